Background: an optimization exercise with open tools, aiming at small area. Do not read the settings as production practice.
Function was checked by simulation only, so behaviour that the tests miss may differ from the original.
Order is by start time. A run may have started before the one above it ended, and the first run may already hold edits.
Not every run is shown, and edits may drop behaviour that the tests do not exercise.

[run.sh]
#!/bin/bash
# synth_recipe.tcl (not shown) runs the flow's synth.tcl, then flattens the netlist and writes it again
# the make line also repeats each setting of config.mk as NAME=value (left out here)
make -C /OpenROAD-flow-scripts/flow DESIGN_CONFIG=/design/flow/config.mk WORK_HOME=/design/flow/orfs CLKGATE_MAP_FILE= SYNTH_SCRIPT=/design/flow/synth_recipe.tcl finish
[design.v]
`timescale 1ns/1ps
module axi_servo_pwm #
   (
    parameter integer C_CLK_FREQ_HZ     = 100000000,
    parameter integer C_PERIOD_US       = 20000,
    parameter integer C_DUTY_MIN_US     = 500,
    parameter integer C_DUTY_MAX_US     = 1800
)  (
    input wire         resetn,
    input wire         clk,
    input signed [7:0] position,
    input signed [7:0] trim,
    input wire         enable,
    output reg         servo_ctl
);
    localparam integer COUNT_BITS       = $clog2((C_CLK_FREQ_HZ / 1000000) * C_PERIOD_US - 1);
    localparam integer DUTY_MIN_COUNT   = (C_CLK_FREQ_HZ / 1000000) * C_DUTY_MIN_US - 1;
    localparam integer DUTY_MAX_COUNT   = (C_CLK_FREQ_HZ / 1000000) * C_DUTY_MAX_US - 1;
    localparam integer PERIOD_COUNT     = (C_CLK_FREQ_HZ / 1000000) * C_PERIOD_US - 1;
    localparam integer STEP_SIZE        = ((C_CLK_FREQ_HZ / 1000000) * (C_DUTY_MAX_US - C_DUTY_MIN_US) / 256);
    localparam integer CENTER_COUNT     = DUTY_MIN_COUNT + ((C_CLK_FREQ_HZ / 1000000) * (C_DUTY_MAX_US - C_DUTY_MIN_US)) / 2;
    reg signed [COUNT_BITS-1:0] position_reg;
    reg signed [COUNT_BITS-1:0] trim_reg;
    reg signed [COUNT_BITS-1:0] target_position;
    reg signed [COUNT_BITS:0] pwm_counter;
    always @(posedge clk) begin
        if (resetn == 1'b0)
            pwm_counter <= 0;
        else begin
            if ((enable == 1'b0) || (pwm_counter == PERIOD_COUNT))
                pwm_counter <= 0;
            else
                pwm_counter <= pwm_counter + 1;
        end
    end
    always @(posedge clk) begin
        if (pwm_counter == PERIOD_COUNT) begin
            position_reg    <= position * STEP_SIZE;
            trim_reg        <= trim * STEP_SIZE;
            target_position <= CENTER_COUNT + position_reg + trim_reg;
        end
    end
    always @(posedge clk) begin
        if (resetn == 1'b0)
            servo_ctl <= 1'b0;
        else
            if (((pwm_counter <= DUTY_MIN_COUNT) || (pwm_counter <= target_position)) &&
                (pwm_counter <= DUTY_MAX_COUNT) && (enable == 1'b1))
                servo_ctl  <= 1'b1;
            else
                servo_ctl <= 1'b0;
    end
endmodule
`timescale 1ns / 1ps
module axi_servo_ctl #
   (
    parameter integer C_AXI_DATA_WIDTH  = 32,
    parameter integer C_CLK_FREQ_HZ     = 100000000,
    parameter integer C_AXI_ADDR_WIDTH  = 32,
    parameter integer C_NUM_SERVOS      = 8,
    parameter integer C_PERIOD_US       = 20000,
    parameter integer C_DUTY_MIN_US     = 500,
    parameter integer C_DUTY_MAX_US     = 1800
)  (
    output wire [C_NUM_SERVOS-1:0]        servo_ctl,
    input wire                            s_axi_aclk,
    input wire                            s_axi_aresetn,
    input wire [C_AXI_ADDR_WIDTH-1:0]     s_axi_awaddr,
    input wire [2:0]                      s_axi_awprot,
    input wire                            s_axi_awvalid,
    output reg                            s_axi_awready,
    input wire [C_AXI_DATA_WIDTH-1:0]     s_axi_wdata,
    input wire                            s_axi_wvalid,
    output reg                            s_axi_wready,
    output reg [1:0]                      s_axi_bresp,
    output reg                            s_axi_bvalid,
    input wire                            s_axi_bready,
    input wire [C_AXI_ADDR_WIDTH-1:0]     s_axi_araddr,
    input wire [2:0]                      s_axi_arprot,
    input wire                            s_axi_arvalid,
    output reg                            s_axi_arready,
    output reg [C_AXI_DATA_WIDTH-1:0]     s_axi_rdata,
    output reg [1:0]                      s_axi_rresp,
    output reg                            s_axi_rvalid,
    input wire                            s_axi_rready
    );
    localparam integer       ADDR_LSB           = (C_AXI_DATA_WIDTH / 32) + 1;
    localparam integer       OPT_MEM_ADDR_BITS  = $clog2(1 + 2 * C_NUM_SERVOS);
    reg [C_AXI_DATA_WIDTH-1:0]  enable_reg;
    reg [C_AXI_DATA_WIDTH-1:0]  trim_reg [C_NUM_SERVOS-1:0];
    reg [C_AXI_DATA_WIDTH-1:0]  position_reg [C_NUM_SERVOS-1:0];
    reg [OPT_MEM_ADDR_BITS-1:0] reg_waddr;
    reg [OPT_MEM_ADDR_BITS-1:0] reg_raddr;
    wire                        slv_reg_rden;
    wire                        slv_reg_wren;
    reg [C_AXI_DATA_WIDTH-1:0]  reg_data_out;
    always @(posedge s_axi_aclk) begin
        if (s_axi_aresetn == 1'b0)
            s_axi_awready <= 1'b0;
        else begin
            if (~s_axi_awready && s_axi_awvalid && s_axi_wvalid)
                s_axi_awready <= 1'b1;
            else
                s_axi_awready <= 1'b0;
        end
    end
    always @(posedge s_axi_aclk) begin
        if (s_axi_aresetn == 1'b0)
            reg_waddr <= 0;
        else
            if (~s_axi_awready && s_axi_awvalid && s_axi_wvalid)
                reg_waddr <= s_axi_awaddr[ADDR_LSB+OPT_MEM_ADDR_BITS:ADDR_LSB];
    end
    always @(posedge s_axi_aclk) begin
        if (s_axi_aresetn == 1'b0)
            s_axi_wready <= 1'b0;
        else
            if (~s_axi_wready && s_axi_wvalid && s_axi_awvalid)
                s_axi_wready <= 1'b1;
            else
                s_axi_wready <= 1'b0;
    end
    assign slv_reg_wren  = s_axi_wready && s_axi_wvalid && s_axi_awready && s_axi_awvalid;
    always @(posedge s_axi_aclk) begin
        if (s_axi_aresetn == 1'b0) begin
            enable_reg <= 0;
            for(int i = 0; i < C_NUM_SERVOS; i = i + 1) begin
                    trim_reg[i]     <= 0;
                    position_reg[i] <= 0;
            end
        end
        else begin
            if (slv_reg_wren) begin
                if (reg_waddr == 0)
                    enable_reg <= s_axi_wdata;
                else begin
                    for (int i = 1; i <= C_NUM_SERVOS; i = i + 1) begin
                        if (reg_waddr == 2 * i - 1)
                            trim_reg[i-1]  <= s_axi_wdata;
                        else if (reg_waddr == 2 * i)
                            position_reg[i-1] <= s_axi_wdata;
                    end
                end
            end
        end
    end
    always @(posedge s_axi_aclk) begin
        if (s_axi_aresetn == 1'b0) begin
            s_axi_bvalid <= 0;
            s_axi_bresp  <= 2'b0;
        end
        else
            if (s_axi_awready && s_axi_awvalid && ~s_axi_bvalid && s_axi_wready && s_axi_wvalid) begin
                s_axi_bvalid <= 1'b1;
                s_axi_bresp  <= 2'b0;
            end
            else if (s_axi_bready && s_axi_bvalid)
                s_axi_bvalid <= 1'b0;
    end
    always @(posedge s_axi_aclk) begin
        if (s_axi_aresetn == 1'b0) begin
            s_axi_arready <= 1'b0;
            reg_raddr     <= 0;
        end
        else
            if (~s_axi_arready && s_axi_arvalid) begin
                s_axi_arready <= 1'b1;
                reg_raddr     <= s_axi_araddr[ADDR_LSB+OPT_MEM_ADDR_BITS:ADDR_LSB];
            end
            else
                s_axi_arready <= 1'b0;
    end
    always @(posedge s_axi_aclk) begin
        if (s_axi_aresetn == 1'b0) begin
            s_axi_rvalid <= 1'b0;
            s_axi_rresp  <= 2'b0;
        end
        else
            if (s_axi_arready && s_axi_arvalid && ~s_axi_rvalid) begin
                s_axi_rvalid <= 1'b1;
                s_axi_rresp  <= 2'b0;
            end
            else if (s_axi_rvalid && s_axi_rready)
                s_axi_rvalid <= 1'b0;
    end
    assign slv_reg_rden  = s_axi_arready & s_axi_arvalid & ~s_axi_rvalid;
    always_comb begin
        reg_data_out  <= 0;
        if (reg_raddr == 0)
            reg_data_out <= enable_reg;
        for(int i = 1; i <= C_NUM_SERVOS; i = i + 1) begin
            if (reg_raddr == 2 * i - 1)
                reg_data_out <= trim_reg[i-1];
            else if (reg_raddr == 2 * i)
                reg_data_out <= position_reg[i-1];
        end
    end
    always @(posedge s_axi_aclk) begin
        if (s_axi_aresetn == 1'b0)
            s_axi_rdata <= 0;
        else
            if (slv_reg_rden)
                s_axi_rdata <= reg_data_out;
    end
    genvar i;
    generate
        for (i = 0; i < C_NUM_SERVOS; i = i + 1) begin
            axi_servo_pwm #
               (
                .C_CLK_FREQ_HZ  ( C_CLK_FREQ_HZ         ),
                .C_PERIOD_US    ( C_PERIOD_US           ),
                .C_DUTY_MAX_US  ( C_DUTY_MAX_US         ),
                .C_DUTY_MIN_US  ( C_DUTY_MIN_US         )
               ) pwm
               (
                .resetn         ( s_axi_aresetn         ),
                .clk            ( s_axi_aclk            ),
                .position       ( position_reg[i][7:0]  ),
                .trim           ( trim_reg[i][7:0]      ),
                .enable         ( enable_reg[i]         ),
                .servo_ctl      ( servo_ctl[i]          )
               );
        end
    endgenerate
endmodule
[constraint.sdc]
create_clock -name core_clock -period 10.0 [get_ports {s_axi_aclk}]
set_input_delay 2.0000 -clock core_clock [delete_from_list [all_inputs] [get_ports {s_axi_aclk}]]
set_output_delay 2.0000 -clock core_clock [all_outputs]
set_load 0.01 [all_outputs]
[config.mk]
export PLATFORM = sky130hd
export DESIGN_NAME = axi_servo_ctl
export DESIGN_NICKNAME = axi_servo_ctl
export VERILOG_FILES = /design/flow/design.v
export SDC_FILE = /design/flow/constraint.sdc
export NUM_CORES = 4
export LEC_CHECK = 0
export CAP_MARGIN = 20
export CORE_MARGIN = 2
export CORE_UTILIZATION = 40
export SLEW_MARGIN = 20
==> results.cfg, run 1 <==
[clock_tree]
clockBufferDepth = 3
cts_num_sinks = 1231
cts_root_buf = clkbuf_16
cts_tree = done
post_cts_buffers = 0
cts.clk_slew.worst_paths_ns = 0.06
numCtsBuffers = 147
cts_htree_levels = 4
ctsHoldBuffers = 0
cts_resized = 0
worstSkewPairLatency_ns = 0.83

[floorplanning]
dieArea_um2 = 216000
rows = 169
initial_core_util = 0.402
die_h_um = 465
fp.coreArea_um2 = 212000
die_w_um = 465
ios = 158

[yosys]
synth_ff_type = dfxtp_1
netlist_area_um2 = 85000
syn_avg_cell_area_um2 = 9.04
ys_async_sr_fraction = 0
ys_ff_latch = 1231
yosysUniqueCellTypes = 89
synth_edf_count = 456
yosysSeqAreaShare = 0.344
synth_cells = 9403
ys_warn_count = 6

[placement]
place_hpwl_um = 162000
gp_congestion = 0.896
io_buffers = 93
placed_area_um2 = 88500

[layout]
nets = 11000
utilization = 0.442
design_area_um2 = 93700
multi_input_area_um2 = 49700
area.growth.synth_to_final_pct = 10.2
regArea_um2 = 29200
drive_gt1_frac = 0.0442
filler_cell_count = 20200

[sta]
period_share = 0.501
timing.final.crit_period_ns = 5.01
worst_slew_pin_slew_ns = 1.31
setup-violations-final = 0
worst_clock_skew_ns = 0.0514
holdWs_ns = 0.453
slew_headroom = 0.128
maxSlewViolCount = 0
fmax_mhz = 199
setup_tns_ns = 0
finalHoldViolations = 0
rsz0062_at_grt = no

[grt]
grt_pass1_wl_um = 356000
antenna_found_initial = 15
grt_pass1_vias = 64700
grt_overflow = 0
grt_max_degree = 240
grt_usage = 0.205

[route]
wirelength_um = 224000
drt_iter0_markers = 4983
wire_per_inst_um = 18.3
route.detailed.drc = 0
antenna_left = 0
drtPass1Iterations = 7
vias = 65300
viasPerCell = 5.31

[critical_path]
path_depth = 16
start_kind = flop
path_delay_family = adder cells
critPathKind = reg2reg
reg2regPathDepth = 16
crit_top_cell = inv_1
cp-end-kind = flop
cp.arrival_ns = 5.56
cp_num_buf_inv = 4
crit_chain = inv_1 > ha_1 > fa_1 > inv_1 > ha_1 > inv_1 > fa_1 > inv_1 > fa_1 > a21oi_1 > o21ai_0 > o41ai_1 > o21ai_0 > nor3_1 > o21bai_1 > xor2_1
slowest_stage = dfxtp_1
crit_required_ns = 10.54
slowest_delay_ns = 0.72
crit_path_max_fanout = 8

[run]
max_cap_viol_count = 0

[hold_path]
holdPathStages = 2
hold_path.class = reg2reg

[run_status]
outcome = finished clean
-- layout by cell type (no fill, tap or decap), types with 178 or more instances in the layout --
| master | count |
|---|---|
| nor2_1 | 491 |
| nand2_1 | 1352 |
| dfxtp_1 | 773 |
| xnor2_1 | 291 |
| a21oi_1 | 930 |
| inv_1 | 1248 |
| ha_1 | 1120 |
| o21ai_0 | 239 |
| a21o_1 | 178 |
| fa_1 | 392 |
| edfxtp_1 | 456 |
-- cell families after synthesis --
family,after synthesis,share of synthesized area
mux,47,0.00559
compound gates,1966,0.141
simple gates,2566,0.132
fa+ha+maj,1512,0.257
xor+xnor,452,0.0466
other cells,1,0.0000441
buf+inv,1628,0.0739
flops,1231,0.344
-- path summary, 6_finish.rpt --
| path | startpoint | endpoint | slack (ns) |
|---|---|---|---|
| setup / recovery | position_reg[3][0] | genblk1[3].pwm.position_reg[16] | 4.99 |
| hold reg to reg | enable_reg[26] | enable_reg[26] | 0.45 |
| hold / removal | enable_reg[26] | enable_reg[26] | 0.45 |
| setup reg to reg | position_reg[3][0] | genblk1[3].pwm.position_reg[16] | 4.99 |
-- synthesized netlist by cell type (all sizes together), types with 60 or more instances --
cell type | count | area, um2
a21o | 178 | 1340
a21oi | 931 | 4660
and3 | 64 | 400
buf | 62 | 403
clkbuf | 317 | 1190
dfxtp | 775 | 15500
edfxtp | 456 | 13700
fa | 392 | 7850
ha | 1120 | 14000
inv | 1249 | 4690
nand2 | 1353 | 5080
nand3 | 113 | 566
nand4 | 91 | 569
nor2 | 515 | 1950
nor2b | 67 | 419
nor3 | 158 | 823
o21a | 112 | 841
o21ai | 255 | 1280
o22ai | 60 | 375
xnor2 | 291 | 2550
xor2 | 161 | 1410
-- metal layers --
metal | vias up | global-route usage | routed length [um]
met5 | - | 0 | 66
li1 | 31600 | - | -
met4 | 10 | 0.0852 | 9560
met3 | 458 | 0.0329 | 15000
met1 | 31300 | 0.272 | 98200
met2 | 1899 | 0.332 | 101000
-- metrics by stage --
step | std cells | setup WS [ns]
CTS | 12300 | 4.95
global placement | 12000 | 4.63
global route | 12300 | 4.68
detailed placement | 12000 | 4.57
finish | 12300 | 4.99
floorplan | 9406 | 2.37
-- cell type report --
class / instances / share of cell area
multi-input combinational: 6547 / 0.530
sequential: 1231 / 0.312
inverter: 1249 / 0.0501
clock buffer: 198 / 0.0442
tap: 2821 / 0.0377
timing repair buffer: 161 / 0.0157
clock inverter: 72 / 0.00971
antenna: 4 / 0.000107
-- tightest hold or removal path, cell delays in order (launching register included) --
cell,delay [ns]
dfxtp_1,0.30
nand2_1,0.05
a21oi_1,0.05
Power of run 1 is not shown: the default activity estimate is doubtful for this run.
==> run 2, diff against run 1 <==
==> design.v (replaced) <==
`timescale 1ns/1ps
module axi_servo_pwm (
    input  wire       resetn,
    input  wire       clk,
    input  wire [7:0] position,
    input  wire [7:0] trim,
    input  wire       enable,
    output reg        servo_ctl
);
    reg [8:0]  lo;
    reg [11:0] hi;
    reg [8:0]  pend;    
    reg [8:0]  tgt;     
    wire lo_end = &{lo[8:3], lo[1]};
    wire wrap   = &{hi[11:7], hi[2:1], lo[8:5]};
    always @(posedge clk) begin
        if (!resetn || !enable || wrap) begin
            hi <= 12'd30;
            lo <= 9'd89;
        end else if (lo_end) begin
            hi <= hi + 12'd1;
            lo <= 9'd0;
        end else
            lo <= lo + 9'd1;
    end
    wire [8:0] sum = {1'b0, ~position[7], position[6:0]} + {1'b0, ~trim[7], trim[6:0]};
    always @(posedge clk) begin
        if (wrap) begin
            pend <= sum;
            tgt  <= pend;
        end
    end
    wire le_min = (hi < 12'd128) || (hi == 12'd128 && lo <= 9'd402);
    wire le_max = (hi < 12'd385) || (hi == 12'd385 && lo <= 9'd103);
    wire le_tgt = hi[8:0] <= tgt;
    always @(posedge clk)
        servo_ctl <= resetn && enable && le_max && (le_min || le_tgt);
endmodule
`timescale 1ns / 1ps
module axi_servo_ctl #
   (
    parameter integer C_AXI_DATA_WIDTH  = 32,
    parameter integer C_CLK_FREQ_HZ     = 100000000,
    parameter integer C_AXI_ADDR_WIDTH  = 32,
    parameter integer C_NUM_SERVOS      = 8,
    parameter integer C_PERIOD_US       = 20000,
    parameter integer C_DUTY_MIN_US     = 500,
    parameter integer C_DUTY_MAX_US     = 1800
)  (
    output wire [7:0]                     servo_ctl,
    input wire                            s_axi_aclk,
    input wire                            s_axi_aresetn,
    input wire [C_AXI_ADDR_WIDTH-1:0]     s_axi_awaddr,
    input wire [2:0]                      s_axi_awprot,
    input wire                            s_axi_awvalid,
    output wire                           s_axi_awready,
    input wire [C_AXI_DATA_WIDTH-1:0]     s_axi_wdata,
    input wire                            s_axi_wvalid,
    output wire                           s_axi_wready,
    output wire [1:0]                     s_axi_bresp,
    output reg                            s_axi_bvalid,
    input wire                            s_axi_bready,
    input wire [C_AXI_ADDR_WIDTH-1:0]     s_axi_araddr,
    input wire [2:0]                      s_axi_arprot,
    input wire                            s_axi_arvalid,
    output reg                            s_axi_arready,
    output reg [C_AXI_DATA_WIDTH-1:0]     s_axi_rdata,
    output wire [1:0]                     s_axi_rresp,
    output reg                            s_axi_rvalid,
    input wire                            s_axi_rready
    );
    reg [17*32-1:0] regs;
    reg aw_rdy;
    assign s_axi_awready = aw_rdy;
    assign s_axi_wready  = aw_rdy;
    assign s_axi_bresp   = 2'b00;
    assign s_axi_rresp   = 2'b00;
    always @(posedge s_axi_aclk)
        aw_rdy <= s_axi_aresetn && !aw_rdy && s_axi_awvalid && s_axi_wvalid;
    wire wren = aw_rdy && s_axi_awvalid && s_axi_wvalid;
    always @(posedge s_axi_aclk) begin
        if (!s_axi_aresetn)
            s_axi_bvalid <= 1'b0;
        else if (wren && !s_axi_bvalid)
            s_axi_bvalid <= 1'b1;
        else if (s_axi_bready && s_axi_bvalid)
            s_axi_bvalid <= 1'b0;
    end
    wire [4:0]  widx = s_axi_awaddr[6:2];
    wire [31:0] wd   = s_axi_wdata & {32{s_axi_aresetn}};
    genvar k;
    generate
        for (k = 0; k < 17; k = k + 1) begin : g_reg
            always @(posedge s_axi_aclk)
                if (!s_axi_aresetn || (wren && widx == k))
                    regs[32 * k +: 32] <= wd;
        end
    endgenerate
    always @(posedge s_axi_aclk) begin
        if (!s_axi_aresetn)
            s_axi_arready <= 1'b0;
        else
            s_axi_arready <= !s_axi_arready && s_axi_arvalid;
    end
    wire rden = s_axi_arready && s_axi_arvalid && !s_axi_rvalid;
    always @(posedge s_axi_aclk) begin
        if (!s_axi_aresetn)
            s_axi_rvalid <= 1'b0;
        else if (rden)
            s_axi_rvalid <= 1'b1;
        else if (s_axi_rvalid && s_axi_rready)
            s_axi_rvalid <= 1'b0;
    end
    wire [4:0] ridx = s_axi_araddr[6:2];
    reg [31:0] rmux;
    always @(*) begin
        rmux = 32'd0;
        if (ridx <= 5'd16)
            rmux = regs[32 * ridx +: 32];
    end
    always @(posedge s_axi_aclk)
        if (rden)
            s_axi_rdata <= rmux;
    genvar i;
    generate
        for (i = 0; i < 8; i = i + 1) begin : g_servo
            axi_servo_pwm pwm (
                .resetn    ( s_axi_aresetn           ),
                .clk       ( s_axi_aclk              ),
                .position  ( regs[32 * (2 * i + 2) +: 8] ),
                .trim      ( regs[32 * (2 * i + 1) +: 8] ),
                .enable    ( regs[i]                 ),
                .servo_ctl ( servo_ctl[i]            )
            );
        end
    endgenerate
endmodule
==> run 2 against run 1 <==
Compared with the run above: worst setup slack better by 0.38 ns; non-clock buffer count down 33; global-route usage down 3.4 points; cell area down 52%; critical path depth down 8; clock-buffer cell count down 65; sequential share of layout area up 25 points; hold slack worse by 0.039 ns; fmax up 8.2%; die area down 54%; core utilization up 2.0 points; flip-flop and latch count down 331; critical path type is now in2reg; highest routed layer is now met4.
==> results.cfg, run 2 <==
[layout]
filler_cell_count = 8278
nets = 3151
multi_input_area_um2 = 13100
largest_reg_flops = 544
utilization = 0.463
final_cells = 4215
regArea_um2 = 25200
drive_gt1_frac = 0.122
final_cell_mix = 720 x edfxtp_1, 243 x nor2_1, 180 x dfxtp_1
final_common_cell = edfxtp_1
area.growth.synth_to_final_pct = 14.7
top_register = regs

[yosys]
netlist_area_um2 = 39000
synth_edf_count = 720
synth_top_area_share = 0.555
ys_async_sr_fraction = 0
ys_ff_latch = 900
synth_ff_type = edfxtp_1
synth_top_family_by_area = multiplexers
synth_compound_area_frac = 0.0551
yosysTopAreaCell = edfxtp_1
syn_avg_cell_area_um2 = 14.3
yosysUniqueCellTypes = 62
synth_common_cells = 720 x edfxtp_1, 244 x nor2_1, 180 x dfxtp_1, 176 x ha_1, 142 x o21ai_0
yosys.area_share.simple = 0.0872
synth.most_common_cell = edfxtp_1
synth_area_leaders = edfxtp_1 55%, dfxtp_1 9.2%, mux4_2 7.4%
ys_warn_count = 2
synth_cells = 2717
synthXorXnorAreaFrac = 0.0362
synth_fa_ha_area_frac = 0.0606
yosysSeqAreaShare = 0.647
synth_mux_area_frac = 0.0907

[floorplanning]
die_w_um = 316
rows = 114
dieArea_um2 = 99900
initial_core_util = 0.403
die_h_um = 316
ios = 158
fp.coreArea_um2 = 96600

[route]
wire_per_inst_um = 20.3
antenna_left = 0
wirelength_um = 85600
route.detailed.drc = 0
viasPerCell = 5.33
drtPass1Iterations = 5
drt_iter0_markers = 1650
vias = 22500

[placement]
place_inst = 4035
place_hpwl_um = 52000
io_buffers = 93
gp_congestion = 0.840

[grt]
grt_overflow = 0
antenna_found_initial = 2
grt_pass1_wl_um = 131000
grt_usage = 0.171
grt_max_degree = 66
grt_pass1_vias = 22800

[clock_tree]
ctsHoldBuffers = 0
post_cts_buffers = 0
cts_resized = 0
cts_root_buf = clkbuf_16
numCtsBuffers = 97
cts_htree_levels = 3
cts_tree = done
worstSkewPairLatency_ns = 0.66
cts_num_sinks = 900
cts.clk_slew.worst_paths_ns = 0.06
clockBufferDepth = 3

[sta]
worst_clock_skew_ns = 0.0277
finalHoldViolations = 0
rsz0062_at_grt = no
maxSlewViolCount = 0
worst_slew_pin_slew_ns = 1.03
fmax_mhz = 216
setup-violations-final = 0
slew_headroom = 0.311
period_share = 0.464
holdWs_ns = 0.414
setup_tns_ns = 0
timing.final.crit_period_ns = 4.64

[critical_path]
cp-end-kind = flop
timing.rr.start = aw_rdy
critPathKind = in2reg
start_kind = input pin
startpoint = s_axi_araddr[3]
cp.arrival_ns = 4.99
r2r-end = regs[106]
crit_path_max_fanout = 45
regToRegSetupSlack_ns = 7.41
crit_required_ns = 10.36
reg2regPathDepth = 4

[hold_path]
holdPathStages = 0
hold_end = g_servo[1].pwm.tgt[7]
hold_path.class = reg2reg
hold_start = g_servo[1].pwm.pend[7]

[run_status]
outcome = finished clean

[run]
max_cap_viol_count = 0
## run 2: changes by cell type after synthesis, moves of 206 or more
cell      change
clkbuf_1    -274
edfxtp_1    +264
fa_1        -384
nor2_1      -266
xnor2_1     -206
dfxtp_1     -595
nand2_1    -1232
ha_1        -944
inv_1      -1126
a21oi_1     -806
## run 2: worst max-delay path, stage by stage
cell and delay, ns:
buf_4 0.51, buf_4 0.66, buf_4 0.69, mux4_2 0.45, mux2i_1 0.15, nor2_1 0.08
a21oi_1 0.25, o21ai_0 0.13
## run 2: area by class of cell
class | instances | share of cell area
Antenna cell | 1 | 0.0000560
Clock buffer | 133 | 0.0611
Clock inverter | 46 | 0.00843
Inverter | 123 | 0.0103
Multi-Input combinational cell | 1608 | 0.293
Sequential cell | 900 | 0.564
Tap cell | 1276 | 0.0357
Timing Repair Buffer | 128 | 0.0266
## run 2: per-layer routing
metal | routed length (um) | GRT usage | vias to the layer above
met1 | 36900 | 0.226 | 11300
li1 | - | - | 10500
met4 | 2240 | 0.0515 | 0
met2 | 42000 | 0.291 | 538
met3 | 4360 | 0.0279 | 128
met5 | 0 | 0 | -
## run 2: cells by family after synthesis
logic type / after synthesis
DFF: 900
and+or+nand+nor: 695
AOI/OAI and AO/OA: 371
buffers and inverters: 212
muxes: 193
adders and majority gates: 184
xor gates and xnor gates: 161
other: 1
## run 2: how the worst max path moves through the flow
stage                     cells after the start  slack, ns        endpoint
final                                         8       5.36  s_axi_rdata[1]
after detailed placement                      8       4.68  s_axi_rdata[1]
after global placement                        8       4.70  s_axi_rdata[0]
after CTS                                     8       5.38  s_axi_rdata[1]
after global routing                          8       5.25  s_axi_rdata[2]
after floorplan                               3       4.71        regs[32]
## run 2: per-stage QoR
step           area [um2]  worst slack [ns]
4_1_cts             44700              5.38
5_1_grt             44700              5.25
3_5_place_dp        41600              4.68
3_3_place_gp        41600              4.70
6_report            44700              5.36
2_1_floorplan       39000              4.71
Power of run 2 is not shown: the default activity estimate is doubtful for this run.
==> run 3, diff against run 2 <==
--- a/design.v
+++ b/design.v
@@ -11,18 +11,26 @@
     reg [11:0] hi;
-    reg [8:0]  pend;    
-    reg [8:0]  tgt;     
-    wire lo_end = &{lo[8:3], lo[1]};
-    wire wrap   = &{hi[11:7], hi[2:1], lo[8:5]};
+    reg [8:0]  pend;
+    reg [8:0]  tgt;
+    wire [9:0] lo_inc = {1'b0, lo} + 10'd1;
+    wire lo_end = lo_inc[9];
+    wire wrap   = &{hi[11:7], hi[2:1], lo[8:5], lo[2], lo[0]};    
+    wire clr    = !resetn || !enable || wrap;
     always @(posedge clk) begin
-        if (!resetn || !enable || wrap) begin
-            hi <= 12'd30;
-            lo <= 9'd89;
-        end else if (lo_end) begin
-            hi <= hi + 12'd1;
-            lo <= 9'd0;
-        end else
-            lo <= lo + 9'd1;
+        lo <= clr ? 9'd94  : (lo_inc[8:0] | {6'd0, lo_end, 1'b0, lo_end});
+        hi <= clr ? 12'd30 : hi + {11'd0, lo_end};
     end
-    wire [8:0] sum = {1'b0, ~position[7], position[6:0]} + {1'b0, ~trim[7], trim[6:0]};
-    always @(posedge clk) begin
+    wire [7:0] a = {~position[7], position[6:0]};
+    wire [7:0] b = {~trim[7], trim[6:0]};
+    wire [8:0] c;
+    wire [8:0] sum;
+    assign c[0] = 1'b0;
+    genvar n;
+    generate
+        for (n = 0; n < 8; n = n + 1) begin : g_add
+            assign sum[n]   = a[n] ^ b[n] ^ c[n];
+            assign c[n + 1] = (a[n] & b[n]) | (a[n] & c[n]) | (b[n] & c[n]);
+        end
+    endgenerate
+    assign sum[8] = c[8];
+    always @(posedge clk)
         if (wrap) begin
@@ -31,6 +39,12 @@
         end
-    end
-    wire le_min = (hi < 12'd128) || (hi == 12'd128 && lo <= 9'd402);
-    wire le_max = (hi < 12'd385) || (hi == 12'd385 && lo <= 9'd103);
-    wire le_tgt = hi[8:0] <= tgt;
+    wire [9:0] k;
+    assign k[0] = 1'b1;
+    generate
+        for (n = 0; n < 9; n = n + 1) begin : g_cmp
+            assign k[n + 1] = (tgt[n] & ~hi[n]) | (tgt[n] & k[n]) | (~hi[n] & k[n]);
+        end
+    endgenerate
+    wire le_tgt = k[9];
+    wire le_min = (hi < 12'd128) || (hi == 12'd128 && lo <= 9'd407);
+    wire le_max = (hi < 12'd385) || (hi == 12'd385 && lo <= 9'd108);
     always @(posedge clk)
@@ -115,6 +129,7 @@
     reg [31:0] rmux;
+    integer j;
     always @(*) begin
         rmux = 32'd0;
-        if (ridx <= 5'd16)
-            rmux = regs[32 * ridx +: 32];
+        for (j = 0; j < 17; j = j + 1)
+            rmux = rmux | (regs[32 * j +: 32] & {32{ridx == j}});
     end
--- a/config.mk
+++ b/config.mk
@@ -7,5 +7,6 @@
 export LEC_CHECK = 0
-export CAP_MARGIN = 20
+export CAP_MARGIN = 0
 export CORE_MARGIN = 2
-export CORE_UTILIZATION = 40
-export SLEW_MARGIN = 20
+export CORE_UTILIZATION = 60
+export CTS_BUF_LIST = sky130_fd_sc_hd__clkbuf_4
+export SLEW_MARGIN = 0
==> run 3 against run 2 <==
Compared with the run above: clock skew up 0.0074 ns; register-to-register slack got worse by 1.3 ns; routed wire length up 1.2%; global-route usage increased by 12 points; sequential share of layout area increased by 5.7 points; flip-flop and latch count stayed put; die area is 39% lower; critical path depth up 1; first-iteration DRC count up 18%; hold slack worse by 0.0052 ns; cell area fell by 9.1%; worst setup slack better by 0.30 ns; critical path type unchanged; critical endpoint is now s_axi_rdata[2].
==> results.cfg, run 3 <==
[clock_tree]
worstSkewPairLatency_ns = 1.06
cts_tree = done
clockBufferDepth = 3
post_cts_buffers = 0
cts_htree_levels = 4
cts_root_buf = clkbuf_4
numCtsBuffers = 219
cts.clk_slew.worst_paths_ns = 0.07
ctsHoldBuffers = 0
cts_num_sinks = 900
cts_resized = 0

[floorplanning]
die_h_um = 248
rows = 89
fp.coreArea_um2 = 58900
dieArea_um2 = 61300
die_w_um = 248
ios = 158
initial_core_util = 0.605

[grt]
antenna_found_initial = 3
grt_max_degree = 43
grt_overflow = 0
grt_pass1_vias = 21800
grt_usage = 0.288
grt_pass1_wl_um = 129000

[yosys]
synth.most_common_cell = edfxtp_1
synth_area_leaders = edfxtp_1 61%, dfxtp_1 10%, a22oi_1 3.2%
yosysTopAreaCell = edfxtp_1
ys_warn_count = 2
yosysSeqAreaShare = 0.708
syn_avg_cell_area_um2 = 14.5
synth_common_cells = 720 x edfxtp_1, 180 x dfxtp_1, 168 x nor2_1, 151 x a22oi_1, 142 x nand2_1
netlist_area_um2 = 35600
yosysUniqueCellTypes = 73
synth_top_area_share = 0.607
synth_edf_count = 720
synth_cells = 2461
synth_ff_type = edfxtp_1
ys_ff_latch = 900
ys_async_sr_fraction = 0

[layout]
design_area_um2 = 40600
multi_input_area_um2 = 9860
utilization = 0.690
final_common_cell = edfxtp_1
area.growth.synth_to_final_pct = 14.0
final_cell_mix = 720 x edfxtp_1, 309 x clkbuf_4, 180 x dfxtp_1
regArea_um2 = 25200
largest_reg_flops = 544
filler_cell_count = 4157
top_register = regs
nets = 2940
drive_gt1_frac = 0.153

[sta]
fmax_mhz = 231
setup-violations-final = 0
timing.final.crit_period_ns = 4.34
worst_slew_pin_slew_ns = 1.03
rsz0062_at_grt = no
worst_clock_skew_ns = 0.0351
setup_tns_ns = 0
period_share = 0.434
finalHoldViolations = 0
maxSlewViolCount = 0
slew_headroom = 0.311

[critical_path]
start_kind = input pin
cp.arrival_ns = 5.21
slowest_stage = nor3_2
crit_chain = clkdlybuf4s50_1 > and2b_1 > nand2b_1 > nor3_2 > buf_4 > a22o_1 > a221oi_1 > and3_1 > nand4_1
slowest_delay_ns = 0.80
reg2regPathDepth = 10
crit_required_ns = 10.87
cp-end-kind = flop
critPathKind = in2reg
crit_path_max_fanout = 25

[route]
wire_per_inst_um = 23.5
wirelength_um = 86600
drt_iter0_markers = 1940
viasPerCell = 6.00
drtPass1Iterations = 6
antenna_left = 0
vias = 22100
route.detailed.drc = 0

[placement]
placed_area_um2 = 37800
io_buffers = 93
place_hpwl_um = 50400
gp_congestion = 0.901

[run]
max_cap_viol_count = 0

[hold_path]
hold_path.class = reg2reg
holdPathStages = 0

[run_status]
outcome = finished clean
==> run 3: cell types whose count changed after synthesis, moves of 24 or more <==
cell,previous run,this run
a21oi_1,124,41
a221oi_1,1,45
a22o_1,0,37
a22oi_1,1,151
fa_1,8,56
ha_1,176,40
mux2i_1,65,1
mux4_2,128,0
nor2_1,244,168
o21a_1,26,2
o21ai_0,142,50
==> run 3: stage by stage <==
step                std cells  hold slack, ns  setup WS [ns]
floorplan                2464           0.400           4.73
global placement         3287           0.401           4.76
detailed placement       3287           0.405           4.71
CTS                      3677           0.397           5.86
global route             3679           0.425           5.69
finish                   3684           0.408           5.66
==> run 3: final timing paths <==
kind	from	to	slack, ns
max	s_axi_araddr[5]	s_axi_rdata[2]	5.66
min	g_servo[1].pwm.pend[8]	g_servo[1].pwm.tgt[8]	0.41
max reg2reg	regs[96]	g_servo[1].pwm.pend[7]	6.07
min reg2reg	g_servo[1].pwm.pend[8]	g_servo[1].pwm.tgt[8]	0.41
==> run 3: layer usage <==
metal / GRT usage / vias to the layer above / routed length (um)
met1: 0.378 / 10900 / 34500
met4: 0.120 / 2 / 2690
met5: 0 / - / 14
li1: - / 10000 / -
met3: 0.0615 / 170 / 7300
met2: 0.469 / 993 / 42100
==> run 3: cell families after synthesis <==
kind of cell	synth area share
other	0.000105
buffers and inverters	0.0247
adders and majority gates	0.0508
and+or+nand+nor	0.0966
xor gates and xnor gates	0.0310
muxes	0.000913
DFF	0.708
AOI/OAI and AO/OA	0.0880
==> run 3: final cells by class <==
cell class                      instances  share of cell area
Inverter                              118              0.0109
Multi-Input combinational cell       1353               0.243
Clock buffer                          309              0.0571
Clock inverter                         81              0.0121
Antenna cell                            7            0.000431
Tap cell                              773              0.0238
Sequential cell                       900               0.621
Timing Repair Buffer                  143              0.0321
==> run 3: critical path: cells and delay by family <==
| family | cells | cell delay [ns] |
|---|---|---|
| AND/OR/NAND/NOR | 5 | 1.60 |
| buffers and inverters | 2 | 1.31 |
| AO/OA/AOI/OAI | 2 | 0.28 |
Power of run 3 is not shown: the default activity estimate is doubtful for this run.
==> run 4, diff against run 3 <==
--- a/config.mk
+++ b/config.mk
@@ -10,3 +10,3 @@
 export CORE_UTILIZATION = 60
-export CTS_BUF_LIST = sky130_fd_sc_hd__clkbuf_4
+export CTS_BUF_LIST = sky130_fd_sc_hd__clkbuf_8
 export SLEW_MARGIN = 0
==> run 4 against run 3 <==
Compared with the run above: still clean; hold slack better by 0.0028 ns; critical path type unchanged; flip-flop and latch count unchanged; largest cell class unchanged; die area unchanged.
==> results.cfg, run 4 <==
[run_status]
outcome = finished clean

[critical_path]
start_kind = input pin
crit_required_ns = 10.61
slowest_stage = nor3_2
startpoint = s_axi_araddr[5]
timing.rr.start = regs[96]
crit_path_max_fanout = 25
critPathKind = in2reg
cp-end-kind = flop
crit_chain = clkdlybuf4s50_1 > and2b_1 > nand2b_1 > nor3_2 > buf_4 > a22o_1 > a221oi_1 > and3_1 > nand4_1
cp.arrival_ns = 5.18
slowest_delay_ns = 0.79

[grt]
grt_pass1_vias = 21200
grt_overflow = 0
antenna_found_initial = 2
grt_pass1_wl_um = 128000
grt_max_degree = 43
grt_usage = 0.286

[yosys]
ys_async_sr_fraction = 0
synth_top_area_share = 0.607
synth_ff_type = edfxtp_1
synth.most_common_cell = edfxtp_1
synth_common_cells = 720 x edfxtp_1, 180 x dfxtp_1, 168 x nor2_1, 151 x a22oi_1, 142 x nand2_1
synth_area_leaders = edfxtp_1 61%, dfxtp_1 10%, a22oi_1 3.2%
ys_warn_count = 2
synth_edf_count = 720
yosysSeqAreaShare = 0.708
ys_ff_latch = 900
synth_cells = 2461
yosysUniqueCellTypes = 73
yosysTopAreaCell = edfxtp_1
netlist_area_um2 = 35600
syn_avg_cell_area_um2 = 14.5

[hold_path]
hold_path.class = reg2reg
hold_start = g_servo[2].pwm.pend[2]

[sta]
period_share = 0.456
setup_tns_ns = 0
finalHoldViolations = 0
maxSlewViolCount = 0
fmax_mhz = 219
rsz0062_at_grt = no
layout_setup_ws_ns = 5.44
setup-violations-final = 0
worst_slew_pin_slew_ns = 1.01
worst_clock_skew_ns = 0.0377
timing.final.crit_period_ns = 4.56
slew_headroom = 0.321

[clock_tree]
cts_resized = 0
worstSkewPairLatency_ns = 0.81
clockBufferDepth = 3
post_cts_buffers = 0
cts_num_sinks = 900
numCtsBuffers = 147
cts_tree = done
ctsHoldBuffers = 0
cts_root_buf = clkbuf_8
cts.clk_slew.worst_paths_ns = 0.06
cts_htree_levels = 4

[layout]
multi_input_area_um2 = 9860
drive_gt1_frac = 0.106
area.growth.synth_to_final_pct = 13.8
regArea_um2 = 25200
final_cell_mix = 720 x edfxtp_1, 180 x dfxtp_1, 171 x inv_1
filler_cell_count = 4081
nets = 2868
largest_reg_flops = 544
top_register = regs
final_common_cell = edfxtp_1

[run]
max_cap_viol_count = 0

[route]
drt_iter0_markers = 1906
antenna_left = 0
route.detailed.drc = 0
wire_per_inst_um = 24.2
wirelength_um = 86100
viasPerCell = 6.08
vias = 21600
drtPass1Iterations = 10

[floorplanning]
rows = 89
dieArea_um2 = 61300
initial_core_util = 0.605
die_w_um = 248
ios = 158
die_h_um = 248
fp.coreArea_um2 = 58900

[placement]
gp_congestion = 0.901
io_buffers = 93
dpl_worst_slack_ns = 4.71
place_hpwl_um = 50400
-- run 4: final timing paths --
| path | cells past startpoint | slack, ns | to |
|---|---|---|---|
| worst min register to register | 0 | 0.41 | g_servo[2].pwm.tgt[2] |
| worst min-delay path | 0 | 0.41 | g_servo[2].pwm.tgt[2] |
| worst max register to register | 10 | 6.08 | g_servo[1].pwm.pend[7] |
| worst max-delay path | 9 | 5.44 | s_axi_rdata[2] |
-- run 4: through the flow --
| step | instance area [um2] | std cells | utilization | hold WS [ns] |
|---|---|---|---|---|
| 3_5_place_dp | 37800 | 3287 | 0.642 | 0.405 |
| 4_1_cts | 40600 | 3556 | 0.688 | 0.412 |
| 2_1_floorplan | 35600 | 2464 | - | 0.400 |
| 6_report | 40600 | 3557 | 0.688 | 0.411 |
| 5_1_grt | 40600 | 3557 | 0.688 | 0.422 |
| 3_3_place_gp | 37800 | 3287 | 0.642 | 0.401 |
-- run 4: critical path, delay by kind of cell --
family                 cells  cell delay, ns
AOI/OAI and AO/OA          2            0.28
buffers and inverters      2            1.31
and+or+nand+nor            5            1.57
-- run 4: cells by family after synthesis --
kind of cell,synth area share
adders and majority gates,0.0508
AOI/OAI and AO/OA,0.0880
muxes,0.000913
buffers and inverters,0.0247
DFF,0.708
and+or+nand+nor,0.0966
other,0.000105
xor gates and xnor gates,0.0310
-- run 4: metal layers --
layer | GRT usage | share of wire | wire length, um
met2 | 0.468 | 0.49 | 41900
met4 | 0.117 | 0.032 | 2780
met1 | 0.379 | 0.40 | 34700
met3 | 0.0554 | 0.077 | 6610
met5 | 0 | 0.00016 | 14
-- run 4: layout make-up --
class / count / area share
sequential: 900 / 0.622
tap: 773 / 0.0238
antenna: 1 / 0.0000617
timing repair buffer: 143 / 0.0321
inverter: 118 / 0.0109
clock buffer: 156 / 0.0529
clock inverter: 113 / 0.0151
multi-input combinational: 1353 / 0.243
Power of run 4 is not shown: the default activity estimate is doubtful for this run.
==> run 5, diff against run 4 <==
--- a/config.mk
+++ b/config.mk
@@ -10,3 +10,5 @@
 export CORE_UTILIZATION = 60
-export CTS_BUF_LIST = sky130_fd_sc_hd__clkbuf_8
+export CTS_BUF_LIST = sky130_fd_sc_hd__clkbuf_16
+export CTS_CLUSTER_DIAMETER = 80
+export CTS_CLUSTER_SIZE = 26
 export SLEW_MARGIN = 0
==> run 5 against run 4 <==
Compared with the run above: first-iteration DRC count decreased by 1.9%; via count decreased by 3.6%; cell count decreased by 5.4%; die area is the same; fmax fell by 4.3%; global-route usage fell by 1.0 points; cell area shrank 3.5%; hold slack improved by 0.013 ns; routed wire length decreased by 2.5%; worst setup slack got worse by 0.20 ns.
==> results.cfg, run 5 <==
[grt]
met3_usage = 0.0410
grt_pass1_vias = 20200
gr-usage-met2 = 0.458
antenna_found_initial = 1
grt_usage = 0.275
met1_usage = 0.376
grt_max_degree = 43
grt_pass1_wl_um = 124000
top_usage_layer = met2
grt_overflow = 0

[yosys]
yosysSeqAreaShare = 0.708
ys_async_sr_fraction = 0
synth_area_leaders = edfxtp_1 61%, dfxtp_1 10%, a22oi_1 3.2%
synth_cells = 2461
yosysUniqueCellTypes = 73
synth_edf_count = 720
synth_fa_ha_area_frac = 0.0508
synth_common_cells = 720 x edfxtp_1, 180 x dfxtp_1, 168 x nor2_1, 151 x a22oi_1, 142 x nand2_1
synth_compound_area_frac = 0.0880
synth_top_area_share = 0.607
synth_top_family_by_area = simple AND/OR/NAND/NOR gates
ys_ff_latch = 900
yosysTopAreaCell = edfxtp_1
syn_avg_cell_area_um2 = 14.5
yosys.area_share.simple = 0.0966
synth.most_common_cell = edfxtp_1
ys_warn_count = 2
synthXorXnorAreaFrac = 0.0310
netlist_area_um2 = 35600
synth_mux_area_frac = 0.000913
synth_ff_type = edfxtp_1

[sta]
period_share = 0.477
fmax_mhz = 210
slew_headroom = 0.302
rsz0062_at_grt = no
setup_tns_ns = 0
finalHoldViolations = 0
setup-violations-final = 0
timing.final.crit_period_ns = 4.77
maxSlewViolCount = 0
worst_slew_pin_slew_ns = 1.04
worst_clock_skew_ns = 0.0209

[clock_tree]
cts.clk_slew.worst_paths_ns = 0.09
ctsHoldBuffers = 0
cts_htree_levels = 2
worstSkewPairLatency_ns = 0.61
clockBufferDepth = 3
cts_root_buf = clkbuf_16
post_cts_buffers = 0
numCtsBuffers = 43
cts_resized = 0
cts_tree = done
cts_num_sinks = 900

[critical_path]
crit_path_max_fanout = 25
cp-end-kind = flop
r2r-end = g_servo[1].pwm.pend[7]
slowest_delay_ns = 0.81
reg2regPathDepth = 10
cp.arrival_ns = 5.20
critPathKind = in2reg
cp_num_buf_inv = 2
regToRegSetupSlack_ns = 6.08
path_delay_family = simple AND/OR/NAND/NOR gates
crit_required_ns = 10.43
start_kind = input pin
slowest_stage = nor3_2
timing.rr.start = regs[96]
crit_chain = clkdlybuf4s50_1 > and2b_1 > nand2b_1 > nor3_2 > buf_4 > a22o_1 > a221oi_1 > and3_1 > nand4_1
startpoint = s_axi_araddr[5]

[hold_path]
hold_path.class = reg2reg
hold_end = g_servo[5].pwm.tgt[0]
holdPathStages = 0
hold_start = g_servo[5].pwm.pend[0]

[layout]
final_cell_mix = 720 x edfxtp_1, 180 x dfxtp_1, 161 x nor2_1
filler_cell_count = 4157
drive_gt1_frac = 0.0659
final_common_cell = edfxtp_1
largest_reg_flops = 544
diodes = 0
top_register = regs
area.growth.synth_to_final_pct = 9.90
nets = 2764

[placement]
gp_congestion = 0.901
io_buffers = 93
place_hpwl_um = 50400

[floorplanning]
die_w_um = 248
dieArea_um2 = 61300
die_h_um = 248
initial_core_util = 0.605
rows = 89
ios = 158
fp.coreArea_um2 = 58900

[route]
wire_per_inst_um = 24.9
drt_iter0_markers = 1869
wirelength_um = 83900
vias = 20800
drtPass1Iterations = 6
route.detailed.drc = 0
viasPerCell = 6.19
antenna_left = 0

[run]
max_cap_viol_count = 0

[run_status]
outcome = finished clean
run 5: layout make-up:
type	instances	area, um2	share of cell area
sequential	900	25200	0.644
clock inverter	32	184	0.00470
inverter	118	443	0.0113
clock buffer	47	1180	0.0300
timing repair buffer	143	1300	0.0333
multi-input combinational	1353	9860	0.252
tap	773	967	0.0247
run 5: logic make-up (layout without fill, tap and decap cells):
group,count (synthesis),count (layout)
DFF,900,900
and+or+nand+nor,684,684
AOI/OAI and AO/OA,422,422
buffers and inverters,211,340
xor gates and xnor gates,126,126
adders and majority gates,114,114
muxes,3,3
other,1,4
run 5: worst register-to-register path, cell delays in order (launching register included):
cell and delay [ns]:
edfxtp_1 0.43, ha_1 0.23, fa_1 0.38, fa_1 0.47, fa_1 0.45, fa_1 0.42
fa_1 0.39, fa_1 0.38, inv_1 0.08, fa_1 0.47, inv_1 0.08
run 5: per-layer routing:
layer	routed length, um	vias up
met1	33800	10400
met2	40600	817
met5	19	-
li1	-	9460
met3	6670	151
met4	2760	2
run 5: worst max path at each step:
stage | to | slack [ns] | depth (start not counted)
6_report | s_axi_rdata[2] | 5.23 | 9
5_1_grt | s_axi_rdata[2] | 5.19 | 9
4_1_cts | s_axi_rdata[2] | 5.35 | 9
3_5_place_dp | s_axi_rdata[2] | 4.71 | 9
3_3_place_gp | s_axi_rdata[2] | 4.76 | 9
2_1_floorplan | regs[288] | 4.73 | 2
run 5: metrics by stage:
step | hold slack (ns) | utilization | worst slack (ns) | instance area [um2] | cells
final | 0.424 | 0.665 | 5.23 | 39200 | 3366
after global routing | 0.432 | 0.665 | 5.19 | 39200 | 3366
after CTS | 0.425 | 0.665 | 5.35 | 39200 | 3366
after detailed placement | 0.405 | 0.642 | 4.71 | 37800 | 3287
after global placement | 0.401 | 0.642 | 4.76 | 37800 | 3287
after floorplan | 0.400 | - | 4.73 | 35600 | 2464
Power of run 5 is not shown: the default activity estimate is doubtful for this run.
==> run 6, diff against run 5 <==
--- a/config.mk
+++ b/config.mk
@@ -11,4 +11,4 @@
 export CTS_BUF_LIST = sky130_fd_sc_hd__clkbuf_16
-export CTS_CLUSTER_DIAMETER = 80
-export CTS_CLUSTER_SIZE = 26
+export CTS_CLUSTER_DIAMETER = 90
+export CTS_CLUSTER_SIZE = 30
 export SLEW_MARGIN = 0
==> run 6 against run 5 <==
Compared with the run above: still clean on timing, DRC and antenna; worst setup slack worse by 0.034 ns; routed wire length is 0.22% higher; first-iteration DRC count grew 15%; critical path depth did not move; cell area decreased by 0.40%; global-route usage about the same; non-clock buffer count did not move; register-to-register slack lost 0.02 ns; hold slack gained 0.0025 ns; flip-flop and latch count did not move; critical endpoint unchanged; largest cell class unchanged.
==> results.cfg, run 6 <==
[run_status]
outcome = finished clean

[floorplanning]
ios = 158
die_h_um = 248
initial_core_util = 0.605
die_w_um = 248
fp.coreArea_um2 = 58900
dieArea_um2 = 61300
rows = 89

[critical_path]
reg2regPathDepth = 10
crit_required_ns = 10.43
cp-end-kind = flop
regToRegSetupSlack_ns = 6.06
crit_path_max_fanout = 25
timing.rr.start = regs[96]
cp.arrival_ns = 5.23
critPathKind = in2reg
start_kind = input pin
r2r-end = g_servo[1].pwm.pend[7]

[yosys]
synth_compound_area_frac = 0.0880
synth_common_cells = 720 x edfxtp_1, 180 x dfxtp_1, 168 x nor2_1, 151 x a22oi_1, 142 x nand2_1
synth_top_area_share = 0.607
synth.most_common_cell = edfxtp_1
synth_area_leaders = edfxtp_1 61%, dfxtp_1 10%, a22oi_1 3.2%
syn_avg_cell_area_um2 = 14.5
yosysUniqueCellTypes = 73
yosysTopAreaCell = edfxtp_1
ys_ff_latch = 900
synth_mux_area_frac = 0.000913
synth_top_family_by_area = simple AND/OR/NAND/NOR gates
netlist_area_um2 = 35600
synth_fa_ha_area_frac = 0.0508
yosysSeqAreaShare = 0.708
synth_ff_type = edfxtp_1
ys_async_sr_fraction = 0
synth_edf_count = 720
ys_warn_count = 2
synthXorXnorAreaFrac = 0.0310
yosys.area_share.simple = 0.0966
synth_cells = 2461

[route]
antenna_left = 0
drtPass1Iterations = 7
vias = 20900
route.detailed.drc = 0
wirelength_um = 84100
wire_per_inst_um = 25.1
viasPerCell = 6.24
drt_iter0_markers = 2149

[grt]
grt_overflow = 0
grt_pass1_wl_um = 124000
antenna_found_initial = 1
grt_pass1_vias = 20100
grt_max_degree = 43
grt_usage = 0.276

[clock_tree]
worstSkewPairLatency_ns = 0.60
numCtsBuffers = 38
cts.clk_slew.worst_paths_ns = 0.10
cts_tree = done
cts_resized = 0
ctsHoldBuffers = 0
cts_htree_levels = 2
post_cts_buffers = 0
cts_num_sinks = 900
clockBufferDepth = 3
cts_root_buf = clkbuf_16

[layout]
drive_gt1_frac = 0.0652
filler_cell_count = 4186
top_register = regs
final_common_cell = edfxtp_1
largest_reg_flops = 544
area.growth.synth_to_final_pct = 9.46
final_cell_mix = 720 x edfxtp_1, 180 x dfxtp_1, 161 x nor2_1
nets = 2759

[sta]
slew_headroom = 0.297
setup_tns_ns = 0
rsz0062_at_grt = no
setup-violations-final = 0
worst_clock_skew_ns = 0.0178
finalHoldViolations = 0
period_share = 0.480
fmax_mhz = 208
worst_slew_pin_slew_ns = 1.05
maxSlewViolCount = 0
timing.final.crit_period_ns = 4.80

[hold_path]
hold_end = g_servo[5].pwm.tgt[0]
hold_start = g_servo[5].pwm.pend[0]
hold_path.class = reg2reg
holdPathStages = 0

[placement]
gp_congestion = 0.901
place_hpwl_um = 50400
io_buffers = 93

[run]
max_cap_viol_count = 0
==> run 6: cell counts after synthesis <==
Identical to the previous run, type by type.
==> run 6: worst max-delay path, cell delays in order <==
cell             delay, ns
clkdlybuf4s50_1       0.73
and2b_1               0.29
nand2b_1              0.15
nor3_2                0.81
buf_4                 0.58
a22o_1                0.24
a221oi_1              0.05
and3_1                0.18
nand4_1               0.18
==> run 6: worst max-delay path by stage <==
stage                    start        endpoint  slack [ns]
6_report       s_axi_araddr[5]  s_axi_rdata[2]        5.20
3_3_place_gp   s_axi_araddr[5]  s_axi_rdata[2]        4.76
3_5_place_dp   s_axi_araddr[5]  s_axi_rdata[2]        4.71
2_1_floorplan  s_axi_awaddr[3]       regs[288]        4.73
5_1_grt        s_axi_araddr[5]  s_axi_rdata[2]        5.22
4_1_cts        s_axi_araddr[5]  s_axi_rdata[2]        5.35
==> run 6: final cells by class <==
type / instances / area, um2 / area share
clock buffers: 41 / 1030 / 0.0263
repair buffers: 143 / 1300 / 0.0334
diodes: 1 / 2.50 / 0.0000642
inverters: 118 / 443 / 0.0114
multi-input cells: 1353 / 9860 / 0.253
clock inverters: 22 / 175 / 0.00449
well taps: 773 / 967 / 0.0248
flip-flops and latches: 900 / 25200 / 0.647
==> run 6: cell families (layout without fill, tap and decap cells) <==
family,count (synthesis),count (layout)
AND/OR/NAND/NOR,684,684
AO/OA/AOI/OAI,422,422
XOR/XNOR,126,126
flip-flops,900,900
other,1,5
adder cells (fa/ha/maj),114,114
buffers and inverters,211,324
multiplexers,3,3
==> run 6: metrics by stage <==
stage	setup WS (ns)	hold slack (ns)	utilization	area (um2)	instances
6_report	5.20	0.427	0.662	39000	3351
5_1_grt	5.22	0.435	0.662	39000	3350
4_1_cts	5.35	0.429	0.662	39000	3350
3_5_place_dp	4.71	0.405	0.642	37800	3287
3_3_place_gp	4.76	0.401	0.642	37800	3287
2_1_floorplan	4.73	0.400	-	35600	2464
==> run 6: routing by layer <==
metal  global-route usage  vias up  wire, um
met4               0.0925        0      2940
met2                0.459      856     40700
li1                     -     9452         -
met1                0.377    10400     34100
met5                    0        -         0
met3               0.0394      152      6360
Power of run 6 is not shown: the default activity estimate is doubtful for this run.
==> run 7, diff against run 6 <==
==> flow/run.sh (new file) <==
#!/bin/bash
# Layout flow: the standard ORFS flow (standard.sh), with
#  - port buffers of the smallest buffer cell (buf_1) instead of the default choice,
#  - a clock tree of clkbuf_8 leaf clusters without balancing dummy loads.
# Everything else, synthesis included, is the standard flow. Full tool output goes to
# logs under this folder (orfs/logs/...) and the make output to flow_make.log.
set -euo pipefail
bash standard.sh \
  "BUFFER_PORTS_ARGS=-buffer_cell sky130_fd_sc_hd__buf_1" \
  "CTS_ARGS=-sink_clustering_enable -repair_clock_nets -dont_use_dummy_load -buf_list sky130_fd_sc_hd__clkbuf_8 -sink_clustering_size 16 -sink_clustering_max_diameter 50" \
  finish > flow_make.log 2>&1
==> standard.sh (new file) <==
#!/bin/bash
# synth_recipe.tcl (not shown) runs the flow's synth.tcl, then flattens the netlist and writes it again
# the make line also repeats each setting of config.mk as NAME=value (left out here)
make -C /OpenROAD-flow-scripts/flow DESIGN_CONFIG=/design/flow/config.mk WORK_HOME=/design/flow/orfs CLKGATE_MAP_FILE= SYNTH_SCRIPT=/design/flow/synth_recipe.tcl "${@:-finish}"
--- a/config.mk
+++ b/config.mk
@@ -10,5 +10,2 @@
 export CORE_UTILIZATION = 60
-export CTS_BUF_LIST = sky130_fd_sc_hd__clkbuf_16
-export CTS_CLUSTER_DIAMETER = 90
-export CTS_CLUSTER_SIZE = 30
 export SLEW_MARGIN = 0
removed: run.sh
==> run 7 against run 6 <==
Compared with the run above: still clean on timing, DRC and antenna; worst setup slack improved by 0.37 ns; non-clock buffer count shrank 4; clock-buffer cell count up 44; cell area fell by 1.6%; clock skew up 0.043 ns; core utilization down 1.0 points; cell count increased by 0.57%; first-iteration DRC count shrank 4.7%; critical endpoint unchanged; largest cell class unchanged.
==> results.cfg, run 7 <==
[grt]
grt_pass1_vias = 20700
grt_max_degree = 47
grt_usage = 0.282
grt_pass1_wl_um = 127000
grt_overflow = 0
antenna_found_initial = 2

[critical_path]
critPathKind = in2reg
cp-end-kind = flop
cp.arrival_ns = 4.92
crit_path_max_fanout = 24
reg2regPathDepth = 10
start_kind = input pin
crit_required_ns = 10.48

[yosys]
synth_area_leaders = edfxtp_1 61%, dfxtp_1 10%, a22oi_1 3.2%
synth.most_common_cell = edfxtp_1
ys_warn_count = 2
netlist_area_um2 = 35600
synth_cells = 2461
ys_ff_latch = 900
yosysSeqAreaShare = 0.708
synth_common_cells = 720 x edfxtp_1, 180 x dfxtp_1, 168 x nor2_1, 151 x a22oi_1, 142 x nand2_1
yosysUniqueCellTypes = 73
ys_async_sr_fraction = 0
yosysTopAreaCell = edfxtp_1
syn_avg_cell_area_um2 = 14.5
synth_top_area_share = 0.607
synth_edf_count = 720
synth_ff_type = edfxtp_1

[layout]
final_cell_mix = 720 x edfxtp_1, 180 x dfxtp_1, 161 x nor2_1
area.growth.synth_to_final_pct = 7.74
final_common_cell = edfxtp_1
nets = 2802
drive_gt1_frac = 0.0755
largest_reg_flops = 544
multi_input_area_um2 = 9880
design_area_um2 = 38400
final_cells = 3370
regArea_um2 = 25200
filler_cell_count = 4318
utilization = 0.652
top_register = regs

[placement]
place_inst = 3283
io_buffers = 93
place_hpwl_um = 49700
placed_area_um2 = 37200
gp_congestion = 0.880

[floorplanning]
initial_core_util = 0.605
rows = 89
die_w_um = 248
dieArea_um2 = 61300
fp.coreArea_um2 = 58900
ios = 158
die_h_um = 248

[sta]
setup-violations-final = 0
period_share = 0.443
finalHoldViolations = 0
setup_tns_ns = 0
timing.final.crit_period_ns = 4.43
worst_clock_skew_ns = 0.0605
rsz0062_at_grt = no
fmax_mhz = 226
maxSlewViolCount = 0
slew_headroom = 0.397
worst_slew_pin_slew_ns = 0.898

[clock_tree]
ctsHoldBuffers = 0
cts_htree_levels = 3
cts_num_sinks = 900
post_cts_buffers = 0
cts_tree = done
numCtsBuffers = 85
clockBufferDepth = 3
cts_root_buf = clkbuf_8
worstSkewPairLatency_ns = 0.69
cts_resized = 0
cts.clk_slew.worst_paths_ns = 0.09

[route]
vias = 21000
viasPerCell = 6.23
antenna_left = 0
wirelength_um = 85400
route.detailed.drc = 0
wire_per_inst_um = 25.3
drt_iter0_markers = 2049
drtPass1Iterations = 6

[run_status]
outcome = finished clean

[hold_path]
holdPathStages = 0
hold_path.class = reg2reg

[run]
max_cap_viol_count = 0
[run 7: cell types whose count changed in the layout (fill, tap and decap cells not counted), sizes merged]
cell / before / now
buf: 51 / 138
diode: 1 / 2
clkinvlp: 2 / 0
clkdlybuf4s50: 92 / 0
clkinv: 6 / 0
bufinv: 1 / 0
inv: 131 / 118
clkbuf: 41 / 86
[run 7: cell type report]
class	count	share of cell area
sequential	900	0.657
multi-input combinational	1353	0.257
clock buffer	85	0.0305
tap	773	0.0252
timing repair buffer	139	0.0182
inverter	118	0.0115
antenna	2	0.000130
[run 7: path summary, 6_finish.rpt]
kind / to / slack [ns] / start
setup / recovery: s_axi_rdata[2] / 5.57 / s_axi_araddr[3]
hold reg to reg: g_servo[1].pwm.tgt[3] / 0.39 / g_servo[1].pwm.pend[3]
hold / removal: g_servo[1].pwm.tgt[3] / 0.39 / g_servo[1].pwm.pend[3]
setup reg to reg: g_servo[6].pwm.pend[7] / 6.09 / regs[416]
[run 7: metal layers]
metal | vias up | routed length (um) | track usage
met3 | 167 | 6850 | 0.0434
met1 | 10400 | 34300 | 0.385
li1 | 9482 | - | -
met5 | - | 10 | 0
met4 | 2 | 3000 | 0.107
met2 | 887 | 41300 | 0.463
[run 7: metrics by stage]
stage | worst slack (ns) | hold WS [ns]
3_5_place_dp | 4.96 | 0.405
3_3_place_gp | 5.02 | 0.402
2_1_floorplan | 4.73 | 0.400
6_report | 5.57 | 0.394
5_1_grt | 5.58 | 0.401
4_1_cts | 5.69 | 0.396
[run 7: cells by family after synthesis]
| logic type | after synthesis | share of synthesized area |
|---|---|---|
| xor+xnor | 126 | 0.0310 |
| flops | 900 | 0.708 |
| other cells | 1 | 0.000105 |
| mux | 3 | 0.000913 |
| compound gates | 422 | 0.0880 |
| fa+ha+maj | 114 | 0.0508 |
| buf+inv | 211 | 0.0247 |
| simple gates | 684 | 0.0966 |
[run 7: critical path: stages]
cell,delay [ns]
buf_1,0.55
nand2_1,0.37
nor4_4,0.76
buf_4,0.58
a22oi_1,0.22
and3_1,0.22
nand4_1,0.18
Power of run 7 is not shown: the default activity estimate is doubtful for this run.
==> run 8, diff against run 7 <==
==> flow/run.sh (replaced) <==
#!/bin/bash
# Layout flow: the standard ORFS flow (standard.sh) with three changes:
#  1. after the standard synthesis, the combinational gates are mapped again by ABC with an
#     area-oriented script (flow/reopt.tcl, flow/area.abc); the flip-flops are untouched. The
#     new netlist is used only if a SAT proof (flow/equiv.ys) shows it equal to the standard
#     one with the flip-flops cut into ports; otherwise the standard netlist is kept;
#  2. port buffers of the smallest buffer cell (buf_1);
#  3. a clock tree of clkbuf_8 leaf clusters without balancing dummy loads.
# Each tool writes its full output to a log in this folder (orfs/logs/... for ORFS steps).
set -euo pipefail
HERE=$PWD
FL=$HERE/flow
R=$HERE/orfs/results/$FLOW_PLATFORM/axi_servo_ctl/base
LIB=$FLOW_HOME/platforms/$FLOW_PLATFORM/lib/sky130_fd_sc_hd__tt_025C_1v80.lib
YOSYS=$(command -v yosys || echo "$FLOW_HOME/../tools/install/yosys/bin/yosys")

bash standard.sh synth > synth_make.log 2>&1

cp "$R/1_2_yosys.v" std_1_2_yosys.v
python3 "$FL/genmodels.py" "$LIB" cells.v > genmodels.log 2>&1
DONT_USE=$(make -s -C "$FLOW_HOME" DESIGN_CONFIG="$HERE/config.mk" print-DONT_USE_CELLS 2>/dev/null | sed 's/^DONT_USE_CELLS: //')
if LIBFILE="$LIB" CELLS_V=cells.v IN_V=std_1_2_yosys.v TOP="$FLOW_TOP" DONT_USE="$DONT_USE" \
     ABC_SCRIPT="$FL/area.abc" OUT_V=reopt.v "$YOSYS" -c "$FL/reopt.tcl" > reopt.log 2>&1 &&
   python3 "$FL/cutff.py" std_1_2_yosys.v std_cut.v > cutff.log 2>&1 &&
   python3 "$FL/cutff.py" reopt.v reopt_cut.v >> cutff.log 2>&1 &&
   "$YOSYS" "$FL/equiv.ys" > equiv.log 2>&1 &&
   grep -q "SAT proof finished - no model found: SUCCESS" equiv.log; then
  echo "using the re-mapped netlist" > reopt_used.txt
  cp reopt.v "$R/1_2_yosys.v"
  touch "$R/1_2_yosys.v"
else
  echo "re-mapping failed or was not proven; keeping the standard netlist" > reopt_used.txt
fi

bash standard.sh \
  "BUFFER_PORTS_ARGS=-buffer_cell sky130_fd_sc_hd__buf_1" \
  "CTS_ARGS=-sink_clustering_enable -repair_clock_nets -dont_use_dummy_load -buf_list sky130_fd_sc_hd__clkbuf_8 -sink_clustering_size 16 -sink_clustering_max_diameter 50" \
  finish > flow_make.log 2>&1
==> flow/area.abc (new file) <==
&get -n
&st
&dch -f
&nf -R 1000
&put
strash
&get -n
&st
&dch -f
&nf -R 1000
&put
strash
&get -n
&st
&dch -f
&nf -R 1000
&put
==> flow/cutff.py (new file) <==
#!/usr/bin/env python3
"""Cut the flip-flops of a flat cell netlist: each flop's Q becomes a new input port and its
D/DE new output ports, named after the flop instance. usage: cutff.py IN.v OUT.v"""
import re, sys
t = open(sys.argv[1]).read()
inst = re.compile(r'^\s*(sky130_fd_sc_hd__(?:e?dfxtp)_\d)\s+(\\\S+|\S+)\s*\((.*?)\);\s*$', re.S | re.M)
newports, decls, assigns = [], [], []
def sub(m):
    cell, name, body = m.groups()
    pins = dict(re.findall(r'\.(\w+)\s*\(\s*(.*?)\s*\)\s*(?:,|$)', body.strip(), re.S))
    n = re.sub(r'\W', '_', name.lstrip('\\'))
    newports.append('ff_q_' + n); decls.append('  input ff_q_%s;' % n)
    assigns.append('  assign %s = ff_q_%s ;' % (pins['Q'], n))
    newports.append('ff_d_' + n); decls.append('  output ff_d_%s;' % n)
    assigns.append('  assign ff_d_%s = %s ;' % (n, pins['D']))
    if 'DE' in pins:
        newports.append('ff_de_' + n); decls.append('  output ff_de_%s;' % n)
        assigns.append('  assign ff_de_%s = %s ;' % (n, pins['DE']))
    return ''
t2 = inst.sub(sub, t)
# add ports to the module header
m = re.search(r'module\s+\w+\s*\(', t2)
t2 = t2[:m.end()] + ', '.join(newports) + ', ' + t2[m.end():]
t2 = t2.replace('endmodule', '\n'.join(decls + assigns) + '\nendmodule', 1)
open(sys.argv[2], 'w').write(t2)
print(len(newports), 'ports')
==> flow/equiv.ys (new file) <==
# Combinational equivalence of two netlists whose flip-flops are cut into ports (cutff.py).
read_verilog cells.v
read_verilog std_cut.v
rename axi_servo_ctl gold
read_verilog reopt_cut.v
rename axi_servo_ctl gate
hierarchy -check
flatten gold gate
proc
opt_clean
miter -equiv -flatten -make_outputs gold gate miter
hierarchy -top miter
sat -verify -prove trigger 0 miter
==> flow/genmodels.py (new file) <==
#!/usr/bin/env python3
"""Write Verilog models of the liberty's cells: combinational cells as assigns from their
liberty functions, sequential ones as blackboxes. usage: genmodels.py LIB OUT.v"""
import re, sys

def blocks(text, start, kind):
    """yield (name, body) for each 'kind (name) { body }' group directly inside text[start:]."""
    pat = re.compile(r'\b' + kind + r'\s*\(\s*"?([^")]*)"?\s*\)\s*\{')
    for m in pat.finditer(text, start):
        i = m.end(); depth = 1
        while depth:
            c = text[i]
            if c == '{': depth += 1
            elif c == '}': depth -= 1
            i += 1
        yield m.group(1), text[m.end():i - 1]

lib = open(sys.argv[1]).read()
out = []
for cname, body in blocks(lib, 0, 'cell'):
    seq = re.search(r'\b(ff|latch|statetable|ff_bank|latch_bank)\s*\(', body) is not None
    pins = []
    for pname, pbody in blocks(body, 0, 'pin'):
        d = re.search(r'direction\s*:\s*"?(\w+)', pbody)
        f = re.search(r'\bfunction\s*:\s*"([^"]*)"', pbody)
        tri = re.search(r'three_state', pbody)
        pins.append((pname, d.group(1) if d else None, f.group(1) if f else None, tri))
    if not pins:
        continue
    seen = set(); ports = []
    for p in pins:
        if p[1] in ('input', 'output', 'inout') and p[0] not in seen:
            seen.add(p[0]); ports.append(p)
    decl = ', '.join(p[0] for p in ports)
    lines = []
    comb_ok = not seq
    for pname, d, f, tri in ports:
        if d == 'output' and (f is None or tri):
            comb_ok = False
    if comb_ok:
        lines.append('module %s(%s);' % (cname, decl))
        for pname, d, f, tri in ports:
            lines.append('  %s %s;' % (d, pname))
        for pname, d, f, tri in ports:
            if d == 'output':
                e = f.replace('!', '~')
                e = re.sub(r'\b1\b', "1'b1", e); e = re.sub(r'\b0\b', "1'b0", e)
                lines.append('  assign %s = %s;' % (pname, e))
    else:
        lines.append('(* blackbox *)')
        lines.append('module %s(%s);' % (cname, decl))
        for pname, d, f, tri in ports:
            lines.append('  %s %s;' % (d, pname))
    lines.append('endmodule')
    out.append('\n'.join(lines))
open(sys.argv[2], 'w').write('\n'.join(out) + '\n')
==> flow/reopt.tcl (new file) <==
# Re-map the combinational logic of the standard synthesis netlist for area. The flip-flops
# stay as they are (same instances, names and cell types); only the gates between them are
# mapped again with ABC.
yosys -import
set lib $::env(LIBFILE)
read_verilog $::env(CELLS_V)
read_verilog $::env(IN_V)
hierarchy -top $::env(TOP)
flatten
techmap
opt -fast
set dont_use {}
foreach c $::env(DONT_USE) { lappend dont_use -dont_use $c }
abc -script $::env(ABC_SCRIPT) -liberty $lib {*}$dont_use
opt_clean -purge
setundef -zero
splitnets
opt_clean -purge
hilomap -singleton -hicell sky130_fd_sc_hd__conb_1 HI -locell sky130_fd_sc_hd__conb_1 LO
insbuf -buf sky130_fd_sc_hd__buf_4 A X
opt_clean -purge
read_liberty -lib -overwrite $lib
check -assert -mapped
tee -o $::env(OUT_V).stat stat -liberty $lib
write_verilog -noattr -nohex -nodec $::env(OUT_V)
==> run 8 against run 7 <==
Compared with the run above: largest cell class unchanged; critical path depth unchanged; worst setup slack improved by 0.38 ns; hold slack got worse by 0.0076 ns; still clean; synthesized cell count decreased by 4.2%.
==> results.cfg, run 8 <==
[run_status]
outcome = finished clean

[clock_tree]
cts_num_sinks = 900
post_cts_buffers = 0
numCtsBuffers = 82
clockBufferDepth = 3
cts_htree_levels = 3
ctsHoldBuffers = 0
worstSkewPairLatency_ns = 0.69
cts_resized = 0
cts_tree = done
cts.clk_slew.worst_paths_ns = 0.09
cts_root_buf = clkbuf_8

[layout]
final_cell_mix = 720 x edfxtp_1, 180 x dfxtp_1, 154 x a222oi_1
nets = 2677
largest_reg_flops = 544
final_common_cell = edfxtp_1
area.growth.synth_to_final_pct = 8.79
top_register = regs
drive_gt1_frac = 0.0663
filler_cell_count = 4170

[route]
wire_per_inst_um = 25.6
antenna_left = 0
route.detailed.drc = 0
drt_iter0_markers = 2706
viasPerCell = 6.51
drtPass1Iterations = 13
wirelength_um = 84900
vias = 21600

[floorplanning]
fp.coreArea_um2 = 56400
die_w_um = 243
dieArea_um2 = 59000
initial_core_util = 0.607
die_h_um = 243
rows = 87
ios = 158

[sta]
worst_slew_pin_slew_ns = 1.22
maxSlewViolCount = 0
period_share = 0.406
layout_setup_ws_ns = 5.94
rsz0062_at_grt = no
setup_tns_ns = 0
holdWs_ns = 0.386
finalHoldViolations = 0
setup-violations-final = 0
worst_clock_skew_ns = 0.0655
fmax_mhz = 247
slew_headroom = 0.183
timing.final.crit_period_ns = 4.06

[critical_path]
start_kind = input pin
crit_path_max_fanout = 20
timing.rr.start = regs[513]
r2r-end = g_servo[7].pwm.pend[6]
cp-end-kind = flop
crit_required_ns = 10.52
critPathKind = in2reg
regToRegSetupSlack_ns = 6.58
reg2regPathDepth = 9
cp.arrival_ns = 4.57

[placement]
place_hpwl_um = 49400
gp_congestion = 0.852
dpl_worst_slack_ns = 5.29
io_buffers = 93

[yosys]
netlist_area_um2 = 34200
synth_cells = 2357
syn_avg_cell_area_um2 = 14.5
ys_warn_count = 2

[grt]
grt_usage = 0.289
grt_max_degree = 38
antenna_found_initial = 1
grt_overflow = 0
grt_pass1_vias = 20500
grt_pass1_wl_um = 127000

[hold_path]
hold_start = g_servo[6].pwm.pend[7]
hold_end = g_servo[6].pwm.tgt[7]
hold_path.class = reg2reg
holdPathStages = 0

[run]
max_cap_viol_count = 0
## run 8: changes by cell type in the layout (fill, tap and decap cells not counted), sizes merged, moves of 44 or more
cell and change:
fa -56, xor2 -44, clkinv +54, o21ai +94
inv -118, a22oi -112, a222oi +137, nor3 +45
a21oi +79
## run 8: layer usage
metal	routed length (um)	part of all wire	global-route usage	vias to the layer above
met4	2820	0.033	0.0938	0
li1	-	-	-	9740
met2	40500	0.48	0.468	1075
met1	33800	0.40	0.405	10600
met3	7820	0.092	0.0454	170
met5	0	0	0	-
## run 8: cell type report
| class | instances | area [um2] | share of cell area |
|---|---|---|---|
| tap | 756 | 946 | 0.0254 |
| sequential | 900 | 25200 | 0.677 |
| inverter | 54 | 203 | 0.00544 |
| clock buffer | 82 | 1130 | 0.0303 |
| timing repair buffer | 137 | 683 | 0.0183 |
| multi-input combinational | 1393 | 9060 | 0.243 |
| antenna | 1 | 2.50 | 0.0000672 |
## run 8: how the worst max path moves through the flow
stage	from	endpoint	slack (ns)	depth (start not counted)
floorplan	s_axi_awaddr[6]	regs[128]	4.82	2
global placement	s_axi_araddr[5]	s_axi_rdata[5]	5.27	7
detailed placement	s_axi_araddr[5]	s_axi_rdata[5]	5.29	7
CTS	s_axi_araddr[5]	s_axi_rdata[5]	6.03	7
global route	s_axi_araddr[2]	s_axi_rdata[9]	5.96	8
finish	s_axi_araddr[2]	s_axi_rdata[7]	5.94	7
## run 8: stage by stage
step                std cells  utilization  instance area (um2)
CTS                      3322        0.661                37200
detailed placement       3240        0.641                36100
global route             3323        0.661                37200
global placement         3240        0.641                36100
floorplan                2360            -                34300
finish                   3323        0.661                37200
## run 8: critical path: stages
cell and delay (ns):
buf_1 0.38, nand2b_1 0.30, nor2_2 0.77, buf_4 0.52, a222oi_1 0.20, and4_1 0.27, nand3_1 0.11
Power of run 8 is not shown: the default activity estimate is doubtful for this run.
==> run 9, diff against run 8 <==
--- a/design.v
+++ b/design.v
@@ -85,3 +85,8 @@
     );
-    reg [17*32-1:0] regs;
+    wire resetn = s_axi_aresetn;
+    reg [31:0]     en_r;      
+    reg [16*8-1:0] lowb;      
+    reg [8*24-1:0] ra, rb;    
+    reg            ph;        
+    reg            clr2;      
     reg aw_rdy;
@@ -91,7 +96,8 @@
     assign s_axi_rresp   = 2'b00;
+    wire aw_req = resetn && !aw_rdy && s_axi_awvalid && s_axi_wvalid;
+    wire wren   = aw_rdy && s_axi_awvalid && s_axi_wvalid;
     always @(posedge s_axi_aclk)
-        aw_rdy <= s_axi_aresetn && !aw_rdy && s_axi_awvalid && s_axi_wvalid;
-    wire wren = aw_rdy && s_axi_awvalid && s_axi_wvalid;
+        aw_rdy <= aw_req;
     always @(posedge s_axi_aclk) begin
-        if (!s_axi_aresetn)
+        if (!resetn)
             s_axi_bvalid <= 1'b0;
@@ -103,9 +109,28 @@
     wire [4:0]  widx = s_axi_awaddr[6:2];
-    wire [31:0] wd   = s_axi_wdata & {32{s_axi_aresetn}};
+    wire [31:0] wd   = s_axi_wdata & {32{resetn}};
+    always @(posedge s_axi_aclk)
+        if (!resetn || (wren && widx == 5'd0))
+            en_r <= wd;
     genvar k;
     generate
-        for (k = 0; k < 17; k = k + 1) begin : g_reg
+        for (k = 1; k <= 16; k = k + 1) begin : g_low
             always @(posedge s_axi_aclk)
-                if (!s_axi_aresetn || (wren && widx == k))
-                    regs[32 * k +: 32] <= wd;
+                if (!resetn || (wren && widx == k))
+                    lowb[8 * (k - 1) +: 8] <= wd[7:0];
+        end
+    endgenerate
+    wire       wring = (widx != 5'd0) && (widx <= 5'd16);
+    wire [3:0] wm1   = widx[3:0] - 4'd1;
+    wire       win_b = !(ph ^ widx[0]);
+    wire       ins   = (aw_req || wren) && resetn && wring && win_b;
+    wire       hold  = resetn && !clr2;
+    genvar i;
+    generate
+        for (i = 0; i < 8; i = i + 1) begin : g_ring
+            wire s1 = ins && (wm1[3:1] == i);
+            wire s2 = !s1 && hold;
+            always @(posedge s_axi_aclk) begin
+                ra[24 * i +: 24] <= (s_axi_wdata[31:8] & {24{s1}}) | (rb[24 * i +: 24] & {24{s2}});
+                rb[24 * i +: 24] <= ra[24 * i +: 24];
+            end
         end
@@ -113,3 +138,7 @@
     always @(posedge s_axi_aclk) begin
-        if (!s_axi_aresetn)
+        ph   <= !ph;
+        clr2 <= !resetn;
+    end
+    always @(posedge s_axi_aclk) begin
+        if (!resetn)
             s_axi_arready <= 1'b0;
@@ -120,3 +149,3 @@
     always @(posedge s_axi_aclk) begin
-        if (!s_axi_aresetn)
+        if (!resetn)
             s_axi_rvalid <= 1'b0;
@@ -127,3 +156,5 @@
     end
-    wire [4:0] ridx = s_axi_araddr[6:2];
+    wire [4:0] ridx  = s_axi_araddr[6:2];
+    wire [31:0] rdec  = 32'd1 << ridx;
+    wire        rin_a = ph ^ ridx[0];
     reg [31:0] rmux;
@@ -131,10 +162,18 @@
     always @(*) begin
-        rmux = 32'd0;
-        for (j = 0; j < 17; j = j + 1)
-            rmux = rmux | (regs[32 * j +: 32] & {32{ridx == j}});
+        rmux = en_r & {32{rdec[0]}};
+        for (j = 1; j <= 16; j = j + 1)
+            rmux[7:0] = rmux[7:0] | (lowb[8 * (j - 1) +: 8] & {8{rdec[j]}});
+        for (j = 0; j < 8; j = j + 1)
+            rmux[31:8] = rmux[31:8]
+                       | (ra[24 * j +: 24] & {24{(rdec[2 * j + 1] | rdec[2 * j + 2]) & rin_a & !clr2}})
+                       | (rb[24 * j +: 24] & {24{(rdec[2 * j + 1] | rdec[2 * j + 2]) & !rin_a & !clr2}});
     end
+    wire ar_req = resetn && !s_axi_arready && s_axi_arvalid;
+    wire rconf  = aw_req && wring && win_b && ar_req && !s_axi_rvalid && (ridx == widx);
+    reg  skip;
     always @(posedge s_axi_aclk)
-        if (rden)
+        skip <= rconf;
+    always @(posedge s_axi_aclk)
+        if ((rden && !skip) || rconf)
             s_axi_rdata <= rmux;
-    genvar i;
     generate
@@ -142,8 +181,8 @@
             axi_servo_pwm pwm (
-                .resetn    ( s_axi_aresetn           ),
-                .clk       ( s_axi_aclk              ),
-                .position  ( regs[32 * (2 * i + 2) +: 8] ),
-                .trim      ( regs[32 * (2 * i + 1) +: 8] ),
-                .enable    ( regs[i]                 ),
-                .servo_ctl ( servo_ctl[i]            )
+                .resetn    ( resetn                       ),
+                .clk       ( s_axi_aclk                   ),
+                .position  ( lowb[8 * (2 * i + 1) +: 8]   ),
+                .trim      ( lowb[8 * (2 * i) +: 8]       ),
+                .enable    ( en_r[i]                      ),
+                .servo_ctl ( servo_ctl[i]                 )
             );
==> flow/area.abc (replaced) <==
&get -n
&st
&dch
&nf -R 1000
&put
&get -n
&st
&dch
&nf -R 1000
&put
&get -n
&st
&dch
&nf -R 1000
&put
&get -n
&st
&dch
&nf -R 1000
&put
&get -n
&st
&dch
&nf -R 1000
&put
&get -n
&st
&dch
&nf -R 1000
&put
==> run 9 against run 8 <==
Compared with the run above: still clean on timing, DRC and antenna; clock-buffer cell count decreased by 6; routed wire length increased by 2.2%; flip-flop and latch count increased by 3; clock skew decreased by 0.013 ns; die area decreased by 1.9%; global-route usage increased by 1.2 points; cell count increased by 22%; first-iteration DRC count decreased by 4.6%; largest cell class unchanged.
==> results.cfg, run 9 <==
[route]
vias = 25000
route.detailed.drc = 0
antenna_left = 0
wirelength_um = 86800
drtPass1Iterations = 8
drt_iter0_markers = 2582
viasPerCell = 6.16
wire_per_inst_um = 21.4

[grt]
grt_overflow = 0
antenna_found_initial = 5
grt_max_degree = 99
grt_pass1_wl_um = 134000
grt_usage = 0.301
grt_pass1_vias = 24200

[floorplanning]
initial_core_util = 0.608
die_w_um = 241
fp.coreArea_um2 = 55200
die_h_um = 241
rows = 86
dieArea_um2 = 57900
ios = 158

[yosys]
ys_warn_count = 2
netlist_area_um2 = 33600
syn_avg_cell_area_um2 = 10.9
synth_cells = 3088

[critical_path]
crit_chain = buf_1 > buf_4 > nor2b_1 > nand2b_1 > nor2_1 > or2_2 > buf_4 > nor2b_1 > o21ai_0 > nor2_1 > a221oi_1 > nand2_1
start_kind = input pin
slowest_stage = nor2_1
crit_path_max_fanout = 41
cp_num_buf_inv = 3
path_delay_family = simple AND/OR/NAND/NOR gates
slowest_delay_ns = 0.86
critPathKind = in2reg
cp.arrival_ns = 5.51
cp-end-kind = flop
crit_required_ns = 10.56

[clock_tree]
clockBufferDepth = 3
ctsHoldBuffers = 0
numCtsBuffers = 76
cts_root_buf = clkbuf_8
cts.clk_slew.worst_paths_ns = 0.09
post_cts_buffers = 0
cts_resized = 0
cts_num_sinks = 903
cts_tree = done
cts_htree_levels = 3
worstSkewPairLatency_ns = 0.69

[hold_path]
hold_path.class = reg2reg

[sta]
timing.final.crit_period_ns = 4.95
fmax_mhz = 202
rsz0062_at_grt = no
maxSlewViolCount = 0
period_share = 0.495
worst_clock_skew_ns = 0.0523
setup-violations-final = 0
slew_headroom = 0.150
finalHoldViolations = 0
worst_slew_pin_slew_ns = 1.26
setup_tns_ns = 0

[placement]
io_buffers = 93
gp_congestion = 0.944
place_hpwl_um = 55500

[layout]
drive_gt1_frac = 0.0482
nets = 3410
area.growth.synth_to_final_pct = 8.39
final_cell_mix = 567 x dfxtp_1, 564 x nand2_1, 350 x o21ai_0
final_common_cell = dfxtp_1

[run]
max_cap_viol_count = 0

[run_status]
outcome = finished clean
-- run 9: cell count changes in the layout (fill, tap and decap cells not counted), moves of 14 or more --
| cell | previous run | this run |
|---|---|---|
| a221oi_1 | 5 | 37 |
| and4_1 | 26 | 8 |
| o21ai_4 | 17 | 1 |
| nand2_1 | 142 | 564 |
| nor3_1 | 55 | 70 |
| nor2_1 | 149 | 185 |
| o21ai_0 | 127 | 350 |
| a21oi_1 | 121 | 162 |
| a222oi_1 | 154 | 88 |
| a22o_1 | 1 | 15 |
| edfxtp_1 | 720 | 336 |
| dfxtp_1 | 180 | 567 |
-- run 9: worst register-to-register path, delay by kind of cell (launching register included) --
kind | cells | cell delay [ns]
simple gates | 2 | 1.69
buf+inv | 2 | 0.67
flops | 1 | 0.47
compound gates | 2 | 0.27
xor+xnor | 1 | 0.16
-- run 9: area by class of cell --
type	count	area, um2
sequential	903	21400
fill	4351	18800
multi-input combinational	2125	12000
clock buffer	76	1050
tap	748	936
timing repair buffer	145	741
inverter	50	188
antenna	3	7.51
-- run 9: per-layer routing --
metal	wire (um)	GRT usage	up-vias	part of all wire
li1	-	-	11800	-
met2	42300	0.510	948	0.49
met4	3650	0.128	6	0.042
met1	34600	0.386	12000	0.40
met3	6180	0.0475	241	0.071
met5	34	0	-	0.00039
-- run 9: metrics by stage --
| stage | utilization | hold slack [ns] | std cells | cell area, um2 | setup WS [ns] |
|---|---|---|---|---|---|
| floorplan | - | 0.324 | 3091 | 33600 | 1.75 |
| global placement | 0.640 | 0.330 | 3971 | 35300 | 4.58 |
| detailed placement | 0.640 | 0.335 | 3971 | 35300 | 4.50 |
| CTS | 0.659 | 0.313 | 4047 | 36400 | 5.27 |
| global route | 0.659 | 0.310 | 4048 | 36400 | 5.13 |
| finish | 0.659 | 0.315 | 4050 | 36400 | 5.05 |
-- run 9: path summary, 6_finish.rpt --
path | slack, ns | start | endpoint | cells after the start
worst max register to register | 6.58 | ph | s_axi_rdata[22] | 7
worst min register to register | 0.32 | ra[158] | rb[158] | 0
worst min-delay path | 0.32 | ra[158] | rb[158] | 0
worst max-delay path | 5.05 | s_axi_araddr[5] | s_axi_rdata[18] | 12
Power of run 9 is not shown: the default activity estimate is doubtful for this run.
==> run 10, diff against run 9 <==
--- a/flow/run.sh
+++ b/flow/run.sh
@@ -36,3 +36,3 @@
   "BUFFER_PORTS_ARGS=-buffer_cell sky130_fd_sc_hd__buf_1" \
-  "CTS_ARGS=-sink_clustering_enable -repair_clock_nets -dont_use_dummy_load -buf_list sky130_fd_sc_hd__clkbuf_8 -sink_clustering_size 16 -sink_clustering_max_diameter 50" \
+  "CTS_ARGS=-sink_clustering_enable -repair_clock_nets -dont_use_dummy_load -buf_list sky130_fd_sc_hd__clkbuf_8 -sink_clustering_size 20 -sink_clustering_max_diameter 60" \
   finish > flow_make.log 2>&1
==> run 10 against run 9 <==
Compared with the run above: still clean on timing, DRC and antenna; register-to-register slack gained 0.03 ns; die area is the same; cell count fell by 0.57%; clock-buffer cell count fell by 21.
==> results.cfg, run 10 <==
[run_status]
outcome = finished clean

[floorplanning]
fp.coreArea_um2 = 55200
die_h_um = 241
dieArea_um2 = 57900
initial_core_util = 0.608
ios = 158
rows = 86
die_w_um = 241

[hold_path]
hold_path.class = reg2reg
hold_start = ra[101]

[clock_tree]
ctsHoldBuffers = 0
cts.clk_slew.worst_paths_ns = 0.11
cts_root_buf = clkbuf_8
numCtsBuffers = 55
cts_resized = 0
cts_htree_levels = 2
cts_tree = done
cts_num_sinks = 903
worstSkewPairLatency_ns = 0.75
post_cts_buffers = 0
clockBufferDepth = 3

[route]
antenna_left = 0
viasPerCell = 6.16
vias = 24800
wirelength_um = 86400
route.detailed.drc = 0
drtPass1Iterations = 7
drt_iter0_markers = 2486
wire_per_inst_um = 21.5

[critical_path]
crit_top_cell = buf_4
slowest_stage = nor2_1
crit_required_ns = 10.56
slowest_delay_ns = 0.85
start_kind = input pin
timing.rr.start = ph
path_delay_family = simple AND/OR/NAND/NOR gates
cp_num_buf_inv = 3
startpoint = s_axi_araddr[5]
critPathKind = in2reg
cp.arrival_ns = 5.42
crit_path_max_fanout = 41
crit_chain = buf_1 > buf_4 > nor2b_1 > nand2b_1 > nor2_1 > or2_2 > buf_4 > a222oi_1 > nand4_1 > a21oi_1 > a211oi_1 > a221o_1
cp-end-kind = flop

[yosys]
syn_avg_cell_area_um2 = 10.9
synth_cells = 3088
ys_warn_count = 2
netlist_area_um2 = 33600

[sta]
setup-violations-final = 0
maxSlewViolCount = 0
finalHoldViolations = 0
setup_tns_ns = 0
slew_headroom = 0.157
layout_setup_ws_ns = 5.14
period_share = 0.486
rsz0062_at_grt = no
timing.final.crit_period_ns = 4.86
worst_slew_pin_slew_ns = 1.25
worst_clock_skew_ns = 0.101
fmax_mhz = 206

[grt]
antenna_found_initial = 3
grt_usage = 0.298
grt_pass1_vias = 24000
grt_overflow = 0
grt_max_degree = 99
grt_pass1_wl_um = 133000

[placement]
io_buffers = 93
gp_congestion = 0.944
place_hpwl_um = 55500
dpl_worst_slack_ns = 4.50
placed_area_um2 = 35300

[layout]
area.growth.synth_to_final_pct = 7.52
drive_gt1_frac = 0.0421
design_area_um2 = 36100
final_cell_mix = 567 x dfxtp_1, 564 x nand2_1, 350 x o21ai_0
final_common_cell = dfxtp_1
utilization = 0.654
nets = 3389

[run]
max_cap_viol_count = 0
## run 10: worst paths after layout
| kind | to | slack (ns) | cells after the start |
|---|---|---|---|
| max | s_axi_rdata[25] | 5.14 | 12 |
| min | rb[101] | 0.33 | 0 |
| max reg2reg | s_axi_rdata[22] | 6.61 | 7 |
| min reg2reg | rb[101] | 0.33 | 0 |
## run 10: stage by stage
stage	hold slack, ns	instances
2_1_floorplan	0.324	3091
3_3_place_gp	0.330	3971
6_report	0.329	4027
5_1_grt	0.325	4026
4_1_cts	0.325	4026
3_5_place_dp	0.335	3971
## run 10: area by class of cell
cell class | instances | area, um2
antenna | 1 | 2.50
inverter | 50 | 188
sequential | 903 | 21400
tap | 748 | 936
timing repair buffer | 145 | 741
clock buffer | 55 | 757
fill | 4395 | 19100
multi-input combinational | 2125 | 12000
## run 10: per-layer routing
layer / share of wire / vias to the layer above / GRT usage
met3: 0.073 / 214 / 0.0421
met1: 0.40 / 11900 / 0.386
met4: 0.040 / 6 / 0.115
li1: - / 11700 / -
met2: 0.49 / 963 / 0.509
met5: 0.00038 / - / 0
Power of run 10 is not shown: the default activity estimate is doubtful for this run.
==> run 11, diff against run 10 <==
--- a/flow/run.sh
+++ b/flow/run.sh
@@ -36,3 +36,3 @@
   "BUFFER_PORTS_ARGS=-buffer_cell sky130_fd_sc_hd__buf_1" \
-  "CTS_ARGS=-sink_clustering_enable -repair_clock_nets -dont_use_dummy_load -buf_list sky130_fd_sc_hd__clkbuf_8 -sink_clustering_size 20 -sink_clustering_max_diameter 60" \
+  "CTS_ARGS=-sink_clustering_enable -repair_clock_nets -dont_use_dummy_load -buf_list sky130_fd_sc_hd__clkbuf_16 -sink_clustering_size 26 -sink_clustering_max_diameter 80" \
   finish > flow_make.log 2>&1
==> run 11 against run 10 <==
Compared with the run above: still clean; clock skew shrank 0.055 ns; synthesized cell count is the same; global-route usage shrank 0.12 points; sequential share of layout area shrank 0.44 points; critical path depth is the same; non-clock buffer count is the same; critical endpoint is now s_axi_rdata[15].
==> results.cfg, run 11 <==
[critical_path]
crit_path_max_fanout = 41
crit_required_ns = 10.47
critPathKind = in2reg
start_kind = input pin
cp.arrival_ns = 5.39
cp-end-kind = flop

[clock_tree]
numCtsBuffers = 41
post_cts_buffers = 0
worstSkewPairLatency_ns = 0.62
cts_tree = done
ctsHoldBuffers = 0
cts.clk_slew.worst_paths_ns = 0.10
cts_htree_levels = 2
clockBufferDepth = 3
cts_root_buf = clkbuf_16
cts_num_sinks = 903
cts_resized = 0

[run_status]
outcome = finished clean

[sta]
maxSlewViolCount = 0
setup_tns_ns = 0
finalHoldViolations = 0
period_share = 0.492
holdWs_ns = 0.346
rsz0062_at_grt = no
timing.final.crit_period_ns = 4.92
worst_slew_pin_slew_ns = 1.28
fmax_mhz = 203
slew_headroom = 0.147
setup-violations-final = 0
worst_clock_skew_ns = 0.0462

[grt]
grt_pass1_vias = 23900
grt_usage = 0.297
antenna_found_initial = 4
grt_pass1_wl_um = 133000
grt_max_degree = 99
grt_overflow = 0

[yosys]
netlist_area_um2 = 33600
ys_warn_count = 2
syn_avg_cell_area_um2 = 10.9
synth_cells = 3088

[route]
route.detailed.drc = 0
viasPerCell = 6.15
wirelength_um = 86000
drt_iter0_markers = 2563
vias = 24700
antenna_left = 0
wire_per_inst_um = 21.4
drtPass1Iterations = 6

[floorplanning]
initial_core_util = 0.608
ios = 158
die_w_um = 241
rows = 86
die_h_um = 241
fp.coreArea_um2 = 55200
dieArea_um2 = 57900

[layout]
drive_gt1_frac = 0.0380
final_common_cell = dfxtp_1
area.growth.synth_to_final_pct = 8.32
final_cell_mix = 567 x dfxtp_1, 564 x nand2_1, 350 x o21ai_0
nets = 3375

[placement]
gp_congestion = 0.944
io_buffers = 93
place_hpwl_um = 55500

[run]
max_cap_viol_count = 0

[hold_path]
hold_path.class = reg2reg
[run 11: path summary, 6_finish.rpt]
check | end | slack, ns | startpoint | depth (start not counted)
setup / recovery | s_axi_rdata[15] | 5.08 | s_axi_araddr[5] | 12
hold / removal | rb[152] | 0.35 | ra[152] | 0
setup reg to reg | s_axi_rdata[22] | 6.61 | ph | 7
hold reg to reg | rb[152] | 0.35 | ra[152] | 0
[run 11: area by class of cell]
class / instances / area [um2]
Clock buffer: 41 / 1030
Timing Repair Buffer: 145 / 741
Sequential cell: 903 / 21400
Antenna cell: 1 / 2.50
Fill cell: 4355 / 18800
Multi-Input combinational cell: 2125 / 12000
Inverter: 50 / 188
Tap cell: 748 / 936
[run 11: worst max-delay path: stages]
cell and delay, ns:
buf_1 0.07, buf_4 0.32, nor2b_1 0.25, nand2b_1 0.29
nor2_1 0.77, or2_2 0.25, buf_4 0.51, nor2b_1 0.40
o21ai_0 0.15, nor2_1 0.12, a2111oi_0 0.07, nand2_1 0.13
[run 11: layer usage]
layer | vias up | share of wire | track usage
li1 | 11700 | - | -
met1 | 11900 | 0.40 | 0.386
met2 | 895 | 0.49 | 0.512
met3 | 190 | 0.069 | 0.0365
met4 | 8 | 0.035 | 0.112
met5 | - | 0.00057 | 0
[run 11: metrics by stage]
step	instance area, um2	utilization	setup slack, ns	instances
2_1_floorplan	33600	-	1.75	3091
3_3_place_gp	35300	0.640	4.58	3971
3_5_place_dp	35300	0.640	4.50	3971
4_1_cts	36400	0.659	5.17	4012
5_1_grt	36400	0.659	5.01	4012
6_report	36400	0.659	5.08	4013
Power of run 11 is not shown: the default activity estimate is doubtful for this run.
==> run 12, diff against run 11 <==
--- a/flow/run.sh
+++ b/flow/run.sh
@@ -1,7 +1,9 @@
 #!/bin/bash
-# Layout flow: the standard ORFS flow (standard.sh) with three changes:
-#  1. after the standard synthesis, the combinational gates are mapped again by ABC with an
-#     area-oriented script (flow/reopt.tcl, flow/area.abc); the flip-flops are untouched. The
-#     new netlist is used only if a SAT proof (flow/equiv.ys) shows it equal to the standard
-#     one with the flip-flops cut into ports; otherwise the standard netlist is kept;
+# Layout flow: the standard ORFS flow (standard.sh) with these changes:
+#  1. synthesis is the standard flow's (synth_recipe.tcl), except that ABC uses an area-oriented script
+#     (flow/synth_area.tcl, flow/area.abc); registers are mapped before ABC, so they are the
+#     standard synthesis's. Then the combinational gates are mapped again by ABC with the same
+#     script (flow/reopt.tcl); the flip-flops are untouched. The re-mapped netlist is used only
+#     if a SAT proof (flow/equiv.ys) shows it equal to the synthesized one with the flip-flops
+#     cut into ports;
 #  2. port buffers of the smallest buffer cell (buf_1);
@@ -16,3 +18,9 @@
 
-bash standard.sh synth > synth_make.log 2>&1
+sed -e "s|@AREA_ABC@|$FL/area.abc|" -e "s|@FLOW_SYNTH@|$HERE/synth_recipe.tcl|" \
+  "$FL/synth_area.tcl" > synth_area_run.tcl
+if ! bash standard.sh "SYNTH_SCRIPT=$HERE/synth_area_run.tcl" synth > synth_make.log 2>&1; then
+  echo "area synthesis failed; running the standard synthesis" > synth_fallback.txt
+  rm -rf orfs
+  bash standard.sh synth > synth_std_make.log 2>&1
+fi
 
@@ -36,3 +44,3 @@
   "BUFFER_PORTS_ARGS=-buffer_cell sky130_fd_sc_hd__buf_1" \
-  "CTS_ARGS=-sink_clustering_enable -repair_clock_nets -dont_use_dummy_load -buf_list sky130_fd_sc_hd__clkbuf_16 -sink_clustering_size 26 -sink_clustering_max_diameter 80" \
+  "CTS_ARGS=-sink_clustering_enable -repair_clock_nets -dont_use_dummy_load -buf_list sky130_fd_sc_hd__clkbuf_8 -sink_clustering_size 16 -sink_clustering_max_diameter 50" \
   finish > flow_make.log 2>&1
==> flow/synth_area.tcl (new file) <==
# The standard flow's synthesis script (synth_recipe.tcl: ORFS synthesis without the fsm and share passes,
# then flattened and renamed), with one change: ABC maps the combinational logic with the
# area-oriented script @AREA_ABC@ (run.sh fills in the paths) instead of ORFS's speed script. Registers are mapped
# before ABC runs, so they are the same as in the standard synthesis.
proc abc {args} {
  set i [lsearch $args -script]
  if { $i >= 0 } {
    set args [lreplace $args $i [expr {$i + 1}] -script {@AREA_ABC@}]
  }
  yosys abc {*}$args
}
source {@FLOW_SYNTH@}
==> run 12 against run 11 <==
Compared with the run above: clock skew is 0.013 ns higher; routed wire length up 1.4%; fmax fell by 1.3%; worst setup slack got worse by 0.065 ns; hold slack worse by 0.039 ns; non-clock buffer count decreased by 6; die area is 3.9% lower; critical path depth down 2; synthesized area fell by 3.9%; critical endpoint is now s_axi_rdata[24]; register-to-register slack barely moved; core utilization rose by 0.54 points; first-iteration DRC count rose by 4.9%.
==> results.cfg, run 12 <==
[yosys]
syn_avg_cell_area_um2 = 12.6
ys_warn_count = 2
netlist_area_um2 = 32300
synth_cells = 2568

[clock_tree]
cts.clk_slew.worst_paths_ns = 0.10
cts_num_sinks = 903
cts_root_buf = clkbuf_8
ctsHoldBuffers = 0
cts_tree = done
post_cts_buffers = 0
worstSkewPairLatency_ns = 0.69
clockBufferDepth = 3
cts_htree_levels = 3
cts_resized = 0
numCtsBuffers = 80

[run]
max_cap_viol_count = 0

[layout]
final_common_cell = dfxtp_1
filler_cell_count = 3968
regArea_um2 = 21400
area.growth.synth_to_final_pct = 8.86
final_cell_mix = 567 x dfxtp_1, 336 x edfxtp_1, 192 x a22o_1
drive_gt1_frac = 0.0619
multi_input_area_um2 = 10800
nets = 2888

[floorplanning]
rows = 84
die_h_um = 236
fp.coreArea_um2 = 52900
initial_core_util = 0.610
die_w_um = 236
ios = 158
dieArea_um2 = 55600

[critical_path]
crit_required_ns = 10.55
cp-end-kind = flop
regToRegSetupSlack_ns = 6.62
crit_path_max_fanout = 24
cp.arrival_ns = 5.53
critPathKind = in2reg
reg2regPathDepth = 9
start_kind = input pin

[placement]
io_buffers = 93
dpl_worst_slack_ns = 4.53
place_hpwl_um = 53500
gp_congestion = 0.976

[hold_path]
holdPathStages = 0
hold_path.class = reg2reg

[sta]
worst_slew_pin_slew_ns = 1.34
maxSlewViolCount = 0
fmax_mhz = 201
period_share = 0.498
worst_clock_skew_ns = 0.0595
setup_tns_ns = 0
finalHoldViolations = 0
setup-violations-final = 0
slew_headroom = 0.0952
timing.final.crit_period_ns = 4.98
rsz0062_at_grt = no
layout_setup_ws_ns = 5.02

[route]
drt_iter0_markers = 2689
viasPerCell = 6.67
drtPass1Iterations = 10
vias = 23200
antenna_left = 0
wire_per_inst_um = 25.1
route.detailed.drc = 0
wirelength_um = 87300

[grt]
grt_usage = 0.310
grt_pass1_vias = 22600
grt_max_degree = 40
antenna_found_initial = 5
grt_overflow = 0
grt_pass1_wl_um = 132000

[run_status]
outcome = finished clean
-- run 12: cell count changes in the layout (fill, tap and decap cells not counted), moves of 17 or more --
cell and delta:
nor2_1 -37, o21ai_0 -193, clkbuf_16 -41, a22o_1 +177, a221oi_1 -28, clkbuf_8 +80, a21oi_1 -22, and4_1 +17
nand2_1 -431, a222oi_1 +69
-- run 12: routing by layer --
layer,up-vias,track usage,part of all wire
met4,2,0.160,0.048
met3,301,0.0623,0.098
met1,11200,0.393,0.39
met5,-,0,0.00014
met2,1202,0.505,0.47
li1,10400,-,-
-- run 12: metrics by stage --
stage               instance area, um2  std cells  utilization  hold slack, ns
CTS                              35100       3465        0.664           0.307
global route                     35100       3468        0.664           0.314
global placement                 34000       3385        0.643           0.330
floorplan                        32300       2571            -           0.325
finish                           35100       3471        0.664           0.307
detailed placement               34000       3385        0.643           0.334
-- run 12: cell type report --
cell class	count	area share
diodes	6	0.000428
inverters	43	0.00460
well taps	688	0.0245
clock buffers	80	0.0314
flip-flops and latches	903	0.611
repair buffers	139	0.0198
multi-input cells	1612	0.309
-- run 12: path summary, 6_finish.rpt --
check                           end       startpoint
min                         rb[178]          ra[178]
max reg2reg  g_servo[7].pwm.pend[8]        lowb[121]
min reg2reg                 rb[178]          ra[178]
max                 s_axi_rdata[24]  s_axi_araddr[4]
-- run 12: worst max-delay path, stage by stage --
cell	delay (ns)
buf_1	0.44
clkinv_1	0.26
or2_0	0.30
nor2_1	0.69
nor2_1	0.28
nor2_4	0.88
a222oi_1	0.23
nand4_1	0.18
a221oi_1	0.06
nand2_1	0.17
Power of run 12 is not shown: the default activity estimate is doubtful for this run.
==> run 13, diff against run 12 <==
--- a/flow/run.sh
+++ b/flow/run.sh
@@ -44,3 +44,3 @@
   "BUFFER_PORTS_ARGS=-buffer_cell sky130_fd_sc_hd__buf_1" \
-  "CTS_ARGS=-sink_clustering_enable -repair_clock_nets -dont_use_dummy_load -buf_list sky130_fd_sc_hd__clkbuf_8 -sink_clustering_size 16 -sink_clustering_max_diameter 50" \
+  "CTS_ARGS=-sink_clustering_enable -repair_clock_nets -dont_use_dummy_load -buf_list sky130_fd_sc_hd__clkbuf_8 -sink_clustering_size 18 -sink_clustering_max_diameter 55" \
   finish > flow_make.log 2>&1
==> run 13 against run 12 <==
Compared with the run above: synthesized area unchanged; clock skew increased by 0.025 ns; critical path depth unchanged; worst setup slack got worse by 0.00068 ns; critical path type unchanged; largest cell class unchanged.
==> results.cfg, run 13 <==
[layout]
area.growth.synth_to_final_pct = 8.04
final_cell_mix = 567 x dfxtp_1, 336 x edfxtp_1, 192 x a22o_1
final_common_cell = dfxtp_1
utilization = 0.659
nets = 2869
drive_gt1_frac = 0.0555

[critical_path]
slowest_delay_ns = 0.89
cp_num_buf_inv = 2
start_kind = input pin
crit_required_ns = 10.58
crit_top_cell = nor2_1
slowest_stage = nor2_4
crit_chain = buf_1 > clkinv_1 > or2_0 > nor2_1 > nor2_1 > nor2_4 > a222oi_1 > nand4_1 > a221oi_1 > nand2_1
critPathKind = in2reg
crit_path_max_fanout = 24
cp-end-kind = flop
path_delay_family = simple AND/OR/NAND/NOR gates
cp.arrival_ns = 5.56

[placement]
gp_congestion = 0.976
place_hpwl_um = 53500
io_buffers = 93

[floorplanning]
dieArea_um2 = 55600
die_h_um = 236
ios = 158
initial_core_util = 0.610
die_w_um = 236
rows = 84
fp.coreArea_um2 = 52900

[sta]
period_share = 0.498
fmax_mhz = 201
setup-violations-final = 0
timing.final.crit_period_ns = 4.98
rsz0062_at_grt = no
maxSlewViolCount = 0
slew_headroom = 0.102
finalHoldViolations = 0
worst_clock_skew_ns = 0.0848
worst_slew_pin_slew_ns = 1.33
setup_tns_ns = 0

[grt]
grt_pass1_vias = 22400
grt_pass1_wl_um = 132000
antenna_found_initial = 6
grt_overflow = 0
grt_usage = 0.307
grt_max_degree = 40

[run]
max_cap_viol_count = 0

[clock_tree]
cts_htree_levels = 2
cts_root_buf = clkbuf_8
worstSkewPairLatency_ns = 0.75
cts_num_sinks = 903
cts_resized = 0
cts_tree = done
post_cts_buffers = 0
numCtsBuffers = 61
clockBufferDepth = 3
ctsHoldBuffers = 0
cts.clk_slew.worst_paths_ns = 0.11

[route]
route.detailed.drc = 0
drt_iter0_markers = 2691
wirelength_um = 87300
antenna_left = 0
viasPerCell = 6.69
drtPass1Iterations = 11
vias = 23100
wire_per_inst_um = 25.3

[run_status]
outcome = finished clean

[yosys]
synth_cells = 2568
ys_warn_count = 2
netlist_area_um2 = 32300
syn_avg_cell_area_um2 = 12.6

[hold_path]
hold_path.class = reg2reg
-- run 13: metal layers --
metal	vias to the layer above	wire (um)	GRT usage
met5	-	92	0
met4	8	3710	0.141
met3	262	8300	0.0566
met2	1155	41400	0.505
met1	11200	33800	0.398
li1	10400	-	-
-- run 13: cell type report --
cell class | instances | area, um2
diodes | 5 | 12.5
clock buffers | 61 | 840
fillers | 3991 | 18000
inverters | 43 | 161
multi-input cells | 1612 | 10800
flip-flops and latches | 903 | 21400
well taps | 688 | 861
repair buffers | 139 | 696
-- run 13: worst paths after layout --
check | from | endpoint | slack (ns) | cells past startpoint
worst max-delay path | s_axi_araddr[4] | s_axi_rdata[24] | 5.02 | 10
worst min-delay path | ra[191] | rb[191] | 0.31 | 0
worst max register to register | lowb[72] | g_servo[4].pwm.pend[8] | 6.58 | 9
worst min register to register | ra[191] | rb[191] | 0.31 | 0
-- run 13: stage by stage --
| stage | hold WS (ns) | cells | cell area [um2] | setup WS, ns |
|---|---|---|---|---|
| finish | 0.308 | 3451 | 34800 | 5.02 |
| global route | 0.317 | 3450 | 34800 | 4.96 |
| CTS | 0.302 | 3446 | 34800 | 5.30 |
| detailed placement | 0.334 | 3385 | 34000 | 4.53 |
| global placement | 0.330 | 3385 | 34000 | 4.62 |
| floorplan | 0.325 | 2571 | 32300 | 4.56 |
Power of run 13 is not shown: the default activity estimate is doubtful for this run.
==> run 14, diff against run 13 <==
--- a/design.v
+++ b/design.v
@@ -156,24 +156,29 @@
     end
-    wire [4:0] ridx  = s_axi_araddr[6:2];
-    wire [31:0] rdec  = 32'd1 << ridx;
-    wire        rin_a = ph ^ ridx[0];
-    reg [31:0] rmux;
+    wire [4:0]  ridx   = s_axi_araddr[6:2];
+    wire [31:0] rdec   = 32'd1 << ridx;
+    wire        rring  = (ridx != 5'd0) && (ridx <= 5'd16);
+    wire        rin_b  = !(ph ^ ridx[0]);
+    wire        ar_req = resetn && !s_axi_arready && s_axi_arvalid;
+    wire        e0_ld  = ar_req && !s_axi_rvalid && rring && rin_b;
+    wire        bypass = e0_ld && wren && (widx == ridx);
+    reg         hi_done;    
+    always @(posedge s_axi_aclk)
+        hi_done <= e0_ld;
+    reg [7:0]  rlo;
+    reg [23:0] rhi;
     integer j;
     always @(*) begin
-        rmux = en_r & {32{rdec[0]}};
+        rlo = en_r[7:0] & {8{rdec[0]}};
         for (j = 1; j <= 16; j = j + 1)
-            rmux[7:0] = rmux[7:0] | (lowb[8 * (j - 1) +: 8] & {8{rdec[j]}});
+            rlo = rlo | (lowb[8 * (j - 1) +: 8] & {8{rdec[j]}});
+        rhi = (en_r[31:8] & {24{rdec[0]}}) | (s_axi_wdata[31:8] & {24{bypass}});
         for (j = 0; j < 8; j = j + 1)
-            rmux[31:8] = rmux[31:8]
-                       | (ra[24 * j +: 24] & {24{(rdec[2 * j + 1] | rdec[2 * j + 2]) & rin_a & !clr2}})
-                       | (rb[24 * j +: 24] & {24{(rdec[2 * j + 1] | rdec[2 * j + 2]) & !rin_a & !clr2}});
+            rhi = rhi | (rb[24 * j +: 24] & {24{(rdec[2 * j + 1] | rdec[2 * j + 2]) && !bypass && !clr2}});
     end
-    wire ar_req = resetn && !s_axi_arready && s_axi_arvalid;
-    wire rconf  = aw_req && wring && win_b && ar_req && !s_axi_rvalid && (ridx == widx);
-    reg  skip;
     always @(posedge s_axi_aclk)
-        skip <= rconf;
+        if (rden)
+            s_axi_rdata[7:0] <= rlo;
     always @(posedge s_axi_aclk)
-        if ((rden && !skip) || rconf)
-            s_axi_rdata <= rmux;
+        if ((rden && !hi_done) || e0_ld)
+            s_axi_rdata[31:8] <= rhi;
     generate
--- a/config.mk
+++ b/config.mk
@@ -9,3 +9,4 @@
 export CORE_MARGIN = 2
-export CORE_UTILIZATION = 60
+export CORE_UTILIZATION = 70
+export PLACE_DENSITY = 0.75
 export SLEW_MARGIN = 0
==> run 14 against run 13 <==
Compared with the run above: still clean; first-iteration DRC count is 22% higher; non-clock buffer count grew 5; clock skew up 0.020 ns; cell area fell by 2.0%; fmax decreased by 19%; sequential share of layout area increased by 1.3 points; core utilization is 9.8 points higher; via count is 4.5% lower; die area down 15%; cell count fell by 3.7%; critical endpoint is now s_axi_rdata[14]; largest cell class unchanged; highest routed layer unchanged.
==> results.cfg, run 14 <==
[run_status]
outcome = finished clean

[yosys]
netlist_area_um2 = 31800
syn_avg_cell_area_um2 = 12.6
synth_cells = 2529
ys_warn_count = 2

[grt]
grt_max_degree = 58
antenna_found_initial = 2
grt_pass1_wl_um = 117000
grt_pass1_vias = 21200
grt_overflow = 0
grt_usage = 0.322

[placement]
io_buffers = 93
place_hpwl_um = 49000
placed_area_um2 = 33400
gp_congestion = 0.983
place_inst = 3263

[layout]
final_cell_mix = 567 x dfxtp_1, 336 x edfxtp_1, 206 x a22o_1
design_area_um2 = 34200
final_cells = 3322
drive_gt1_frac = 0.0515
area.growth.synth_to_final_pct = 7.50
final_common_cell = dfxtp_1
nets = 2832

[clock_tree]
cts_tree = done
post_cts_buffers = 0
worstSkewPairLatency_ns = 0.76
numCtsBuffers = 58
clockBufferDepth = 3
cts_num_sinks = 903
cts_root_buf = clkbuf_8
ctsHoldBuffers = 0
cts.clk_slew.worst_paths_ns = 0.11
cts_resized = 0
cts_htree_levels = 2

[critical_path]
cp.arrival_ns = 6.60
slowest_stage = or2_1
path_delay_family = simple AND/OR/NAND/NOR gates
reg2regPathDepth = 10
slowest_delay_ns = 0.92
path_depth = 11
crit_required_ns = 10.47
cp_num_buf_inv = 1
crit_path_max_fanout = 22
critPathKind = in2reg
start_kind = input pin
crit_chain = buf_1 > nor4_1 > and2_0 > o21ai_0 > nor4_2 > or2_1 > nor2b_1 > a22oi_1 > nand3_1 > a221oi_1 > nand3_1
crit_top_cell = nand3_1
cp-end-kind = flop

[sta]
rsz0062_at_grt = no
maxSlewViolCount = 0
finalHoldViolations = 0
worst_clock_skew_ns = 0.105
slew_headroom = 0.148
setup-violations-final = 0
setup_tns_ns = 0
timing.final.crit_period_ns = 6.14
period_share = 0.614
fmax_mhz = 163
worst_slew_pin_slew_ns = 1.27

[floorplanning]
dieArea_um2 = 47100
initial_core_util = 0.705
ios = 158
die_h_um = 217
die_w_um = 217
rows = 78
fp.coreArea_um2 = 45100

[route]
drt_iter0_markers = 3296
wirelength_um = 77000
drtPass1Iterations = 10
antenna_left = 0
viasPerCell = 6.64
vias = 22000
wire_per_inst_um = 23.2
route.detailed.drc = 0

[run]
max_cap_viol_count = 0

[hold_path]
hold_path.class = reg2reg
holdPathStages = 0
[run 14: metal layers]
metal  GRT usage  wire, um  share of wire  up-vias
li1            -         -              -     9977
met1       0.417     29600           0.38    10600
met2       0.537     36900           0.48     1215
met3      0.0644      7740           0.10      230
met4       0.130      2760          0.036        2
met5           0        11        0.00014        -
[run 14: stage by stage]
stage                     setup slack [ns]  hold slack (ns)  utilization
after floorplan                       3.36            0.310            -
after global placement                3.56            0.310        0.740
after detailed placement              3.38            0.312        0.740
after CTS                             4.13            0.317        0.757
after global routing                  3.75            0.332        0.757
final                                 3.86            0.321        0.758
[run 14: worst register-to-register path: cells and delay by family, from the launching register on]
family | cells | cell delay (ns)
xor gates and xnor gates | 1 | 0.17
and+or+nand+nor | 6 | 2.62
AOI/OAI and AO/OA | 3 | 0.96
DFF | 1 | 0.36
[run 14: worst paths after layout]
check                  start  slack (ns)         endpoint
max          s_axi_araddr[2]        3.86  s_axi_rdata[14]
max reg2reg               ph        5.65  s_axi_rdata[14]
min reg2reg           ra[60]        0.32           rb[60]
min                   ra[60]        0.32           rb[60]
[run 14: final cells by class]
class                   instances  area [um2]
flip-flops and latches        903       21400
well taps                     600         751
multi-input cells            1572       10300
inverters                      44         165
clock buffers                  58         798
repair buffers                144         733
diodes                          1        2.50
fillers                      3016       10900
Power of run 14 is not shown: the default activity estimate is doubtful for this run.
==> run 15, diff against run 14 <==
--- a/config.mk
+++ b/config.mk
@@ -9,4 +9,3 @@
 export CORE_MARGIN = 2
-export CORE_UTILIZATION = 70
-export PLACE_DENSITY = 0.75
+export CORE_UTILIZATION = 60
 export SLEW_MARGIN = 0
==> run 15 against run 14 <==
Compared with the run above: critical path depth rose by 3; first-iteration DRC count shrank 34%; sequential share of layout area decreased by 0.23 points; synthesized area unchanged; still clean; register-to-register slack better by 0.35 ns; via count down 1.9%; routed wire length up 1.2%; clock skew shrank 0.032 ns.
==> results.cfg, run 15 <==
[grt]
grt_pass1_wl_um = 118000
grt_overflow = 0
grt_max_degree = 61
grt_usage = 0.282
antenna_found_initial = 8
grt_pass1_vias = 20400

[floorplanning]
die_w_um = 234
rows = 84
die_h_um = 234
dieArea_um2 = 54800
initial_core_util = 0.606
ios = 158
fp.coreArea_um2 = 52400

[sta]
worst_clock_skew_ns = 0.0732
worst_slew_pin_slew_ns = 1.30
period_share = 0.583
maxSlewViolCount = 0
fmax_mhz = 172
setup_tns_ns = 0
finalHoldViolations = 0
slew_headroom = 0.135
timing.final.crit_period_ns = 5.83
rsz0062_at_grt = no
setup-violations-final = 0

[layout]
drive_gt1_frac = 0.0519
nets = 2830
area.growth.synth_to_final_pct = 7.89
final_cell_mix = 567 x dfxtp_1, 336 x edfxtp_1, 206 x a22o_1
final_common_cell = dfxtp_1
filler_cell_count = 4043
final_cells = 3410

[clock_tree]
ctsHoldBuffers = 0
post_cts_buffers = 0
cts_num_sinks = 903
cts_htree_levels = 2
cts_resized = 0
cts.clk_slew.worst_paths_ns = 0.10
cts_root_buf = clkbuf_8
cts_tree = done
numCtsBuffers = 59
worstSkewPairLatency_ns = 0.73
clockBufferDepth = 3

[yosys]
synth_cells = 2529
ys_warn_count = 2
syn_avg_cell_area_um2 = 12.6
netlist_area_um2 = 31800

[placement]
io_buffers = 93
gp_congestion = 0.930
place_hpwl_um = 48500
place_inst = 3348

[critical_path]
path_delay_family = simple AND/OR/NAND/NOR gates
cp.arrival_ns = 6.31
reg2regPathDepth = 13
crit_required_ns = 10.48
regToRegSetupSlack_ns = 6.00
cp_num_buf_inv = 4
crit_chain = buf_1 > nor4_1 > and2_0 > o21ai_0 > nor4_2 > buf_4 > or2_0 > buf_4 > nor2b_1 > buf_4 > a22oi_1 > nand3_1 > a221oi_1 > nand3_1
crit_path_max_fanout = 25
slowest_stage = and2_0
start_kind = input pin
critPathKind = in2reg
timing.rr.start = ph
r2r-end = s_axi_rdata[22]
slowest_delay_ns = 0.76
cp-end-kind = flop
crit_top_cell = buf_4

[hold_path]
hold_end = rb[85]
hold_path.class = reg2reg
holdPathStages = 0
hold_start = ra[85]

[run_status]
outcome = finished clean

[run]
max_cap_viol_count = 0

[route]
vias = 21600
wire_per_inst_um = 22.9
viasPerCell = 6.34
antenna_left = 0
wirelength_um = 77900
drtPass1Iterations = 9
route.detailed.drc = 0
drt_iter0_markers = 2184
==> run 15: changes by cell type in the layout (fill, tap and decap cells not counted) <==
| cell | delta |
|---|---|
| nor2b_2 | +3 |
| nor2b_1 | -3 |
| or2_1 | -1 |
| diode_2 | +2 |
| buf_4 | -3 |
| clkbuf_8 | +1 |
| nor2_4 | +2 |
| or2_0 | +1 |
| nor2_2 | -2 |
==> run 15: worst max path at each step <==
stage                                 end  cells past startpoint  slack [ns]       startpoint
after floorplan           s_axi_rdata[18]                      9        3.36  s_axi_araddr[5]
after global placement    s_axi_rdata[22]                     14        3.73  s_axi_araddr[2]
after detailed placement  s_axi_rdata[22]                     14        3.58  s_axi_araddr[2]
after CTS                 s_axi_rdata[22]                     14        4.36  s_axi_araddr[2]
after global routing      s_axi_rdata[22]                     14        4.03  s_axi_araddr[2]
final                     s_axi_rdata[22]                     14        4.17  s_axi_araddr[2]
==> run 15: cell type report <==
cell class	count	area, um2	area share
Inverter	44	165	0.00482
Sequential cell	903	21400	0.625
Multi-Input combinational cell	1572	10300	0.300
Antenna cell	3	7.51	0.000219
Clock buffer	59	812	0.0237
Timing Repair Buffer	141	711	0.0207
Tap cell	688	861	0.0251
==> run 15: routing by layer <==
| layer | track usage | wire, um | vias to the layer above |
|---|---|---|---|
| met2 | 0.460 | 36400 | 872 |
| met4 | 0.106 | 2760 | 10 |
| met5 | 0 | 65 | - |
| met1 | 0.382 | 32700 | 10600 |
| met3 | 0.0463 | 6000 | 207 |
| li1 | - | - | 9970 |
==> run 15: through the flow <==
step	worst slack, ns	utilization	hold slack, ns	area (um2)
floorplan	3.36	-	0.310	31800
global route	4.03	0.654	0.329	34300
finish	4.17	0.654	0.322	34300
detailed placement	3.58	0.638	0.312	33500
global placement	3.73	0.638	0.311	33500
CTS	4.36	0.653	0.323	34300
Power of run 15 is not shown: the default activity estimate is doubtful for this run.
==> run 16, diff against run 15 <==
--- a/design.v
+++ b/design.v
@@ -87,4 +87,4 @@
     reg [31:0]     en_r;      
-    reg [16*8-1:0] lowb;      
     reg [8*24-1:0] ra, rb;    
+    reg [8*8-1:0]  la, lb;    
     reg            ph;        
@@ -113,10 +113,2 @@
             en_r <= wd;
-    genvar k;
-    generate
-        for (k = 1; k <= 16; k = k + 1) begin : g_low
-            always @(posedge s_axi_aclk)
-                if (!resetn || (wren && widx == k))
-                    lowb[8 * (k - 1) +: 8] <= wd[7:0];
-        end
-    endgenerate
     wire       wring = (widx != 5'd0) && (widx <= 5'd16);
@@ -126,2 +118,3 @@
     wire       hold  = resetn && !clr2;
+    wire       lins  = wren && resetn && wring;
     genvar i;
@@ -131,2 +124,6 @@
             wire s2 = !s1 && hold;
+            wire la_in = lins && (wm1[3:1] == i) && win_b;
+            wire lb_in = lins && (wm1[3:1] == i) && !win_b;
+            wire la_hd = !la_in && resetn;
+            wire lb_hd = !lb_in && resetn;
             always @(posedge s_axi_aclk) begin
@@ -134,2 +131,4 @@
                 rb[24 * i +: 24] <= ra[24 * i +: 24];
+                la[8 * i +: 8]   <= (s_axi_wdata[7:0] & {8{la_in}}) | (lb[8 * i +: 8] & {8{la_hd}});
+                lb[8 * i +: 8]   <= (s_axi_wdata[7:0] & {8{lb_in}}) | (la[8 * i +: 8] & {8{lb_hd}});
             end
@@ -166,19 +165,13 @@
         hi_done <= e0_ld;
-    reg [7:0]  rlo;
-    reg [23:0] rhi;
+    reg [31:0] rmux;
     integer j;
     always @(*) begin
-        rlo = en_r[7:0] & {8{rdec[0]}};
-        for (j = 1; j <= 16; j = j + 1)
-            rlo = rlo | (lowb[8 * (j - 1) +: 8] & {8{rdec[j]}});
-        rhi = (en_r[31:8] & {24{rdec[0]}}) | (s_axi_wdata[31:8] & {24{bypass}});
+        rmux = (en_r & {32{rdec[0]}}) | (s_axi_wdata & {32{bypass}});
         for (j = 0; j < 8; j = j + 1)
-            rhi = rhi | (rb[24 * j +: 24] & {24{(rdec[2 * j + 1] | rdec[2 * j + 2]) && !bypass && !clr2}});
+            rmux = rmux | ({rb[24 * j +: 24], lb[8 * j +: 8]}
+                           & {32{(rdec[2 * j + 1] | rdec[2 * j + 2]) && !bypass && !clr2}});
     end
     always @(posedge s_axi_aclk)
-        if (rden)
-            s_axi_rdata[7:0] <= rlo;
-    always @(posedge s_axi_aclk)
         if ((rden && !hi_done) || e0_ld)
-            s_axi_rdata[31:8] <= rhi;
+            s_axi_rdata <= rmux;
     generate
@@ -188,4 +181,4 @@
                 .clk       ( s_axi_aclk                   ),
-                .position  ( lowb[8 * (2 * i + 1) +: 8]   ),
-                .trim      ( lowb[8 * (2 * i) +: 8]       ),
+                .position  ( la[8 * i +: 8]               ),
+                .trim      ( lb[8 * i +: 8]               ),
                 .enable    ( en_r[i]                      ),
==> run 16 against run 15 <==
Compared with the run above: still clean; die area fell by 1.7%; synthesized area fell by 1.7%; fmax rose by 12%; global-route usage fell by 0.38 points; sequential share of layout area fell by 2.6 points; first-iteration DRC count fell by 14%; critical path depth fell by 3; via count rose by 0.60%; core utilization rose by 0.10 points; routed wire length fell by 3.0%; flip-flop and latch count did not move.
==> results.cfg, run 16 <==
[floorplanning]
initial_core_util = 0.608
die_w_um = 232
dieArea_um2 = 53900
ios = 158
rows = 83
fp.coreArea_um2 = 51400
die_h_um = 232

[sta]
maxSlewViolCount = 0
timing.final.crit_period_ns = 5.19
setup-violations-final = 0
finalHoldViolations = 0
holdWs_ns = 0.327
period_share = 0.519
fmax_mhz = 193
worst_slew_pin_slew_ns = 1.08
slew_headroom = 0.276
worst_clock_skew_ns = 0.0960
setup_tns_ns = 0
rsz0062_at_grt = no

[route]
route.detailed.drc = 0
wirelength_um = 75600
viasPerCell = 6.27
drtPass1Iterations = 6
vias = 21800
drt_iter0_markers = 1886
wire_per_inst_um = 21.8
antenna_left = 0

[clock_tree]
worstSkewPairLatency_ns = 0.74
cts_resized = 0
cts_htree_levels = 2
clockBufferDepth = 3
cts.clk_slew.worst_paths_ns = 0.10
cts_tree = done
cts_num_sinks = 903
post_cts_buffers = 0
numCtsBuffers = 60
ctsHoldBuffers = 0
cts_root_buf = clkbuf_8

[yosys]
synth_cells = 2607
ys_warn_count = 2
syn_avg_cell_area_um2 = 12.0
netlist_area_um2 = 31200

[placement]
io_buffers = 93
gp_congestion = 0.863
place_hpwl_um = 46300

[grt]
grt_overflow = 0
antenna_found_initial = 3
gr-usage-met2 = 0.444
met1_usage = 0.383
met3_usage = 0.0530
grt_pass1_vias = 20600
grt_usage = 0.278
grt_max_degree = 34
top_usage_layer = met2
grt_pass1_wl_um = 117000

[layout]
final_common_cell = dfxtp_1
filler_cell_count = 4047
drive_gt1_frac = 0.0474
nets = 2897
final_cell_mix = 695 x dfxtp_1, 341 x a22o_1, 208 x edfxtp_1
area.growth.synth_to_final_pct = 7.73

[run]
max_cap_viol_count = 0

[run_status]
outcome = finished clean

[critical_path]
cp-end-kind = flop
cp.arrival_ns = 5.75
start_kind = input pin
regToRegSetupSlack_ns = 6.44
crit_path_max_fanout = 14
crit_required_ns = 10.56
critPathKind = in2reg

[hold_path]
hold_path.class = reg2reg
-- run 16: metrics by stage --
stage / std cells / util / area, um2 / setup slack (ns)
after floorplan: 2610 / - / 31200 / 2.86
after global placement: 3406 / 0.639 / 32800 / 4.25
after detailed placement: 3406 / 0.639 / 32800 / 4.23
after CTS: 3466 / 0.655 / 33600 / 4.96
after global routing: 3467 / 0.655 / 33700 / 4.66
final: 3467 / 0.655 / 33700 / 4.81
-- run 16: final timing paths --
kind                                       from              to  depth (start not counted)
worst max register to register           aw_rdy  s_axi_rdata[6]                          8
worst min-delay path                    ra[187]         rb[187]                          0
worst min register to register          ra[187]         rb[187]                          0
worst max-delay path            s_axi_awaddr[2]          la[18]                         11
-- run 16: cell type report --
| cell class | instances | area [um2] | area share |
|---|---|---|---|
| diodes | 1 | 2.50 | 0.0000744 |
| clock buffers | 60 | 826 | 0.0245 |
| inverters | 49 | 184 | 0.00547 |
| multi-input cells | 1645 | 11000 | 0.327 |
| flip-flops and latches | 903 | 20200 | 0.599 |
| well taps | 680 | 851 | 0.0253 |
| repair buffers | 129 | 621 | 0.0184 |
-- run 16: critical path, stage by stage --
cell and delay, ns:
buf_1 0.19, nor3_1 0.56, nand2b_1 0.29, a21oi_1 0.20
o21ai_0 0.22, nor2_1 0.20, nand2_1 0.17, nor2_2 0.82
and2_0 0.62, nor2_1 0.25, a22o_1 0.24
-- run 16: layer usage --
layer / part of all wire / vias up
li1: - / 10200
met1: 0.43 / 10600
met2: 0.46 / 855
met3: 0.080 / 160
met4: 0.031 / 2
met5: 0.00020 / -
Power of run 16 is not shown: the default activity estimate is doubtful for this run.
==> run 17, diff against run 16 <==
--- a/flow/run.sh
+++ b/flow/run.sh
@@ -44,3 +44,3 @@
   "BUFFER_PORTS_ARGS=-buffer_cell sky130_fd_sc_hd__buf_1" \
-  "CTS_ARGS=-sink_clustering_enable -repair_clock_nets -dont_use_dummy_load -buf_list sky130_fd_sc_hd__clkbuf_8 -sink_clustering_size 18 -sink_clustering_max_diameter 55" \
+  "CTS_ARGS=-sink_clustering_enable -repair_clock_nets -dont_use_dummy_load -buf_list sky130_fd_sc_hd__clkbuf_16 -sink_clustering_size 30 -sink_clustering_max_diameter 70" \
   finish > flow_make.log 2>&1
==> run 17 against run 16 <==
Compared with the run above: first-iteration DRC count grew 2.3%; critical path depth rose by 1; global-route usage shrank 0.096 points; fmax shrank 0.40%; cell area is 0.59% higher; clock-buffer cell count decreased by 19; die area is the same; cell count fell by 0.58%; worst setup slack lost 0.021 ns; routed wire length fell by 0.21%.
==> results.cfg, run 17 <==
[run_status]
outcome = finished clean

[sta]
setup_tns_ns = 0
worst_clock_skew_ns = 0.0417
maxSlewViolCount = 0
finalHoldViolations = 0
worst_slew_pin_slew_ns = 1.10
setup-violations-final = 0
period_share = 0.521
rsz0062_at_grt = no
fmax_mhz = 192
timing.final.crit_period_ns = 5.21
slew_headroom = 0.270

[hold_path]
hold_path.class = reg2reg
hold_start = ra[55]

[placement]
place_hpwl_um = 46300
io_buffers = 93
placed_area_um2 = 32800
gp_congestion = 0.863

[clock_tree]
cts_resized = 0
worstSkewPairLatency_ns = 0.61
cts_tree = done
numCtsBuffers = 41
clockBufferDepth = 3
cts_root_buf = clkbuf_16
cts.clk_slew.worst_paths_ns = 0.11
cts_htree_levels = 2
cts_num_sinks = 903
ctsHoldBuffers = 0
post_cts_buffers = 0

[critical_path]
critPathKind = in2reg
cp.arrival_ns = 5.56
cp-end-kind = flop
timing.rr.start = aw_rdy
start_kind = input pin
crit_required_ns = 10.34
startpoint = s_axi_aresetn
crit_path_max_fanout = 31

[layout]
nets = 2878
final_common_cell = dfxtp_1
utilization = 0.658
final_cell_mix = 695 x dfxtp_1, 341 x a22o_1, 208 x edfxtp_1
area.growth.synth_to_final_pct = 8.37
design_area_um2 = 33900
diodes = 0
drive_gt1_frac = 0.0408

[yosys]
synth_cells = 2607
ys_warn_count = 2
netlist_area_um2 = 31200
syn_avg_cell_area_um2 = 12.0

[floorplanning]
dieArea_um2 = 53900
ios = 158
die_h_um = 232
die_w_um = 232
fp.coreArea_um2 = 51400
rows = 83
initial_core_util = 0.608

[route]
drt_iter0_markers = 1929
antenna_left = 0
top_layer = met5
viasPerCell = 6.26
wire_per_inst_um = 21.9
vias = 21600
wirelength_um = 75400
drtPass1Iterations = 10
wl_met1_um = 32900
route.met3.wl_um = 5430
route.detailed.drc = 0
dr_wl_met2_um = 34800

[grt]
grt_pass1_wl_um = 116000
grt_overflow = 0
grt_pass1_vias = 20500
grt_usage = 0.277
grt_max_degree = 34
antenna_found_initial = 2

[run]
max_cap_viol_count = 0
[run 17: final timing paths]
path	end	slack, ns	depth (start not counted)
min reg2reg	rb[55]	0.30	0
max	s_axi_rdata[6]	4.79	12
max reg2reg	s_axi_rdata[6]	6.53	8
min	rb[55]	0.30	0
[run 17: per-stage QoR]
stage	hold WS (ns)	instances	setup slack (ns)
final	0.304	3447	4.79
after detailed placement	0.312	3406	4.23
after global routing	0.306	3447	4.57
after CTS	0.302	3447	4.87
after global placement	0.311	3406	4.25
after floorplan	0.310	2610	2.86
[run 17: routing by layer]
metal,track usage,up-vias
li1,-,10100
met1,0.383,10500
met2,0.444,807
met3,0.0413,153
met4,0.105,2
met5,0,-
[run 17: critical path: stages]
cell	delay [ns]
clkbuf_2	0.38
buf_4	0.50
nand2_1	0.09
nor2_1	0.14
nand3_1	0.21
nor4_2	0.37
nor2_1	0.11
and3_1	0.52
buf_4	0.41
a22o_1	0.22
a221oi_1	0.42
nand3_1	0.16
[run 17: layout make-up]
cell class                 count  area (um2)
clock buffer                  41        1030
fill                        4025       17600
inverter                      49         184
multi-input combinational   1645       11000
sequential                   903       20200
tap                          680         851
timing repair buffer         129         621
Power of run 17 is not shown: the default activity estimate is doubtful for this run.
==> run 18, diff against run 17 <==
--- a/flow/run.sh
+++ b/flow/run.sh
@@ -44,3 +44,3 @@
   "BUFFER_PORTS_ARGS=-buffer_cell sky130_fd_sc_hd__buf_1" \
-  "CTS_ARGS=-sink_clustering_enable -repair_clock_nets -dont_use_dummy_load -buf_list sky130_fd_sc_hd__clkbuf_16 -sink_clustering_size 30 -sink_clustering_max_diameter 70" \
+  "CTS_ARGS=-sink_clustering_enable -repair_clock_nets -dont_use_dummy_load -buf_list sky130_fd_sc_hd__clkbuf_8 -sink_clustering_size 18 -sink_clustering_max_diameter 55" \
   finish > flow_make.log 2>&1
==> flow/area.abc (replaced) <==
&get -n
&st
&syn4
&dch
&nf -R 1000
&put
&get -n
&st
&dch
&nf -R 1000
&put
&get -n
&st
&dch
&nf -R 1000
&put
==> run 18 against run 17 <==
Compared with the run above: non-clock buffer count grew 5; worst setup slack lost 0.42 ns; via count grew 1.9%; synthesized cell count grew 0.58%; first-iteration DRC count grew 14%; routed wire length grew 0.61%; fmax shrank 7.5%; die area grew 0.10%; critical path type unchanged; highest routed layer unchanged.
==> results.cfg, run 18 <==
[route]
viasPerCell = 6.31
wire_per_inst_um = 21.8
wirelength_um = 75900
vias = 22000
drt_iter0_markers = 2191
route.detailed.drc = 0
antenna_left = 0
drtPass1Iterations = 6

[sta]
period_share = 0.564
finalHoldViolations = 0
fmax_mhz = 177
rsz0062_at_grt = no
setup_tns_ns = 0
worst_clock_skew_ns = 0.0860
slew_headroom = 0.257
worst_slew_pin_slew_ns = 1.11
setup-violations-final = 0
timing.final.crit_period_ns = 5.64
maxSlewViolCount = 0

[yosys]
synth_cells = 2622
syn_avg_cell_area_um2 = 11.9
ys_warn_count = 2
netlist_area_um2 = 31300

[placement]
place_hpwl_um = 47300
io_buffers = 93
gp_congestion = 0.864

[clock_tree]
numCtsBuffers = 60
ctsHoldBuffers = 0
cts_num_sinks = 903
post_cts_buffers = 0
cts.clk_slew.worst_paths_ns = 0.10
cts_tree = done
clockBufferDepth = 3
cts_root_buf = clkbuf_8
worstSkewPairLatency_ns = 0.74
cts_htree_levels = 2
cts_resized = 0

[grt]
grt_max_degree = 46
grt_usage = 0.278
antenna_found_initial = 3
grt_pass1_wl_um = 118000
grt_pass1_vias = 21300
grt_overflow = 0

[run_status]
outcome = finished clean

[floorplanning]
die_w_um = 232
dieArea_um2 = 54000
rows = 83
fp.coreArea_um2 = 51400
ios = 158
die_h_um = 232
initial_core_util = 0.608

[hold_path]
hold_path.class = reg2reg
hold_start = ra[121]

[critical_path]
slowest_delay_ns = 0.55
crit_path_max_fanout = 34
slowest_stage = buf_4
critPathKind = in2reg
path_delay_family = simple AND/OR/NAND/NOR gates
cp.arrival_ns = 6.08
startpoint = s_axi_araddr[2]
crit_chain = buf_1 > or2_0 > nor3_1 > xnor2_1 > o2111ai_1 > nor4_2 > buf_4 > or3_1 > nor2_2 > buf_4 > a222oi_1 > nand2_1 > a221oi_1 > nand2_1
cp_num_buf_inv = 3
start_kind = input pin
crit_required_ns = 10.45
timing.rr.start = ph
cp-end-kind = flop

[layout]
nets = 2917
filler_cell_count = 3978
area.growth.synth_to_final_pct = 7.81
final_cell_mix = 695 x dfxtp_1, 333 x a22o_1, 208 x edfxtp_1
final_common_cell = dfxtp_1
drive_gt1_frac = 0.0492

[run]
max_cap_viol_count = 0
-- run 18: cell types whose count changed in the layout (fill, tap and decap cells not counted), sizes merged, moves of 8 or more --
cell | previous run | this run
a21oi | 127 | 112
a221oi | 19 | 30
a22o | 341 | 333
a22oi | 13 | 25
and3 | 59 | 51
clkbuf | 42 | 61
nand2 | 142 | 166
nand2b | 15 | 5
nand4 | 18 | 29
nor2b | 25 | 15
-- run 18: layout make-up --
type / count / area, um2 / share of cell area
Antenna cell: 1 / 2.50 / 0.0000742
Multi-Input combinational cell: 1653 / 11000 / 0.326
Inverter: 56 / 210 / 0.00624
Sequential cell: 903 / 20200 / 0.598
Tap cell: 680 / 851 / 0.0252
Clock buffer: 60 / 826 / 0.0245
Timing Repair Buffer: 134 / 658 / 0.0195
-- run 18: worst reg2reg max path, cell delays in order (launching register included) --
cell       delay, ns
dfxtp_1         0.41
clkinv_1        0.18
a21oi_1         0.19
o2111ai_1       0.25
nor4_2          0.36
buf_4           0.55
or3_1           0.36
nor2_2          0.28
buf_4           0.33
a222oi_1        0.43
nand2_1         0.14
a221oi_1        0.37
nand2_1         0.10
-- run 18: path summary, 6_finish.rpt --
check             slack (ns)              to  depth (start not counted)
hold reg to reg         0.32         rb[121]                          0
setup / recovery        4.36  s_axi_rdata[4]                         14
setup reg to reg        5.79  s_axi_rdata[4]                         12
hold / removal          0.32         rb[121]                          0
-- run 18: layer usage --
metal | part of all wire | up-vias | track usage | routed length (um)
met5 | 0.00040 | - | 0 | 30
met3 | 0.076 | 147 | 0.0472 | 5790
met4 | 0.029 | 4 | 0.0958 | 2210
met1 | 0.43 | 10800 | 0.374 | 32300
li1 | - | 10300 | - | -
met2 | 0.47 | 801 | 0.457 | 35500
-- run 18: metrics by stage --
step	instance area, um2	setup slack, ns	hold WS (ns)	util	cells
after floorplan	31300	2.81	0.310	-	2625
after global placement	32900	3.85	0.311	0.640	3426
after detailed placement	32900	3.82	0.312	0.640	3426
after CTS	33700	4.56	0.320	0.656	3486
after global routing	33700	4.26	0.317	0.656	3486
final	33700	4.36	0.321	0.656	3487
Power of run 18 is not shown: the default activity estimate is doubtful for this run.

-- separate check: timing with driven ports --
The flow's constraints put no driver on any port. The routed layouts listed below were extracted and timed again, unchanged, in two steps.
Step 1 (the two cells are an assumption about what drives the block):
set clk [get_ports {s_axi_aclk}]
set_driving_cell -lib_cell sky130_fd_sc_hd__clkbuf_16 $clk
set_driving_cell -lib_cell sky130_fd_sc_hd__buf_2 [delete_from_list [all_inputs] $clk]
Step 2 adds t to the input delays and takes it off the output delays; t is the mean of the earliest and latest rising clock arrival at the registers after step 1. Input paths then give back, and output paths get back, about the clock's delay inside the block.
Three values: ideal ports, drivers, drivers and shift; two values: the first two.
run | shift t [ns] | slack for setup (ns) | hold slack, ns | clock arrival spread, ns | worst slew at a driven data input, ns
run 1 | 0.888 | 4.985 / 4.985 / 4.594 | 0.453 / 0.453 / 0.453 | 0.074 / 0.074 | 0.30
run 2 | 0.712 | 5.365 / 5.405 / 4.693 | 0.414 / 0.414 / 0.414 | 0.032 / 0.033 | 0.07
run 3 | 1.118 | 5.663 / 5.697 / 4.579 | 0.408 / 0.408 / 0.408 | 0.062 / 0.062 | 0.09
run 4 | 0.851 | 5.437 / 5.472 / 4.621 | 0.411 / 0.411 / 0.411 | 0.041 / 0.041 | 0.10
run 5 | 0.669 | 5.233 / 5.271 / 4.602 | 0.424 / 0.424 / 0.424 | 0.033 / 0.034 | 0.09
run 6 | 0.663 | 5.199 / 5.235 / 4.573 | 0.427 / 0.427 / 0.427 | 0.024 / 0.025 | 0.10
run 7 | 0.738 | 5.566 / 5.600 / 4.862 | 0.394 / 0.394 / 0.394 | 0.093 / 0.092 | 0.11
run 8 | 0.720 | 5.944 / 5.981 / 5.261 | 0.386 / 0.386 / 0.386 | 0.091 / 0.091 | 0.04
run 9 | 0.720 | 5.050 / 5.082 / 4.362 | 0.315 / 0.315 / 0.315 | 0.085 / 0.086 | 0.10
run 10 | 0.760 | 5.142 / 5.178 / 4.418 | 0.329 / 0.329 / 0.329 | 0.105 / 0.106 | 0.11
run 11 | 0.653 | 5.084 / 5.123 / 4.470 | 0.346 / 0.346 / 0.346 | 0.054 / 0.054 | 0.11
run 12 | 0.725 | 5.019 / 4.997 / 4.272 | 0.307 / 0.307 / 0.307 | 0.076 / 0.076 | 0.10
run 13 | 0.767 | 5.018 / 4.991 / 4.224 | 0.308 / 0.308 / 0.308 | 0.096 / 0.096 | 0.09
run 14 | 0.746 | 3.865 / 3.895 / 3.150 | 0.321 / 0.321 / 0.321 | 0.127 / 0.127 | 0.08
run 15 | 0.756 | 4.173 / 4.208 / 3.452 | 0.322 / 0.322 / 0.322 | 0.077 / 0.077 | 0.09
run 16 | 0.753 | 4.806 / 4.847 / 4.094 | 0.327 / 0.327 / 0.327 | 0.098 / 0.098 | 0.08
run 17 | 0.655 | 4.785 / 4.826 / 4.170 | 0.304 / 0.304 / 0.304 | 0.067 / 0.067 | 0.07
run 18 | 0.751 | 4.362 / 4.400 / 3.649 | 0.321 / 0.321 / 0.321 | 0.092 / 0.092 | 0.08
After both steps setup and hold are still met in every run listed. The setup slack of run 3, which loses most, moves by +0.034 ns with the drivers and by -1.084 ns with both steps.
